Background: an optimization exercise with open tools, aiming at small area. Do not read the settings as production practice. Where RTL was checked, it was by simulation tests only, not by an equivalence proof against the original. Runs are listed by start time; runs that overlapped did not see each other's results, and the first one shown may already differ from the original design. Not every run is shown, and edits may drop behaviour that the tests do not exercise. No functional check of the RTL was part of runs 2, 3 and 13. The flow treats the clock pin as an ideal source, which a real chip does not have. Power figures rest on the tool's default switching activity, not on a simulated workload.

[design.v]
`timescale 1ns / 1ps
module BCDToFND_Decoder(
    input [3:0] i_value,
    output [7:0] o_font
    );
    reg [7:0] r_font;
    assign o_font = r_font;
    always @(*) begin
        r_font = 8'hff;
        case (i_value)
            4'h0 : r_font = 8'hc0;
            4'h1 : r_font = 8'hf9;
            4'h2 : r_font = 8'ha4;
            4'h3 : r_font = 8'hb0;
            4'h4 : r_font = 8'h99;
            4'h5 : r_font = 8'h92;
            4'h6 : r_font = 8'h82;
            4'h7 : r_font = 8'hf8;
            4'h8 : r_font = 8'h80;
            4'h9 : r_font = 8'h98;
        endcase
    end
endmodule
`timescale 1ns / 1ps
module ButtonController(
    input i_clk,
    input i_reset,
    input i_button,
    output o_button
    );
    parameter   PUSHED = 1'b1,
                RELEASED = 1'b0,
                TRUE = 1'b1,
                FALSE = 1'b0;
    parameter   DEBOUNCE = 1_000_000;
    reg r_prevState;
    reg [31:0] r_counter;
    reg r_button;
    assign o_button = r_button;
    always @(posedge i_clk or posedge i_reset) begin
        if (i_reset) begin
            r_prevState <= RELEASED;
            r_counter <= 0;
            r_button <= FALSE;
        end
        else begin
            if (i_button == PUSHED && r_prevState == RELEASED && r_counter < DEBOUNCE) begin
                r_counter <= r_counter + 1;
                r_button <= FALSE;
            end
            else if (i_button == PUSHED && r_prevState == RELEASED && r_counter == DEBOUNCE) begin
                r_prevState <= PUSHED;
                r_counter <= 0;
                r_button <= FALSE;
            end
            else if (i_button == RELEASED && r_prevState == PUSHED && r_counter < DEBOUNCE) begin
                r_counter <= r_counter + 1;
                r_button <= FALSE;
            end
            else if (i_button == RELEASED && r_prevState == PUSHED && r_counter == DEBOUNCE) begin
                r_prevState <= RELEASED;
                r_counter <= 0;
                r_button <= TRUE;
            end
            else begin
                r_button <= FALSE;
            end
        end
    end
endmodule
`timescale 1ns / 1ps
module ClockDivider_1KHz(
    input i_clk,
    input i_reset,
    output o_clk,
    output o_tick
    );
    reg r_clk;
    reg [31:0] r_counter;
    assign o_clk = r_clk;
    assign o_tick = (r_counter == 50000 - 1) && !r_clk;
    always @(posedge i_clk or posedge i_reset) begin
        if (i_reset) begin
            r_clk <= 1'b0;
            r_counter <= 0;
        end
        else begin
            if (r_counter == 50000 - 1) begin
                r_clk <= ~r_clk;
                r_counter <= 0;
            end
            else begin
                r_counter <= r_counter + 1;
            end
        end
    end
endmodule
`timescale 1ns / 1ps
module ClockDivider_1MHz(
    input i_clk,
    input i_reset,
    output o_clk,
    output o_tick
    );
    reg r_clk;
    reg [5:0] r_counter;
    assign o_clk = r_clk;
    assign o_tick = (r_counter == 49) && !r_clk;
    always @(posedge i_clk or posedge i_reset) begin
        if(i_reset) begin
            r_clk <= 1'b0;
            r_counter <= 0;
        end
        else begin
            if(r_counter == 49) begin
                r_clk <= ~r_clk;
                r_counter <= 0;
            end
            else begin
                r_counter <= r_counter + 1;
            end
        end
    end
endmodule
`timescale 1ns / 1ps
module Comparator(
    input [9:0] i_counter,
    output o_fan_0, o_fan_1, o_fan_2, o_fan_3
    );
    assign o_fan_0 = (i_counter < 0)   ? 1'b1 : 1'b0;
    assign o_fan_1 = (i_counter < 333) ? 1'b1 : 1'b0;
    assign o_fan_2 = (i_counter < 666) ? 1'b1 : 1'b0;
    assign o_fan_3 = (i_counter < 999) ? 1'b1 : 1'b0;
endmodule
`timescale 1ns / 1ps
module Counter_FND(
    input i_clk,
    input i_reset,
    input i_en,
    output [1:0] o_counter
    );
    reg [1:0] r_counter;
    assign o_counter = r_counter;
    always @(posedge i_clk or posedge i_reset) begin
        if (i_reset) begin
            r_counter <= 0;
        end
        else if (i_en) begin
            r_counter <= r_counter + 1;
        end
    end
endmodule
`timescale 1ns / 1ps
module Counter_Fan(
    input i_clk,
    input i_reset,
    input i_en,
    output [9:0] o_counter
    );
    reg [9:0] r_counter;
    assign o_counter = r_counter;
    always @(posedge i_clk or posedge i_reset) begin
        if(i_reset) begin
            r_counter <= 0;
        end
        else if (i_en) begin
            if(r_counter == 999) begin
                r_counter <= 0;
            end
            else begin
                r_counter <= r_counter + 1;
            end
        end
    end
endmodule
`timescale 1ns / 1ps
module Decoder_2x4(
    input [1:0] i_digitPosition,
    output [3:0] o_Digit
    );
    reg [3:0] r_Digit;
    assign o_Digit = r_Digit;
    always @(*) begin
        case (i_digitPosition)
            2'b00 : r_Digit = 4'b1110;
            2'b01 : r_Digit = 4'b1101;
            2'b10 : r_Digit = 4'b1011;
            2'b11 : r_Digit = 4'b0111;
        endcase
    end
endmodule
`timescale 1ns / 1ps
module FNDValue(
    input [2:0] i_fanState,
    output [3:0] o_1000_value, o_100_value, o_10_value, o_1_value
    );
    reg [3:0] r_1000_value, r_100_value, r_10_value, r_1_value;
    assign o_1000_value = r_1000_value;
    assign o_100_value = r_100_value;
    assign o_10_value = r_10_value;
    assign o_1_value = r_1_value;
    always @(*) begin
        r_1000_value = 4'd0;
        r_100_value = 4'd0;
        r_10_value = 4'd0;
        r_1_value = 4'd0;
        case (i_fanState)
            3'd0 : r_1_value = 4'd0;
            3'd1 : r_1_value = 4'd1;
            3'd2 : r_1_value = 4'd2;
            3'd3 : r_1_value = 4'd3;
        endcase
    end
endmodule
`timescale 1ns / 1ps
module FSM_FanMode(
    input i_clk,
    input i_reset,
    input [3:0] i_button,
    output [2:0] o_fanState
    ); 
    parameter   S_FAN_0 = 3'd0,
                S_FAN_1 = 3'd1,
                S_FAN_2 = 3'd2,
                S_FAN_3 = 3'd3;
    reg [2:0] r_curState;
    reg [2:0] r_nextState;
    reg [2:0] r_fanState;
    assign o_fanState = r_fanState;
    always @(posedge i_clk or posedge i_reset) begin
        if (i_reset)    r_curState <= S_FAN_0;
        else            r_curState <= r_nextState;
    end
    always @(i_button or r_curState) begin
        r_nextState <= S_FAN_0;
        case (r_curState)
            S_FAN_0 : begin
                if     (i_button[1])      r_nextState <= S_FAN_1;
                else if(i_button[2])      r_nextState <= S_FAN_2;
                else if(i_button[3])      r_nextState <= S_FAN_3;
                else                      r_nextState <= S_FAN_0;
            end
            S_FAN_1 : begin
                if     (i_button[0])      r_nextState <= S_FAN_0;
                else if(i_button[2])      r_nextState <= S_FAN_2;
                else if(i_button[3])      r_nextState <= S_FAN_3;
                else                      r_nextState <= S_FAN_1;
            end
            S_FAN_2 : begin
                if     (i_button[0])      r_nextState <= S_FAN_0;
                else if(i_button[1])      r_nextState <= S_FAN_1;
                else if(i_button[3])      r_nextState <= S_FAN_3;
                else                      r_nextState <= S_FAN_2;
            end
            S_FAN_3 : begin
                if     (i_button[0])      r_nextState <= S_FAN_0;
                else if(i_button[1])      r_nextState <= S_FAN_1;
                else if(i_button[2])      r_nextState <= S_FAN_2;
                else                      r_nextState <= S_FAN_3;
            end
        endcase
    end
    always @(r_curState) begin
        case (r_curState)
            S_FAN_0 : r_fanState <= 3'd0;
            S_FAN_1 : r_fanState <= 3'd1;
            S_FAN_2 : r_fanState <= 3'd2;
            S_FAN_3 : r_fanState <= 3'd3;
            default : r_fanState <= 3'd0;
        endcase
    end
endmodule
`timescale 1ns / 1ps
module LightControl(
    input [2:0] i_fanState,
    output [3:0] o_light
    );
    reg [3:0] r_light;
    assign o_light = r_light;
    always @(*) begin
        case (i_fanState)
            3'd0 : r_light = 4'b0000;
            3'd1 : r_light = 4'b0001;
            3'd2 : r_light = 4'b0011;
            3'd3 : r_light = 4'b0111;
            default : r_light = 4'b0000;
        endcase
    end
endmodule
`timescale 1ns / 1ps
module MUX_4x1(
    input [3:0] i_x,
    input [2:0] sel,
    output o_y
    );
    reg r_y;
    assign o_y = r_y;
    always @(*) begin
        r_y = 1'b0;
        case (sel)
            3'b000 : r_y = i_x[0];
            3'b001 : r_y = i_x[1];
            3'b010 : r_y = i_x[2];
            3'b011 : r_y = i_x[3];
        endcase
    end
endmodule
`timescale 1ns / 1ps
module MUX_FNDValueSel(
    input [3:0] i_1000_value, i_100_value, i_10_value, i_1_value,
    input [1:0] i_digitPosition,
    output [3:0] o_value
    );
    reg [3:0] r_value;
    assign o_value = r_value;
    always @(*) begin
        case (i_digitPosition)
            2'b00 : r_value = i_1_value;
            2'b01 : r_value = i_10_value;
            2'b10 : r_value = i_100_value;
            2'b11 : r_value = i_1000_value;
        endcase
    end
endmodule
`timescale 1ns / 1ps
module FSM_Fan(
    input i_clk,
    input i_reset,
    input [3:0] i_button,
    output o_motor,
    output [3:0] o_light,
    output [3:0] o_FND_Digit,
    output [7:0] o_FND_Font
    );
    wire w_1M_clk, w_1M_tick;
    ClockDivider_1MHz clkdiv_1M(
        .i_clk(i_clk),
        .i_reset(i_reset),
        .o_clk(w_1M_clk),
        .o_tick(w_1M_tick)
    );
    wire [9:0] w_counter;
    Counter_Fan count_fan(
        .i_clk(i_clk),
        .i_reset(i_reset),
        .i_en(w_1M_tick),
        .o_counter(w_counter)
    );
    wire [3:0] w_fan;
    Comparator comp(
        .i_counter(w_counter),
        .o_fan_0(w_fan[0]), 
        .o_fan_1(w_fan[1]), 
        .o_fan_2(w_fan[2]), 
        .o_fan_3(w_fan[3])
    );
    wire [3:0] w_button;  
    ButtonController OffBTN(
        .i_clk(i_clk),
        .i_reset(i_reset),
        .i_button(i_button[0]),
        .o_button(w_button[0])
    );
    ButtonController Stage1_BTN(
        .i_clk(i_clk),
        .i_reset(i_reset),
        .i_button(i_button[1]),
        .o_button(w_button[1])
    );
    ButtonController Stage2_BTN(
        .i_clk(i_clk),
        .i_reset(i_reset),
        .i_button(i_button[2]),
        .o_button(w_button[2])
    );
    ButtonController Stage3_BTN(
        .i_clk(i_clk),
        .i_reset(i_reset),
        .i_button(i_button[3]),
        .o_button(w_button[3])
    );
    wire [2:0] w_fanState;
    FSM_FanMode modeSel(
        .i_clk(i_clk),
        .i_reset(i_reset),
        .i_button(w_button),
        .o_fanState(w_fanState)
    ); 
    MUX_4x1 MoterStageSel(
        .i_x(w_fan),
        .sel(w_fanState),
        .o_y(o_motor)
    );
    LightControl light(
        .i_fanState(w_fanState),
        .o_light(o_light)
    );
    wire w_1K_clk, w_1K_tick;
    ClockDivider_1KHz clkDiv_1K(
        .i_clk(i_clk),
        .i_reset(i_reset),
        .o_clk(w_1K_clk),
        .o_tick(w_1K_tick)
    );
    wire [1:0] w_digitPosition;
    Counter_FND count_FND(
        .i_clk(i_clk),
        .i_reset(i_reset),
        .i_en(w_1K_tick),
        .o_counter(w_digitPosition)
    );
    Decoder_2x4 SelDigit(
        .i_digitPosition(w_digitPosition),
        .o_Digit(o_FND_Digit)
    );
    wire [3:0] w_1000_value, w_100_value, w_10_value, w_1_value;
    FNDValue FNDVal(
        .i_fanState(w_fanState),
        .o_1000_value(w_1000_value), 
        .o_100_value(w_100_value), 
        .o_10_value(w_10_value), 
        .o_1_value(w_1_value)
    );
    wire [3:0] w_value;
    MUX_FNDValueSel FNDValSel(
        .i_1000_value(w_1000_value), 
        .i_100_value(w_100_value), 
        .i_10_value(w_10_value), 
        .i_1_value(w_1_value),
        .i_digitPosition(w_digitPosition),
        .o_value(w_value)
    );
    BCDToFND_Decoder Font(
        .i_value(w_value),
        .o_font(o_FND_Font)
    );
endmodule
[config.mk]
export PLATFORM = sky130hd
export DESIGN_NAME = FSM_Fan
export DESIGN_NICKNAME = FSM_Fan
export VERILOG_FILES = /design/flow/design.v
export SDC_FILE = /design/flow/constraint.sdc
export NUM_CORES = 4
export LEC_CHECK = 0
export CAP_MARGIN = 20
export CORE_MARGIN = 2
export CORE_UTILIZATION = 40
export SLEW_MARGIN = 20
[run.sh]
#!/bin/bash
# synth_recipe.tcl (not shown) runs the flow's synth.tcl, then flattens the netlist and writes it again
# the make line also repeats each setting of config.mk as NAME=value (left out here)
make -C /OpenROAD-flow-scripts/flow DESIGN_CONFIG=/design/flow/config.mk WORK_HOME=/design/flow/orfs CLKGATE_MAP_FILE= SYNTH_SCRIPT=/design/flow/synth_recipe.tcl finish
[constraint.sdc]
create_clock -name core_clock -period 10.0 [get_ports {i_clk}]
set_input_delay 2.0000 -clock core_clock [delete_from_list [all_inputs] [get_ports {i_clk}]]
set_output_delay 2.0000 -clock core_clock [all_outputs]
set_load 0.01 [all_outputs]
==> impl_metrics.tcl, run 1 <==
set metrics [dict create \
    synth_area_leader_cell "dfrtp_1" \
    setup-violations-final 0 \
    wl_met3_um 437 \
    synth_flop_cell "dfrtp_1" \
    drive_gt1_share_pct 6.58 \
    final_nets 861 \
    diodes 0 \
    vias 5779 \
    drt_pass1_iterations 5 \
    cts_tree "done" \
    clkSinkCount 190 \
    crit_type "reg2out" \
    yosysSeqAreaShare_pct 53.6 \
    clk_path_buf_depth 2 \
    worst_slew_pin_slew_ns 0.830 \
    die_x_um 153 \
    slew_headroom_pct 44.2 \
    grt_pass1_vias 5606 \
    synth_top_cell_area_share_pct 53.6 \
    p_per_area_mw_per_mm2 168 \
    numCtsBuffers 17 \
    period_needed_ns 4.43 \
    num_rows 54 \
    highest_layer "met4" \
    ant_nets 0 \
    seq_area_mm2 0.00475 \
    dieArea_mm2 0.0234 \
    grt_pass1_wl_um 26900 \
    fillCellCount 2037 \
    hold_start "Stage2_BTN.r_counter[24]" \
    tns_ns 0 \
    wl_per_cell_um 13.5 \
    synthArstFlopShare_pct 100 \
    postCtsSetupRepairBufs 0 \
    critPathRequiredTime_ns 8.00 \
    grt_max_degree 112 \
    cp-start-kind "flip-flop" \
    netlist_area_mm2 0.00887 \
    cts-root-buf "clkbuf_16" \
    hp-class "reg2reg" \
    critical_path_arrival_ns 2.43 \
    multiInputGateArea_mm2 0.00368 \
    netlist_instances 861 \
    rsz0062_at_grt "no" \
    power_leakage_nw 4.40 \
    wl_met2_um 6810 \
    yosysMostFrequentCell "dfrtp_1" \
    synth_edf_count 0 \
    ir_drop_mv 0.113 \
    r2r_start "Stage1_BTN.r_counter[26]" \
    max_freq_mhz 226 \
    drv_cap 0 \
    hold_ws_ns 0.366 \
    synth_warnings 12 \
    ys_ff_latch 190 \
    area_growth_pct 10.2 \
    status "timing/DRC/antenna clean" \
    core-area_mm2 0.0218 \
    yosys-top-cells-count "190 x dfrtp_1, 73 x nand2_1, 63 x nor2_1, 58 x clkbuf_1, 57 x nand3_1" \
    clock_latency_ns 0.43 \
    synth.area.top_cells "dfrtp_1 54%, xnor2_1 5.3%, xor2_1 3.8%" \
    ys_types 59 \
    first_iter_violations 235 \
    hold_viol 0 \
    wl_met1_um 7920 \
    grtUsageTotal_pct 13.8 \
    place_congestion 0.779 \
    finalMaxSlewViolations 0 \
    grt_overflow 0 \
    finClkSkew_ns 0.0120 \
    syn_avg_cell_area_um2 10.3 \
    clkTransAtPathRegs_ns 0.07 \
    drc 0 \
    hpwlAfterDp_um 10300 \
    pin_count 23 \
    end_kind "primary output" \
    wirelength_um 15300 \
    start_util_pct 40.6 \
    cts_hold_buf 0 \
    viasPerCell 5.11 \
    cts_resized 0 \
    port_buffers 19 \
    crit_start "count_fan.r_counter[0]" \
    critPathMaxFanout 4 \
    fp.dieH_um 153 \
    grt_antenna_before_repair 0 \
    finalCritPeriodShare_pct 44.3 \
    h-tree-depth 4 \
]
-- where the power goes --
part | internal (W) | total [W] | switching (W)
Sequential | 0.000811 | 0.000865 | 0.0000542
Clock | 0.000377 | 0.000669 | 0.000292
Combinational | 0.0000491 | 0.000109 | 0.0000596
Total | 0.00124 | 0.00164 | 0.000406
-- state kept, by name, indices dropped and copies added (netlist names) --
| register | flops |
|---|---|
| modeSel.r_curState | 2 |
| Stage2_BTN.r_prevState | 1 |
| OffBTN.r_counter | 32 |
| Stage1_BTN.r_counter | 32 |
| clkDiv_1K.r_counter | 32 |
| Stage1_BTN.r_prevState | 1 |
| OffBTN.r_prevState | 1 |
| count_FND.r_counter | 2 |
| Stage3_BTN.r_button | 1 |
| Stage2_BTN.r_button | 1 |
| OffBTN.r_button | 1 |
| clkdiv_1M.r_counter | 6 |
| Stage2_BTN.r_counter | 32 |
| Stage3_BTN.r_prevState | 1 |
| Stage1_BTN.r_button | 1 |
| Stage3_BTN.r_counter | 32 |
| clkdiv_1M.r_clk | 1 |
| count_fan.r_counter | 10 |
| clkDiv_1K.r_clk | 1 |
-- path summary, 6_finish.rpt --
| check | depth (start not counted) | endpoint | slack [ns] |
|---|---|---|---|
| setup / recovery | 6 | o_motor | 5.57 |
| hold / removal | 0 | Stage2_BTN.r_counter[24] | 0.37 |
| setup reg to reg | 5 | Stage1_BTN.r_counter[17] | 7.48 |
| hold reg to reg | 0 | Stage2_BTN.r_counter[24] | 0.37 |
| max in group asynchronous | 4 | Stage2_BTN.r_counter[30] | 6.79 |
| min in group asynchronous | 2 | OffBTN.r_counter[2] | 2.08 |
-- cells by family after synthesis --
| kind of cell | synth area share (%) |
|---|---|
| AO/OA/AOI/OAI | 4.99 |
| multiplexers | 2.12 |
| flip-flops | 53.6 |
| other | 0.0847 |
| adder cells (fa/ha/maj) | 2.40 |
| AND/OR/NAND/NOR | 22.8 |
| buffers and inverters | 4.88 |
| XOR/XNOR | 9.09 |
-- per-stage QoR --
step | worst slack [ns] | power, W | cell area (um2) | utilization, % | cells
after floorplan | 2.83 | 0.000955 | 8870 | - | 862
after global placement | 5.85 | 0.000986 | 9160 | 42.0 | 1098
after detailed placement | 5.84 | 0.000989 | 9160 | 42.0 | 1098
after CTS | 5.51 | 0.00166 | 9750 | 44.7 | 1130
after global routing | 5.38 | 0.00173 | 9780 | 44.8 | 1131
final | 5.57 | 0.00164 | 9780 | 44.8 | 1131
-- placed cells by master (no fill, tap or decap), types with 19 or more instances in the layout --
cell and count:
clkdlybuf4s50_1 19, dfrtp_1 190, inv_1 38, nand2_1 73, nand3_1 57, nand4_1 39, nor2_1 63, nor3_1 25
nor4_1 26, o21ai_0 21, xnor2_1 54, xor2_1 38
-- critical path, stage by stage, from the launching register on --
cell and delay, ns:
dfrtp_1 0.41, ha_1 0.23, and2_1 0.17, o311ai_0 0.33, o311ai_0 0.20, o31ai_1 0.10
clkdlybuf4s50_1 0.57
-- per-layer routing --
layer,vias to the layer above,GRT usage [%]
li1,2933,-
met1,2775,20.0
met2,61,21.0
met3,10,2.98
met4,0,4.19
met5,-,0
-- area by class of cell --
type,count,share of cell area (%)
flip-flops and latches,190,48.6
multi-input cells,566,37.7
inverters,39,1.57
clock buffers,20,4.57
repair buffers,24,2.53
clock inverters,12,1.41
well taps,280,3.58
==> run 2: changes to the inputs <==
==> design.v (replaced) <==
`timescale 1ns / 1ps
module FSM_Fan(
    input i_clk,
    input i_reset,
    input [3:0] i_button,
    output o_motor,
    output [3:0] o_light,
    output [3:0] o_FND_Digit,
    output [7:0] o_FND_Font
    );
    wire [3:0] w_event;
    genvar g;
    generate
        for (g = 0; g < 4; g = g + 1) begin : deb
            reg         r_state;
            reg  [19:0] r_cnt;
            wire        en = i_button[g] ^ r_state;
            wire [20:0] c;
            wire [19:0] sum = r_cnt ^ c[19:0];
            assign c[0] = en;
            assign c[20:1] = r_cnt & c[19:0];
            wire        full = &(r_cnt | ~20'hF4240);
            wire        flip = en & full;
            assign w_event[g] = flip & r_state;
            always @(posedge i_clk or posedge i_reset) begin
                if (i_reset) begin
                    r_state <= 1'b0;
                    r_cnt   <= 20'd0;
                end else begin
                    r_state <= r_state ^ flip;
                    r_cnt   <= sum & ~(20'hF4241 & {20{flip}});
                end
            end
        end
    endgenerate
    reg [1:0] r_stage, r_next;
    wire [3:0] w_own = 4'b0001 << r_next;
    wire [3:0] w_cand = w_event & ~w_own;
    wire [1:0] w_sel = w_cand[0] ? 2'd0 : w_cand[1] ? 2'd1 : w_cand[2] ? 2'd2 : 2'd3;
    always @(posedge i_clk or posedge i_reset) begin
        if (i_reset) begin
            r_stage <= 2'd0;
            r_next  <= 2'd0;
        end else begin
            r_stage <= r_next;
            if (|w_cand) r_next <= w_sel;
        end
    end
    reg [6:0] r_p;
    reg [9:0] r_f;
    reg [1:0] r_pos;
    wire w_tick = (r_p == 7'd99);
    always @(posedge i_clk or posedge i_reset) begin
        if (i_reset) begin
            r_p   <= 7'd50;
            r_f   <= 10'd0;
            r_pos <= 2'd0;
        end else begin
            r_p <= w_tick ? 7'd0 : r_p + 7'd1;
            if (w_tick) r_f <= (r_f == 10'd999) ? 10'd0 : r_f + 10'd1;
            if (r_p == 7'd49 && r_f == 10'd500) r_pos <= r_pos + 2'd1;
        end
    end
    assign o_motor = (r_stage == 2'd1) ? (r_f < 10'd333) :
                     (r_stage == 2'd2) ? (r_f < 10'd666) :
                     (r_stage == 2'd3) ? (r_f < 10'd999) : 1'b0;
    assign o_light = {1'b0, r_stage == 2'd3, r_stage[1], r_stage != 2'd0};
    assign o_FND_Digit = ~(4'b0001 << r_pos);
    reg [7:0] r_font;
    always @(*) begin
        case (r_pos == 2'd0 ? r_stage : 2'd0)
            2'd0: r_font = 8'hc0;
            2'd1: r_font = 8'hf9;
            2'd2: r_font = 8'ha4;
            default: r_font = 8'hb0;
        endcase
    end
    assign o_FND_Font = r_font;
endmodule
==> impl_metrics.tcl, run 2 <==
set metrics [dict create \
    status "timing/DRC/antenna clean" \
    ant_nets 0 \
    core-area_mm2 0.0119 \
    cts_resized 0 \
    h-tree-depth 3 \
    numCtsBuffers 9 \
    synth_top_cell_area_share_pct 53.7 \
    cp-start-kind "primary input" \
    vias 2707 \
    top_regs "deb.r_cnt: 80 flops, r_f: 10 flops, r_p: 7 flops" \
    rsz0062_at_grt "no" \
    grt_pass1_vias 2688 \
    end_kind "flip-flop" \
    timing.rr.end "deb[2].r_cnt[19]" \
    hp-class "reg2reg" \
    synth.area.top_cells "dfrtp_1 54%, ha_1 22%, nor2b_1 4.0%" \
    setup-violations-final 0 \
    hpwlAfterDp_um 4900 \
    fp.dieH_um 114 \
    area_growth_pct 12.9 \
    grtUsageTotal_pct 11.7 \
    diodes 0 \
    start_util_pct 40.7 \
    drt_pass1_iterations 4 \
    clkTransAtPathRegs_ns 0.07 \
    finClkSkew_ns 0.00444 \
    clk_path_buf_depth 2 \
    syn_avg_cell_area_um2 13.1 \
    critPathRequiredTime_ns 10.20 \
    synthArstFlopShare_pct 100 \
    cts_hold_buf 0 \
    port_buffers 19 \
    drv_cap 0 \
    viasPerCell 4.99 \
    tns_ns 0 \
    die_x_um 114 \
    power_w 0.000929 \
    grt_max_degree 59 \
    period_needed_ns 6.09 \
    fillCellCount 1103 \
    num_rows 40 \
    grt_antenna_before_repair 0 \
    timing.final.ws_setup_ns 3.91 \
    yosysMostFrequentCell "dfrtp_1" \
    max_freq_mhz 164 \
    slew_headroom_pct 53.5 \
    rrSetupSlack_ns 5.65 \
    netlist_instances 371 \
    yosysSeqAreaShare_pct 55.3 \
    stdcell_count 542 \
    final_cell_mix "104 x dfrtp_1, 85 x ha_1, 31 x nor2b_1" \
    largest_register "deb.r_cnt" \
    holdPathStages 0 \
    final_nets 482 \
    grt_pass1_wl_um 12100 \
    hold_end "r_stage[1]" \
    dieArea_mm2 0.0130 \
    critical_path_arrival_ns 6.29 \
    grt_overflow 0 \
    wl_per_cell_um 12.4 \
    layout_commonest_cell "dfrtp_1" \
    netlist_area_mm2 0.00485 \
    power_leakage_nw 2.90 \
    drc 0 \
    ys_types 44 \
    yosys-top-cells-count "104 x dfrtp_1, 85 x ha_1, 31 x nor2b_1, 20 x nor2_1" \
    hold_ws_ns 0.473 \
    synth_area_leader_cell "dfrtp_1" \
    postCtsSetupRepairBufs 0 \
    ys_ff_latch 107 \
    clkSinkCount 107 \
    largest_reg_flops 80 \
    cts-root-buf "clkbuf_16" \
    finalCritPeriodShare_pct 60.9 \
    dpl.cell_count 527 \
    first_iter_violations 53 \
    place_congestion 0.859 \
    wirelength_um 6750 \
    finalMaxSlewViolations 0 \
    synth_edf_count 0 \
    cts_tree "done" \
    clock_latency_ns 0.34 \
    pin_count 23 \
    hold_viol 0 \
    pre_cts_ws_ns 3.50 \
    worst_slew_pin_slew_ns 0.698 \
    hold_start "r_next[1]" \
    p_per_area_mw_per_mm2 170 \
    crit_type "in2reg" \
    r2r_cells 22 \
    drive_gt1_share_pct 6.84 \
    ir_drop_mv 0.115 \
    critPathMaxFanout 3 \
    synth_flop_cell "dfrtp_1" \
    synth_warnings 1 \
]
==> run 2: critical path, stage by stage <==
cell and delay (ns):
clkdlybuf4s50_1 0.45, xor2_1 0.18, ha_1 0.18, ha_1 0.18
ha_1 0.19, ha_1 0.18, ha_1 0.18, ha_1 0.18
ha_1 0.18, ha_1 0.18, ha_1 0.18, ha_1 0.17
ha_1 0.18, ha_1 0.18, ha_1 0.18, ha_1 0.18
ha_1 0.18, ha_1 0.19, ha_1 0.18, ha_1 0.18
ha_1 0.19, xnor2_1 0.17, nor2_1 0.06
==> run 2: metrics by stage <==
| step | utilization (%) | instance area, um2 |
|---|---|---|
| 6_report | 45.9 | 5470 |
| 3_3_place_gp | 43.4 | 5170 |
| 2_1_floorplan | - | 4850 |
| 5_1_grt | 45.9 | 5470 |
| 4_1_cts | 45.9 | 5470 |
| 3_5_place_dp | 43.4 | 5170 |
==> run 2: worst max-delay path by stage <==
stage	endpoint	start	slack, ns
finish	deb[2].r_cnt[19]	i_button[2]	3.91
global route	deb[2].r_cnt[19]	i_button[2]	3.60
CTS	deb[1].r_cnt[18]	i_button[1]	3.86
detailed placement	deb[1].r_cnt[18]	i_button[1]	3.50
global placement	deb[1].r_cnt[18]	i_button[1]	3.57
floorplan	deb[2].r_cnt[18]	i_button[2]	4.25
==> run 2: final cells by class <==
type	count	area, um2	share of cell area, %
multi-input cells	238	2050	37.4
repair buffers	20	198	3.61
clock buffers	12	256	4.69
flip-flops and latches	107	2680	49.0
well taps	147	184	3.36
inverters	15	58.8	1.07
clock inverters	3	46.3	0.846
==> run 2: kinds of logic (layout without fill, tap and decap cells) <==
logic type	after synthesis	count (layout)	synth area share, %
flops	107	107	55.3
xor+xnor	19	19	3.43
other cells	2	3	0.155
buf+inv	27	50	2.50
compound gates	21	21	2.87
mux	5	5	1.21
fa+ha+maj	85	85	21.9
simple gates	105	105	12.5
==> run 2: power by group <==
| group | internal, W | switching [W] | total (W) |
|---|---|---|---|
| Combinational | 0.0000339 | 0.0000347 | 0.0000686 |
| Clock | 0.000207 | 0.000148 | 0.000355 |
| Sequential | 0.000487 | 0.0000190 | 0.000506 |
| Total | 0.000728 | 0.000201 | 0.000929 |
==> run 2: per-layer routing <==
| metal | global-route usage, % | vias up | share of wire [%] |
|---|---|---|---|
| li1 | - | 1314 | - |
| met1 | 14.6 | 1334 | 47 |
| met2 | 19.1 | 42 | 47 |
| met3 | 3.18 | 17 | 3.4 |
| met4 | 5.61 | 0 | 2.8 |
| met5 | 0 | - | 0 |
==> run 3: changes to the inputs <==
--- a/design.v
+++ b/design.v
@@ -49,16 +49,17 @@
     reg [6:0] r_p;
     reg [9:0] r_f;
     reg [1:0] r_pos;
-    wire w_tick = (r_p == 7'd99);
+    wire w_tick = (r_p == 7'd38);
+    wire w_p49  = (r_p == 7'd68);
     always @(posedge i_clk or posedge i_reset) begin
         if (i_reset) begin
-            r_p   <= 7'd50;
+            r_p   <= 7'd9;
             r_f   <= 10'd0;
             r_pos <= 2'd0;
         end else begin
-            r_p <= w_tick ? 7'd0 : r_p + 7'd1;
+            r_p <= {r_p[5:0], ~(r_p[6] ^ r_p[2]) ^ w_tick};
             if (w_tick) r_f <= (r_f == 10'd999) ? 10'd0 : r_f + 10'd1;
-            if (r_p == 7'd49 && r_f == 10'd500) r_pos <= r_pos + 2'd1;
+            if (w_p49 && r_f == 10'd500) r_pos <= r_pos + 2'd1;
         end
     end
     assign o_motor = (r_stage == 2'd1) ? (r_f < 10'd333) :
==> flow/run.sh (new file) <==
#!/bin/bash
# The standard layout (standard.sh), with two changes made through ORFS's own
# variables: the port buffers are sky130_fd_sc_hd__buf_1, and clock tree
# synthesis inserts no dummy loads and builds the tree from clkbuf_4.
set -euo pipefail
export BUFFER_PORTS_ARGS="-buffer_cell sky130_fd_sc_hd__buf_1"
export CTS_ARGS="-sink_clustering_enable -repair_clock_nets -dont_use_dummy_load -buf_list sky130_fd_sc_hd__clkbuf_8"
bash standard.sh > standard.log 2>&1
==> standard.sh (new file) <==
#!/bin/bash
# synth_recipe.tcl (not shown) runs the flow's synth.tcl, then flattens the netlist and writes it again
# the make line also repeats each setting of config.mk as NAME=value (left out here)
make -C /OpenROAD-flow-scripts/flow DESIGN_CONFIG=/design/flow/config.mk WORK_HOME=/design/flow/orfs CLKGATE_MAP_FILE= SYNTH_SCRIPT=/design/flow/synth_recipe.tcl "${@:-finish}"
--- a/config.mk
+++ b/config.mk
@@ -7,5 +7,5 @@
 export LEC_CHECK = 0
 export CAP_MARGIN = 20
 export CORE_MARGIN = 2
-export CORE_UTILIZATION = 40
+export CORE_UTILIZATION = 80
 export SLEW_MARGIN = 20
removed: run.sh
==> impl_metrics.tcl, run 3 <==
set metrics [dict create \
    drt_pass1_iterations 4 \
    hpwlAfterDp_um 5320 \
    finClkSkew_ns 0.0326 \
    postCtsSetupRepairBufs 0 \
    status "timing/DRC/antenna clean" \
    synth_edf_count 0 \
    critPathMaxFanout 3 \
    cts-root-buf "clkbuf_8" \
    clkSinkCount 107 \
    grt_pass1_vias 2702 \
    cts_resized 0 \
    hold_ws_ns 0.385 \
    numCtsBuffers 9 \
    h-tree-depth 3 \
    cts_hold_buf 0 \
    largest_reg_flops 80 \
    hold_viol 0 \
    synthArstFlopShare_pct 100 \
    holdPathStages 0 \
    grt_max_degree 63 \
    ys_ff_latch 107 \
    rsz0062_at_grt "no" \
    hold_start "r_p[4]" \
    cts_tree "done" \
    final_nets 460 \
    worst_slew_pin_slew_ns 0.740 \
    tns_ns 0 \
    ys_types 42 \
    hp-class "reg2reg" \
    wl_per_cell_um 16.8 \
    dpl.cell_count 432 \
    synth_area_leader_cell "dfrtp_1" \
    top_regs "deb.r_cnt: 80 flops, r_f: 10 flops, r_p: 7 flops" \
    yosys-top-cells-count "105 x dfrtp_1, 83 x ha_1, 31 x nor2b_1, 18 x nor2_1, 11 x inv_1" \
    fp.dieH_um 80.8 \
    yosysMostFrequentCell "dfrtp_1" \
    setup-violations-final 0 \
    grtUsageTotal_pct 26.3 \
    final_cell_mix "105 x dfrtp_1, 83 x ha_1, 31 x nor2b_1" \
    clk_path_buf_depth 2 \
    vias 2583 \
    finalMaxSlewViolations 0 \
    grt_antenna_before_repair 0 \
    clock_latency_ns 0.36 \
    fillCellCount 250 \
    dieArea_mm2 0.00653 \
    clkTransAtPathRegs_ns 0.08 \
    grt_pass1_wl_um 12700 \
    crit_type "in2reg" \
    place_congestion 0.914 \
    drive_gt1_share_pct 5.96 \
    drv_cap 0 \
    power_leakage_nw 2.75 \
    synth_warnings 1 \
    syn_avg_cell_area_um2 13.5 \
    critical_path_arrival_ns 6.04 \
    r2r_cells 22 \
    finalCritPeriodShare_pct 58.2 \
    ir_drop_mv 0.158 \
    yosysSeqAreaShare_pct 56.8 \
    stdcell_count 441 \
    ant_nets 0 \
    end_kind "flip-flop" \
    port_buffers 19 \
    area_growth_pct 4.98 \
    num_rows 27 \
    layout_commonest_cell "dfrtp_1" \
    netlist_area_mm2 0.00472 \
    grt_overflow 0 \
    rrSetupSlack_ns 5.55 \
    synth_flop_cell "dfrtp_1" \
    first_iter_violations 154 \
    period_needed_ns 5.82 \
    cp-start-kind "primary input" \
    critPathRequiredTime_ns 10.22 \
    diodes 0 \
    max_freq_mhz 172 \
    p_per_area_mw_per_mm2 156 \
    netlist_instances 349 \
    viasPerCell 5.86 \
    wirelength_um 7410 \
    die_x_um 80.8 \
    slew_headroom_pct 50.7 \
    synth_top_cell_area_share_pct 55.7 \
    largest_register "deb.r_cnt" \
    hold_end "r_p[5]" \
    start_util_pct 84.2 \
    timing.rr.end "deb[0].r_cnt[19]" \
    core-area_mm2 0.00561 \
    synth.area.top_cells "dfrtp_1 56%, ha_1 22%, nor2b_1 4.1%" \
    drc 0 \
    pin_count 23 \
]
-- run 3: cell types whose count changed in the layout (fill, tap and decap cells not counted), sizes merged, moves of 3 or more --
cell and delta:
buf +19, xnor2 -5, clkdlybuf4s50 -19, inv -5, clkbuf -3
-- run 3: metal layers --
metal	global-route usage, %	wire length, um
met1	32.7	3100
met2	46.5	3900
met3	6.22	310
met4	6.95	111
met5	0	0
-- run 3: how the worst max path moves through the flow --
stage	start	to	slack, ns
CTS	i_button[0]	deb[0].r_cnt[19]	4.15
detailed placement	i_button[1]	deb[1].r_cnt[18]	3.82
global route	i_button[0]	deb[0].r_cnt[19]	3.96
global placement	i_button[0]	deb[0].r_cnt[18]	3.94
floorplan	i_button[2]	deb[2].r_cnt[18]	4.25
finish	i_button[0]	deb[0].r_cnt[19]	4.18
-- run 3: final cells by class --
type                       instances  area, um2  share of cell area, %
tap                               72       90.1                   1.82
sequential                       107       2680                   54.1
timing repair buffer              20       78.8                   1.59
multi-input combinational        222       1940                   39.1
inverter                          11       43.8                  0.884
clock buffer                       9        124                   2.50
-- run 3: per-stage QoR --
step	setup slack (ns)	power [W]	instance area, um2	utilization [%]
floorplan	4.25	0.000554	4720	-
global placement	3.94	0.000568	4830	86.1
detailed placement	3.82	0.000583	4830	86.1
CTS	4.15	0.000780	4950	88.4
global route	3.96	0.000816	4950	88.4
finish	4.18	0.000774	4950	88.4
-- run 3: power breakdown --
part | internal (W) | leakage (nW) | total (W) | switching, W
logic | 0.0000304 | 1.25 | 0.0000660 | 0.0000356
clock network | 0.0000812 | 0.0647 | 0.000203 | 0.000122
registers | 0.000485 | 1.43 | 0.000505 | 0.0000195
total | 0.000597 | 2.75 | 0.000774 | 0.000177
-- run 3: kinds of logic after synthesis --
logic type	share of synthesized area, %
XOR/XNOR	2.97
AO/OA/AOI/OAI	2.62
AND/OR/NAND/NOR	12.0
adder cells (fa/ha/maj)	22.0
flip-flops	56.8
buffers and inverters	2.23
multiplexers	1.19
other	0.159
-- run 3: critical path, cell delays in order --
cell and delay [ns]:
buf_1 0.12, xor2_1 0.19, ha_1 0.20, ha_1 0.18
ha_1 0.18, ha_1 0.18, ha_1 0.18, ha_1 0.18
ha_1 0.20, ha_1 0.19, ha_1 0.18, ha_1 0.18
ha_1 0.17, ha_1 0.17, ha_1 0.18, ha_1 0.18
ha_1 0.17, ha_1 0.18, ha_1 0.18, ha_1 0.19
ha_1 0.22, xnor2_1 0.18, nor2_1 0.06
==> run 4: changes to the inputs <==
--- a/design.v
+++ b/design.v
@@ -19,16 +19,16 @@
             wire [19:0] sum = r_cnt ^ c[19:0];
             assign c[0] = en;
             assign c[20:1] = r_cnt & c[19:0];
-            wire        full = &(r_cnt | ~20'hF4240);
+            wire        full = r_cnt[6] & r_cnt[9] & r_cnt[14] & ~|r_cnt[19:16];
             wire        flip = en & full;
             assign w_event[g] = flip & r_state;
             always @(posedge i_clk or posedge i_reset) begin
                 if (i_reset) begin
                     r_state <= 1'b0;
-                    r_cnt   <= 20'd0;
+                    r_cnt   <= 20'h10000;
                 end else begin
                     r_state <= r_state ^ flip;
-                    r_cnt   <= sum & ~(20'hF4241 & {20{flip}});
+                    r_cnt   <= (sum & ~(20'h04241 & {20{flip}})) | {3'd0, flip, 16'd0};
                 end
             end
         end
@@ -51,20 +51,24 @@
     reg [1:0] r_pos;
     wire w_tick = (r_p == 7'd38);
     wire w_p49  = (r_p == 7'd68);
+    wire [10:0] w_fc;
+    wire [9:0]  w_fsum = r_f ^ w_fc[9:0];
+    assign w_fc[0] = w_tick;
+    assign w_fc[10:1] = r_f & w_fc[9:0];
     always @(posedge i_clk or posedge i_reset) begin
         if (i_reset) begin
             r_p   <= 7'd9;
-            r_f   <= 10'd0;
+            r_f   <= 10'd24;
             r_pos <= 2'd0;
         end else begin
             r_p <= {r_p[5:0], ~(r_p[6] ^ r_p[2]) ^ w_tick};
-            if (w_tick) r_f <= (r_f == 10'd999) ? 10'd0 : r_f + 10'd1;
-            if (w_p49 && r_f == 10'd500) r_pos <= r_pos + 2'd1;
+            r_f <= w_fsum | (10'd24 & {10{w_fc[10]}});
+            if (w_p49 && r_f == 10'd524) r_pos <= r_pos + 2'd1;
         end
     end
-    assign o_motor = (r_stage == 2'd1) ? (r_f < 10'd333) :
-                     (r_stage == 2'd2) ? (r_f < 10'd666) :
-                     (r_stage == 2'd3) ? (r_f < 10'd999) : 1'b0;
+    assign o_motor = (r_stage == 2'd1) ? (r_f < 10'd357) :
+                     (r_stage == 2'd2) ? (r_f < 10'd690) :
+                     (r_stage == 2'd3) ? ~&r_f : 1'b0;
     assign o_light = {1'b0, r_stage == 2'd3, r_stage[1], r_stage != 2'd0};
     assign o_FND_Digit = ~(4'b0001 << r_pos);
     reg [7:0] r_font;
==> flow/run.sh (replaced) <==
#!/bin/bash
# The standard layout (standard.sh), with two changes made through ORFS's own
# variables: the port buffers are sky130_fd_sc_hd__buf_1, and clock tree
# synthesis inserts no dummy loads and builds the tree from clkbuf_8.
set -euo pipefail
export BUFFER_PORTS_ARGS="-buffer_cell sky130_fd_sc_hd__buf_1"
export CTS_ARGS="-sink_clustering_enable -repair_clock_nets -dont_use_dummy_load -buf_list sky130_fd_sc_hd__clkbuf_8"
bash standard.sh > standard.log 2>&1
==> impl_metrics.tcl, run 4 <==
set metrics [dict create \
    top_regs "deb.r_cnt: 80 flops, r_f: 10 flops, r_p: 7 flops" \
    cp-start-kind "primary input" \
    area_growth_pct 6.22 \
    end_kind "flip-flop" \
    r2r_cells 21 \
    yosysSeqAreaShare_pct 59.4 \
    diodes 0 \
    max_freq_mhz 172 \
    vias 2393 \
    switchingPower_w 0.000178 \
    critical_path_arrival_ns 6.06 \
    synth_warnings 1 \
    period_needed_ns 5.82 \
    rsz0062_at_grt "no" \
    critPathMaxFanout 3 \
    synth.area.top_cells "dfrtp_1 55%, ha_1 25%, dfstp_2 4.6%" \
    yosysMostFrequentCell "dfrtp_1" \
    critPathCapture "deb[2].r_cnt[19]" \
    h-tree-depth 3 \
    cts_hold_buf 0 \
    clk_path_buf_depth 2 \
    grtUsageTotal_pct 25.0 \
    crit_start "i_button[2]" \
    largest_register "deb.r_cnt" \
    cts-root-buf "clkbuf_8" \
    fillCellCount 246 \
    hold_viol 0 \
    dieArea_mm2 0.00627 \
    pwr-share-clk_pct 25.7 \
    highest_layer "met4" \
    place_congestion 0.810 \
    ys_ff_latch 107 \
    final_nets 429 \
    final_area_mm2 0.00481 \
    ant_nets 0 \
    power_leakage_nw 2.79 \
    cts_resized 0 \
    synth_edf_count 0 \
    wl_met3_um 267 \
    finalMaxSlewViolations 0 \
    timing.rr.end "deb[2].r_cnt[19]" \
    status "timing/DRC/antenna clean" \
    drv_cap 0 \
    grt_overflow 0 \
    ir_drop_mv 0.156 \
    first_iter_violations 90 \
    finalCritPeriodShare_pct 58.2 \
    combPwrFrac_pct 9.3 \
    pin_count 23 \
    drive_gt1_share_pct 10.6 \
    numCtsBuffers 9 \
    slew_headroom_pct 65.7 \
    grt_max_degree 82 \
    drc 0 \
    final_cell_mix "99 x dfrtp_1, 90 x ha_1, 19 x buf_1" \
    start_util_pct 82.7 \
    p_per_area_mw_per_mm2 162 \
    drt_pass1_iterations 4 \
    yosys-top-cells-count "99 x dfrtp_1, 90 x ha_1, 17 x nor2b_1" \
    dpl_cell_area_mm2 0.00466 \
    clkSinkCount 107 \
    worst_slew_pin_slew_ns 0.514 \
    wl_met1_um 2880 \
    ys_types 39 \
    wl_met2_um 3630 \
    seq_area_mm2 0.00269 \
    clkTransAtPathRegs_ns 0.08 \
    clock_latency_ns 0.36 \
    seq_power_share_pct 65.1 \
    die_x_um 79.2 \
    layout_commonest_cell "dfrtp_1" \
    postCtsSetupRepairBufs 0 \
    finClkSkew_ns 0.0304 \
    netlist_area_mm2 0.00452 \
    netlist_instances 305 \
    p_int_w 0.000601 \
    core-area_mm2 0.00547 \
    viasPerCell 5.94 \
    p_sw_share_pct 22.9 \
    largest_reg_flops 80 \
    grt_antenna_before_repair 0 \
    rrSetupSlack_ns 5.56 \
    grt_pass1_vias 2557 \
    synthArstFlopShare_pct 100 \
    cts_tree "done" \
    syn_avg_cell_area_um2 14.8 \
    setup-violations-final 0 \
    num_rows 27 \
    hp-class "reg2reg" \
    synth_area_leader_cell "dfrtp_1" \
    wl_per_cell_um 17.0 \
    synth_flop_cell "dfrtp_1" \
    port_buffers 19 \
    grt_pass1_wl_um 11600 \
    synth_top_cell_area_share_pct 54.8 \
    tns_ns 0 \
    crit_type "in2reg" \
    fp.dieH_um 79.2 \
    multiInputGateArea_mm2 0.00177 \
    critPathRequiredTime_ns 10.24 \
    wirelength_um 6860 \
    hpwlAfterDp_um 4690 \
]
run 4: cell types whose count changed in the layout (fill, tap and decap cells not counted), moves of 7 or more:
cell     previous run  this run
ha_1               83        90
nor2_1             18         7
xnor2_1            10         1
nor2b_1            31        17
run 4: worst min-delay path by stage:
stage / from / to / cells after the start
2_1_floorplan: r_p[4] / r_p[5] / 0
3_3_place_gp: r_p[4] / r_p[5] / 0
3_5_place_dp: r_p[2] / r_p[3] / 0
4_1_cts: r_p[2] / r_p[3] / 0
5_1_grt: r_p[0] / r_p[1] / 0
6_report: r_p[0] / r_p[1] / 0
run 4: area by class of cell:
class / instances / area share (%)
Timing Repair Buffer: 21 / 2.06
Sequential cell: 107 / 55.9
Multi-Input combinational cell: 186 / 36.9
Clock buffer: 9 / 2.58
Inverter: 8 / 0.677
Tap cell: 72 / 1.87
run 4: metal layers:
layer,global-route usage [%],vias to the layer above
met5,0,-
met3,6.25,9
met1,30.4,1226
met2,44.0,52
li1,-,1106
met4,8.28,0
run 4: stage by stage:
| stage | instances | hold WS (ns) | worst slack, ns | utilization, % | power, W |
|---|---|---|---|---|---|
| after floorplan | 306 | 0.373 | 4.33 | - | 0.000558 |
| after global placement | 393 | 0.389 | 4.02 | 85.2 | 0.000573 |
| after detailed placement | 393 | 0.400 | 3.87 | 85.2 | 0.000589 |
| after CTS | 402 | 0.414 | 4.17 | 87.4 | 0.000787 |
| after global routing | 403 | 0.416 | 4.04 | 87.8 | 0.000819 |
| final | 403 | 0.415 | 4.18 | 87.8 | 0.000780 |
run 4: power groups by stage:
stage               sequential, W  clock (W)  combinational, W
finish                   0.000507   0.000200         0.0000721
global route             0.000512   0.000219         0.0000878
CTS                      0.000507   0.000205         0.0000740
detailed placement       0.000516          0         0.0000734
global placement         0.000512          0         0.0000604
floorplan                0.000509          0         0.0000486
run 4: cell families (layout without fill, tap and decap cells):
kind of cell	count (synthesis)	count (layout)	synth area share [%]
DFF	107	107	59.4
xor gates and xnor gates	9	9	1.74
other	2	3	0.166
buffers and inverters	13	38	1.49
muxes	6	6	1.47
AOI/OAI and AO/OA	12	12	1.85
adders and majority gates	90	90	24.9
and+or+nand+nor	66	66	8.99
run 4: critical path, stage by stage:
cell    delay, ns
buf_1        0.14
xor2_1       0.20
ha_1         0.19
ha_1         0.18
ha_1         0.19
ha_1         0.20
ha_1         0.18
ha_1         0.18
ha_1         0.20
ha_1         0.18
ha_1         0.18
ha_1         0.18
ha_1         0.18
ha_1         0.18
ha_1         0.18
ha_1         0.18
ha_1         0.19
ha_1         0.20
ha_1         0.20
ha_1         0.18
ha_1         0.19
xor2_1       0.15
==> run 5: changes to the inputs <==
--- a/config.mk
+++ b/config.mk
@@ -5,7 +5,7 @@
 export SDC_FILE = /design/flow/constraint.sdc
 export NUM_CORES = 4
 export LEC_CHECK = 0
-export CAP_MARGIN = 20
+export CAP_MARGIN = 0
 export CORE_MARGIN = 2
 export CORE_UTILIZATION = 80
-export SLEW_MARGIN = 20
+export SLEW_MARGIN = 0
==> impl_metrics.tcl, run 5 <==
set metrics [dict create \
    grtUsageTotal_pct 25.0 \
    drc 0 \
    power_w 0.000776 \
    grt_pass1_vias 2557 \
    max_freq_mhz 173 \
    wirelength_um 6640 \
    postCtsSetupRepairBufs 0 \
    port_buffers 19 \
    synthXorXnorAreaFrac_pct 1.74 \
    p_int_w 0.000600 \
    numCtsBuffers 9 \
    met1_usage_pct 30.4 \
    ys_types 39 \
    hold_ws_ns 0.413 \
    synth_compound_area_share_pct 1.85 \
    grtUsageMet3_pct 6.25 \
    synth.area.top_cells "dfrtp_1 55%, ha_1 25%, dfstp_2 4.6%" \
    cp-start-kind "primary input" \
    critPathBufInv 1 \
    drt_pass1_iterations 4 \
    synth_area_leader_cell "dfrtp_1" \
    yosysSeqAreaShare_pct 59.4 \
    final_cell_mix "99 x dfrtp_1, 90 x ha_1, 19 x buf_1" \
    critPathMaxFanout 3 \
    critical_path_arrival_ns 6.03 \
    wl_per_cell_um 16.5 \
    power_leakage_nw 2.78 \
    core-area_mm2 0.00547 \
    top_usage_layer "met2" \
    slew_headroom_pct 34.7 \
    netlist_instances 305 \
    start_util_pct 82.7 \
    muxShareOfSynthArea_pct 1.47 \
    first_iter_violations 115 \
    clock_latency_ns 0.36 \
    h-tree-depth 3 \
    status "timing/DRC/antenna clean" \
    dieArea_mm2 0.00627 \
    cts_resized 0 \
    area_growth_pct 5.78 \
    fin_util_pct 87.4 \
    critPathMostFrequentCell "ha_1" \
    grt_max_degree 82 \
    synth_edf_count 0 \
    layout_commonest_cell "dfrtp_1" \
    vias 2351 \
    grt_overflow 0 \
    cpMaxStageDelayCell "ha_1" \
    end_kind "flip-flop" \
    grt_pass1_wl_um 11600 \
    finalCritPeriodShare_pct 57.9 \
    dpl.cell_count 393 \
    synth_flop_cell "dfrtp_1" \
    hpwlAfterDp_um 4690 \
    final_nets 428 \
    hp-class "reg2reg" \
    cp_cell_sequence "buf_1 > xor2_1 > ha_1 > ha_1 > ha_1 > ha_1 > ha_1 > ha_1 > ha_1 > ha_1 > ha_1 > ha_1 > ha_1 > ha_1 > ha_1 > ha_1 > ha_1 > ha_1 > ha_1 > ha_1 > ha_1 > xor2_1" \
    yosys-top-cells-count "99 x dfrtp_1, 90 x ha_1, 17 x nor2b_1" \
    combPwrFrac_pct 9.1 \
    ys_ff_latch 107 \
    yosysMostFrequentCell "dfrtp_1" \
    ant_nets 0 \
    diodes 0 \
    finClkSkew_ns 0.0302 \
    stdcell_count 402 \
    synth_warnings 1 \
    place_congestion 0.810 \
    worst_slew_pin_slew_ns 0.980 \
    pin_count 23 \
    p_per_area_mw_per_mm2 162 \
    viasPerCell 5.85 \
    clk_path_buf_depth 2 \
    drive_gt1_share_pct 10.3 \
    cts_tree "done" \
    switchingPower_w 0.000176 \
    clkSinkCount 107 \
    tns_ns 0 \
    max_stage_delay_ns 0.21 \
    setup-violations-final 0 \
    grt_antenna_before_repair 0 \
    crit_type "in2reg" \
    seq_power_share_pct 65.3 \
    synth_top_family_by_area "adder cells" \
    clkTransAtPathRegs_ns 0.08 \
    synthArstFlopShare_pct 100 \
    largest_register "deb.r_cnt" \
    cts-root-buf "clkbuf_8" \
    pwr-share-clk_pct 25.6 \
    synth_top_cell_area_share_pct 54.8 \
    fp.dieH_um 79.2 \
    die_x_um 79.2 \
    critPathRequiredTime_ns 10.24 \
    finalMaxSlewViolations 0 \
    ir_drop_mv 0.155 \
    syn_avg_cell_area_um2 14.8 \
    hold_viol 0 \
    synth-simple-area-share_pct 8.99 \
    largest_reg_flops 80 \
    num_rows 27 \
    p_sw_share_pct 22.7 \
    cts_hold_buf 0 \
    top_regs "deb.r_cnt: 80 flops, r_f: 10 flops, r_p: 7 flops" \
    drv_cap 0 \
    period_needed_ns 5.79 \
    rsz0062_at_grt "no" \
    grt.met2_usage_pct 44.0 \
    worst_path_dominant_cell_family "adder cells" \
    yosys.area_share.adder_pct 24.9 \
    netlist_area_mm2 0.00452 \
]
[run 5: layer usage]
metal | up-vias | wire (um)
met1 | 1200 | 2870
met3 | 10 | 217
met4 | 0 | 78
li1 | 1104 | -
met2 | 37 | 3480
met5 | - | 0
[run 5: worst paths after layout]
path	startpoint	slack (ns)	end	cells past startpoint
worst max-delay path	i_button[2]	4.21	deb[2].r_cnt[19]	22
worst min-delay path	r_p[2]	0.41	r_p[3]	0
worst max register to register	flip-flop	5.58	deb[3].r_cnt[19]	21
worst min register to register	r_p[2]	0.41	r_p[3]	0
max in group asynchronous	i_reset	7.10	deb[1].r_cnt[17]	3
min in group asynchronous	i_reset	1.59	deb[0].r_cnt[11]	2
[run 5: worst reg2reg max path: stages, from the launching register on]
cell,delay [ns]
dfrtp_1,0.41
xor2_1,0.18
ha_1,0.20
ha_1,0.20
ha_1,0.20
ha_1,0.19
ha_1,0.18
ha_1,0.18
ha_1,0.18
ha_1,0.18
ha_1,0.18
ha_1,0.18
ha_1,0.18
ha_1,0.18
ha_1,0.18
ha_1,0.19
ha_1,0.19
ha_1,0.18
ha_1,0.18
ha_1,0.18
ha_1,0.19
xor2_1,0.14
[run 5: cell families (layout without fill, tap and decap cells)]
logic type | count (synthesis) | after routing
DFF | 107 | 107
muxes | 6 | 6
buffers and inverters | 13 | 37
other | 2 | 3
and+or+nand+nor | 66 | 66
xor gates and xnor gates | 9 | 9
AOI/OAI and AO/OA | 12 | 12
adders and majority gates | 90 | 90
[run 5: through the flow]
stage / area, um2 / worst slack (ns)
after global placement: 4660 / 4.02
after detailed placement: 4660 / 3.87
after CTS: 4790 / 4.17
final: 4790 / 4.21
after global routing: 4790 / 4.03
after floorplan: 4530 / 4.33
[run 5: power by group through the flow]
stage / Sequential, W / Combinational [W] / Clock (W)
2_1_floorplan: 0.000509 / 0.0000486 / 0
3_3_place_gp: 0.000512 / 0.0000604 / 0
3_5_place_dp: 0.000516 / 0.0000734 / 0
4_1_cts: 0.000507 / 0.0000740 / 0.000205
5_1_grt: 0.000512 / 0.0000863 / 0.000220
6_report: 0.000507 / 0.0000707 / 0.000199
[run 5: area by class of cell]
type | count | area [um2]
clock buffer | 9 | 124
inverter | 8 | 32.5
fill | 253 | 687
multi-input combinational | 186 | 1770
tap | 72 | 90.1
sequential | 107 | 2690
timing repair buffer | 20 | 78.8
==> run 6: changes to the inputs <==
==> flow/run.sh (replaced) <==
#!/bin/bash
# The standard layout (standard.sh), with changes made through ORFS's own
# variables and hooks: the port buffers are sky130_fd_sc_hd__buf_1; clock
# tree synthesis inserts no dummy loads and builds the tree from clkbuf_4;
# after it, post_cts.tcl upsizes to clkbuf_8 the clock buffers whose
# estimated clock-pin slew is over LEAF_SLEW_PS.
set -euo pipefail
export BUFFER_PORTS_ARGS="-buffer_cell sky130_fd_sc_hd__buf_1"
export CTS_ARGS="-sink_clustering_enable -repair_clock_nets -dont_use_dummy_load -buf_list sky130_fd_sc_hd__clkbuf_4"
export POST_CTS_TCL="$(pwd)/flow/post_cts.tcl"
export LEAF_SLEW_PS=78
bash standard.sh > standard.log 2>&1
==> flow/post_cts.tcl (new file) <==
# Upsize clock leaf buffers whose estimated clock-pin slew is high, then
# legalize the placement again.
estimate_parasitics -placement
set big [get_lib_cells sky130_fd_sc_hd__clkbuf_8]
foreach net [get_nets clknet_*] {
  set worst 0
  foreach pin [get_pins -of_objects $net -filter "direction == input"] {
    foreach edge {rise fall} {
      foreach a {min max} {
        set s [sta::time_ui_sta [get_property $pin slew_${a}_$edge]]
        set worst [expr {max($worst, $s * 1e12)}]
      }
    }
  }
  set drv [get_cells -of_objects [get_pins -of_objects $net -filter "direction == output"]]
  if {$worst > $::env(LEAF_SLEW_PS)} {
    puts "upsizing [get_full_name $drv] (estimated slew [format %.1f $worst] ps)"
    replace_cell $drv $big
  }
}
detailed_placement
check_placement -verbose
==> impl_metrics.tcl, run 6 <==
set metrics [dict create \
    ys_ff_latch 107 \
    synthXorXnorAreaFrac_pct 1.74 \
    finalMaxSlewViolations 0 \
    pin_count 23 \
    vias 2392 \
    crit_type "in2reg" \
    drive_gt1_share_pct 10.3 \
    ir_drop_mv 0.178 \
    netlist_instances 305 \
    wirelength_um 6550 \
    grtUsageTotal_pct 24.8 \
    syn_avg_cell_area_um2 14.8 \
    yosysMostFrequentCell "dfrtp_1" \
    core-area_mm2 0.00547 \
    top_regs "deb.r_cnt: 80 flops, r_f: 10 flops, r_p: 7 flops" \
    rrSetupSlack_ns 5.58 \
    place_congestion 0.810 \
    largest_register "deb.r_cnt" \
    diodes 0 \
    synth-simple-area-share_pct 8.99 \
    netlist_area_mm2 0.00452 \
    muxShareOfSynthArea_pct 1.47 \
    hp-class "reg2reg" \
    period_needed_ns 5.80 \
    synth_warnings 1 \
    clkTransAtPathRegs_ns 0.08 \
    first_iter_violations 117 \
    largest_reg_flops 80 \
    port_buffers 19 \
    layout_commonest_cell "dfrtp_1" \
    start_util_pct 82.7 \
    max_freq_mhz 172 \
    yosysSeqAreaShare_pct 59.4 \
    drt_pass1_iterations 4 \
    rsz0062_at_grt "no" \
    status "timing/DRC/antenna clean" \
    r2r_cells 21 \
    fillCellCount 255 \
    wl_per_cell_um 16.3 \
    finalCritPeriodShare_pct 58.0 \
    clock_latency_ns 0.35 \
    setup-violations-final 0 \
    grt_antenna_before_repair 0 \
    synth_area_leader_cell "dfrtp_1" \
    drv_cap 0 \
    worst_slew_pin_slew_ns 0.980 \
    grt_pass1_wl_um 11500 \
    critPathRequiredTime_ns 10.23 \
    cp-start-kind "primary input" \
    final_cell_mix "99 x dfrtp_1, 90 x ha_1, 19 x buf_1" \
    clkSinkCount 107 \
    synth_edf_count 0 \
    synthArstFlopShare_pct 100 \
    yosys.area_share.adder_pct 24.9 \
    hold_ws_ns 0.413 \
    grt_overflow 0 \
    hpwlAfterDp_um 4690 \
    final_nets 428 \
    power_leakage_nw 2.78 \
    viasPerCell 5.95 \
    fp.dieH_um 79.2 \
    die_x_um 79.2 \
    grt_max_degree 82 \
    hold_end "r_p[1]" \
    area_growth_pct 5.78 \
    dieArea_mm2 0.00627 \
    end_kind "flip-flop" \
    yosys-top-cells-count "99 x dfrtp_1, 90 x ha_1, 17 x nor2b_1" \
    synth.area.top_cells "dfrtp_1 55%, ha_1 25%, dfstp_2 4.6%" \
    num_rows 27 \
    hold_start "r_p[0]" \
    timing.rr.end "deb[2].r_cnt[19]" \
    synth_top_cell_area_share_pct 54.8 \
    hold_viol 0 \
    slew_headroom_pct 34.6 \
    ant_nets 0 \
    synth_compound_area_share_pct 1.85 \
    critical_path_arrival_ns 6.04 \
    drc 0 \
    critPathMaxFanout 3 \
    synth_flop_cell "dfrtp_1" \
    cts_tree "done" \
    p_per_area_mw_per_mm2 162 \
    grt_pass1_vias 2586 \
    ys_types 39 \
    synth_top_family_by_area "adder cells" \
    holdPathStages 0 \
    finClkSkew_ns 0.0328 \
    tns_ns 0 \
]
==> run 6: report_power, final <==
part / switching (W) / internal (W)
clock network: 0.000117 / 0.0000810
registers: 0.0000203 / 0.000487
logic: 0.0000383 / 0.0000325
total: 0.000175 / 0.000600
==> run 6: how the worst max path moves through the flow <==
stage,start,endpoint,depth (start not counted)
2_1_floorplan,i_button[0],deb[0].r_cnt[19],21
3_3_place_gp,i_button[2],deb[2].r_cnt[19],22
3_5_place_dp,i_button[2],deb[2].r_cnt[19],22
5_1_grt,i_button[2],deb[2].r_cnt[19],22
6_report,i_button[2],deb[2].r_cnt[19],22
==> run 6: area by class of cell <==
class,count,area (um2),share of cell area [%]
Clock buffer,9,124,2.59
Inverter,8,32.5,0.680
Multi-Input combinational cell,186,1770,37.0
Sequential cell,107,2690,56.2
Tap cell,72,90.1,1.88
Timing Repair Buffer,20,78.8,1.65
==> run 6: worst max-delay path: stages <==
cell,delay (ns)
buf_1,0.14
xor2_1,0.20
ha_1,0.20
ha_1,0.18
ha_1,0.18
ha_1,0.21
ha_1,0.19
ha_1,0.18
ha_1,0.20
ha_1,0.18
ha_1,0.18
ha_1,0.18
ha_1,0.19
ha_1,0.18
ha_1,0.18
ha_1,0.18
ha_1,0.18
ha_1,0.19
ha_1,0.19
ha_1,0.18
ha_1,0.19
xor2_1,0.14
==> run 6: layer usage <==
| metal | vias up | routed length [um] | track usage (%) | share of wire [%] |
|---|---|---|---|---|
| li1 | 1107 | - | - | - |
| met1 | 1214 | 2730 | 30.0 | 42 |
| met2 | 51 | 3420 | 43.5 | 52 |
| met3 | 20 | 230 | 5.45 | 3.5 |
| met4 | 0 | 174 | 10.2 | 2.7 |
| met5 | - | 0 | 0 | 0 |
==> run 6: logic make-up after synthesis <==
group | after synthesis
DFF | 107
adders and majority gates | 90
and+or+nand+nor | 66
buffers and inverters | 13
AOI/OAI and AO/OA | 12
xor gates and xnor gates | 9
muxes | 6
other | 2
==> run 6: metrics by stage <==
step / setup slack, ns / power, W / cell area [um2] / util (%) / std cells
after detailed placement: 3.87 / 0.000589 / 4660 / 85.2 / 393
after floorplan: 4.33 / 0.000558 / 4530 / - / 306
after global placement: 4.02 / 0.000573 / 4660 / 85.2 / 393
final: 4.20 / 0.000776 / 4790 / 87.4 / 402
after global routing: 4.05 / 0.000817 / 4790 / 87.4 / 402
==> run 7: changes to the inputs <==
--- a/flow/run.sh
+++ b/flow/run.sh
@@ -8,5 +8,5 @@
 export BUFFER_PORTS_ARGS="-buffer_cell sky130_fd_sc_hd__buf_1"
 export CTS_ARGS="-sink_clustering_enable -repair_clock_nets -dont_use_dummy_load -buf_list sky130_fd_sc_hd__clkbuf_4"
 export POST_CTS_TCL="$(pwd)/flow/post_cts.tcl"
-export LEAF_SLEW_PS=78
+export LEAF_SLEW_PS=115
 bash standard.sh > standard.log 2>&1
==> flow/post_cts.tcl (replaced) <==
# Upsize to clkbuf_8 each clock buffer that drives flip-flops and whose
# estimated clock-pin slew is over LEAF_SLEW_PS, repeating until none is, then
# legalize the placement again.
set big [get_lib_cells sky130_fd_sc_hd__clkbuf_8]
set changed 1
while {$changed} {
  set changed 0
  estimate_parasitics -placement
  foreach net [get_nets clknet_*] {
    set worst 0
    set flops 0
    foreach pin [get_pins -of_objects $net -filter "direction == input"] {
      if {[get_property $pin name] eq "CLK"} { incr flops }
      foreach edge {rise fall} {
        foreach a {min max} {
          set s [sta::time_ui_sta [get_property $pin slew_${a}_$edge]]
          set worst [expr {max($worst, $s * 1e12)}]
        }
      }
    }
    set drv [get_cells -of_objects [get_pins -of_objects $net -filter "direction == output"]]
    puts "clock net [get_full_name $net]: [get_property $drv ref_name], $flops flip-flops, estimated slew [format %.1f $worst] ps"
    if {$flops > 0 && $worst > $::env(LEAF_SLEW_PS) && [get_property $drv ref_name] ne "sky130_fd_sc_hd__clkbuf_8"} {
      puts "upsizing [get_full_name $drv]"
      replace_cell $drv $big
      set changed 1
    }
  }
}
detailed_placement
check_placement -verbose
==> impl_metrics.tcl, run 7 <==
set metrics [dict create \
    yosysSeqAreaShare_pct 59.4 \
    p_per_area_mw_per_mm2 159 \
    rsz0062_at_grt "no" \
    area_growth_pct 5.23 \
    core-area_mm2 0.00547 \
    grtUsageTotal_pct 24.4 \
    grt_pass1_vias 2548 \
    clock_latency_ns 0.43 \
    grt_antenna_before_repair 0 \
    largest_reg_flops 80 \
    critPathRequiredTime_ns 10.30 \
    num_rows 27 \
    fp.dieH_um 79.2 \
    final_area_mm2 0.00476 \
    crit_type "in2reg" \
    grt_overflow 0 \
    dpl.cell_count 393 \
    layout_commonest_cell "dfrtp_1" \
    end_kind "flip-flop" \
    grt_max_degree 82 \
    final_cell_mix "99 x dfrtp_1, 90 x ha_1, 19 x buf_1" \
    yosys-top-cells-count "99 x dfrtp_1, 90 x ha_1, 17 x nor2b_1" \
    clkTransAtPathRegs_ns 0.08 \
    cpMaxStageDelayCell "ha_1" \
    drv_cap 0 \
    netlist_instances 305 \
    netlist_area_mm2 0.00452 \
    vias 2336 \
    worst_path_dominant_cell_family "adder cells" \
    synth_top_cell_area_share_pct 54.8 \
    cp_cell_sequence "buf_1 > xor2_1 > ha_1 > ha_1 > ha_1 > ha_1 > ha_1 > ha_1 > ha_1 > ha_1 > ha_1 > ha_1 > ha_1 > ha_1 > ha_1 > ha_1 > ha_1 > ha_1 > ha_1 > ha_1 > ha_1 > xor2_1" \
    finClkSkew_ns 0.0294 \
    pin_count 23 \
    tns_ns 0 \
    cp-start-kind "primary input" \
    port_buffers 19 \
    yosysMostFrequentCell "dfrtp_1" \
    synth.area.top_cells "dfrtp_1 55%, ha_1 25%, dfstp_2 4.6%" \
    power_leakage_nw 2.77 \
    place_congestion 0.810 \
    critPathBufInv 1 \
    max_stage_delay_ns 0.20 \
    max_freq_mhz 175 \
    largest_register "deb.r_cnt" \
    final_nets 428 \
    critical_path_arrival_ns 6.01 \
    wl_met2_um 3440 \
    wirelength_um 6470 \
    status "timing/DRC/antenna clean" \
    critPathMostFrequentCell "ha_1" \
    diodes 0 \
    stdcell_count 402 \
    setup-violations-final 0 \
    synth_warnings 1 \
    start_util_pct 82.7 \
    viasPerCell 5.81 \
    synth_edf_count 0 \
    die_x_um 79.2 \
    synth_area_leader_cell "dfrtp_1" \
    dpl_cell_area_mm2 0.00466 \
    wl_per_cell_um 16.1 \
    ys_ff_latch 107 \
    finalCritPeriodShare_pct 57.1 \
    drc 0 \
    clkSinkCount 107 \
    first_iter_violations 102 \
    syn_avg_cell_area_um2 14.8 \
    cts_tree "done" \
    worst_slew_pin_slew_ns 0.980 \
    grt_pass1_wl_um 11400 \
    hold_viol 0 \
    ant_nets 0 \
    hp-class "reg2reg" \
    top_regs "deb.r_cnt: 80 flops, r_f: 10 flops, r_p: 7 flops" \
    hpwlAfterDp_um 4690 \
    highest_layer "met4" \
    drt_pass1_iterations 4 \
    period_needed_ns 5.71 \
    drive_gt1_share_pct 10.3 \
    ys_types 39 \
    synth_flop_cell "dfrtp_1" \
    critPathMaxFanout 3 \
    ir_drop_mv 0.176 \
    fillCellCount 261 \
    slew_headroom_pct 34.7 \
    wl_met1_um 2750 \
    wl_met3_um 205 \
    dieArea_mm2 0.00627 \
    finalMaxSlewViolations 0 \
    synthArstFlopShare_pct 100 \
]
## run 7: layout make-up
cell class | count | area (um2) | area share (%)
sequential | 107 | 2690 | 56.5
timing repair buffer | 20 | 78.8 | 1.66
clock buffer | 9 | 98.8 | 2.08
multi-input combinational | 186 | 1770 | 37.2
tap | 72 | 90.1 | 1.89
inverter | 8 | 32.5 | 0.683
## run 7: metrics by stage
step | util (%) | total power (W) | hold slack (ns) | worst slack [ns]
after floorplan | - | 0.000558 | 0.373 | 4.33
after global placement | 85.2 | 0.000573 | 0.389 | 4.02
after detailed placement | 85.2 | 0.000589 | 0.400 | 3.87
after global routing | 87.0 | 0.000798 | 0.416 | 4.16
final | 87.0 | 0.000756 | 0.413 | 4.29
## run 7: path summary, 6_finish.rpt
kind | end | from | cells after the start | slack, ns
max | deb[2].r_cnt[19] | i_button[2] | 22 | 4.29
min | r_p[1] | r_p[0] | 0 | 0.41
max reg2reg | deb[2].r_cnt[19] | flip-flop | 21 | 5.61
min reg2reg | r_p[1] | r_p[0] | 0 | 0.41
max in group asynchronous | r_p[5] | i_reset | 3 | 7.18
min in group asynchronous | deb[0].r_cnt[13] | i_reset | 2 | 1.52
## run 7: metal layers
metal / up-vias / global-route usage [%]
li1: 1107 / -
met4: 0 / 7.07
met5: - / 0
met1: 1187 / 29.3
met3: 6 / 7.16
met2: 36 / 43.1
## run 7: report_power, final
part	total [W]	switching, W	internal (W)
Combinational	0.0000707	0.0000382	0.0000324
Sequential	0.000507	0.0000201	0.000487
Clock	0.000179	0.000116	0.0000633
Total	0.000756	0.000174	0.000582
## run 7: kinds of logic (layout without fill, tap and decap cells)
kind of cell | Yosys count | after routing | synth area share, %
flops | 107 | 107 | 59.4
fa+ha+maj | 90 | 90 | 24.9
simple gates | 66 | 66 | 8.99
buf+inv | 13 | 37 | 1.49
compound gates | 12 | 12 | 1.85
xor+xnor | 9 | 9 | 1.74
mux | 6 | 6 | 1.47
other cells | 2 | 3 | 0.166
==> run 8: changes to the inputs <==
--- a/flow/run.sh
+++ b/flow/run.sh
@@ -3,7 +3,8 @@
 # variables and hooks: the port buffers are sky130_fd_sc_hd__buf_1; clock
 # tree synthesis inserts no dummy loads and builds the tree from clkbuf_4;
 # after it, post_cts.tcl upsizes to clkbuf_8 the clock buffers whose
-# estimated clock-pin slew is over LEAF_SLEW_PS.
+# estimated clock-pin slew is over LEAF_SLEW_PS, and swaps lightly loaded
+# logic cells to their drive-strength-1 variants when those are smaller.
 set -euo pipefail
 export BUFFER_PORTS_ARGS="-buffer_cell sky130_fd_sc_hd__buf_1"
 export CTS_ARGS="-sink_clustering_enable -repair_clock_nets -dont_use_dummy_load -buf_list sky130_fd_sc_hd__clkbuf_4"
--- a/flow/post_cts.tcl
+++ b/flow/post_cts.tcl
@@ -1,6 +1,6 @@
 # Upsize to clkbuf_8 each clock buffer that drives flip-flops and whose
 # estimated clock-pin slew is over LEAF_SLEW_PS, repeating until none is, then
-# legalize the placement again.
+# legalize the placement again. Before that, downsize lightly loaded logic.
 set big [get_lib_cells sky130_fd_sc_hd__clkbuf_8]
 set changed 1
 while {$changed} {
@@ -27,5 +27,24 @@
     }
   }
 }
+# Swap each logic cell that has a smaller variant of the same function
+# (drive strength 1) and drives fewer than 8 pins to that variant.
+foreach inst [get_cells *] {
+  set ref [get_property $inst ref_name]
+  if {![regexp {^(sky130_fd_sc_hd__[a-z0-9]+)_([0-9]+)$} $ref -> base drive]} { continue }
+  if {$drive == 1 || [string match *clkbuf* $base] || [string match *df* $base]} { continue }
+  set small [get_lib_cells -quiet ${base}_1]
+  if {$small eq ""} { continue }
+  if {[get_property $small area] >= [get_property [get_lib_cells $ref] area]} { continue }
+  set loads 0
+  foreach pin [get_pins -of_objects $inst -filter "direction == output"] {
+    set net [get_nets -of_objects $pin]
+    if {$net ne ""} { incr loads [llength [get_pins -of_objects $net -filter "direction == input"]] }
+  }
+  if {$loads >= 8} { continue }
+  puts "downsizing [get_full_name $inst] from $ref to ${base}_1"
+  replace_cell $inst $small
+}
+
 detailed_placement
 check_placement -verbose
==> impl_metrics.tcl, run 8 <==
set metrics [dict create \
    status "timing/DRC/antenna clean" \
    muxShareOfSynthArea_pct 1.47 \
    critPathBufInv 1 \
    port_buffers 19 \
    cts_tree "done" \
    hpwlAfterDp_um 4690 \
    cp-start-kind "primary input" \
    pre_cts_ws_ns 3.87 \
    synth-simple-area-share_pct 8.99 \
    pin_count 23 \
    start_util_pct 82.7 \
    cp_cell_sequence "buf_1 > xor2_1 > ha_1 > ha_1 > ha_1 > ha_1 > ha_1 > ha_1 > ha_1 > ha_1 > ha_1 > ha_1 > ha_1 > ha_1 > ha_1 > ha_1 > ha_1 > ha_1 > ha_1 > ha_1 > ha_1 > xor2_1" \
    ys_ff_latch 107 \
    synth_top_family_by_area "adder cells" \
    worst_slew_pin_slew_ns 0.980 \
    dieArea_mm2 0.00627 \
    ys_types 39 \
    area_growth_pct 5.06 \
    critPathMostFrequentCell "ha_1" \
    num_rows 27 \
    final_nets 428 \
    slew_headroom_pct 34.7 \
    synth_compound_area_share_pct 1.85 \
    core-area_mm2 0.00547 \
    yosysSeqAreaShare_pct 59.4 \
    ant_nets 0 \
    largest_register "deb.r_cnt" \
    stdcell_count 402 \
    tns_ns 0 \
    r2r_cells 21 \
    crit_start "i_button[2]" \
    synthArstFlopShare_pct 100 \
    synth_edf_count 0 \
    synthXorXnorAreaFrac_pct 1.74 \
    finClkSkew_ns 0.0295 \
    grt_pass1_wl_um 11400 \
    max_freq_mhz 175 \
    layout_commonest_cell "dfrtp_1" \
    yosys.area_share.adder_pct 24.9 \
    syn_avg_cell_area_um2 14.8 \
    critPathCapture "deb[2].r_cnt[19]" \
    clkSinkCount 107 \
    final_cell_mix "99 x dfrtp_1, 90 x ha_1, 19 x buf_1" \
    setup-violations-final 0 \
    finalMaxSlewViolations 0 \
    ir_drop_mv 0.176 \
    vias 2334 \
    drv_cap 0 \
    hp-class "reg2reg" \
    diodes 0 \
    top_regs "deb.r_cnt: 80 flops, r_f: 10 flops, r_p: 7 flops" \
    finalCritPeriodShare_pct 57.1 \
    clkTransAtPathRegs_ns 0.08 \
    drc 0 \
    timing.final.ws_setup_ns 4.29 \
    period_needed_ns 5.71 \
    synth_flop_cell "dfrtp_1" \
    synth_area_leader_cell "dfrtp_1" \
    viasPerCell 5.81 \
    largest_reg_flops 80 \
    grt_max_degree 82 \
    max_stage_delay_ns 0.20 \
    grtUsageTotal_pct 24.4 \
    fp.dieH_um 79.2 \
    wirelength_um 6470 \
    grt_antenna_before_repair 0 \
    place_congestion 0.810 \
    synth_warnings 1 \
    rsz0062_at_grt "no" \
    cpMaxStageDelayCell "ha_1" \
    yosysMostFrequentCell "dfrtp_1" \
    yosys-top-cells-count "99 x dfrtp_1, 90 x ha_1, 17 x nor2b_1" \
    clock_latency_ns 0.43 \
    drt_pass1_iterations 4 \
    synth_top_cell_area_share_pct 54.8 \
    end_kind "flip-flop" \
    netlist_area_mm2 0.00452 \
    netlist_instances 305 \
    power_leakage_nw 2.77 \
    rrSetupSlack_ns 5.60 \
    crit_type "in2reg" \
    critPathMaxFanout 3 \
    drive_gt1_share_pct 9.70 \
    crit_cells 22 \
    wl_per_cell_um 16.1 \
    synth.area.top_cells "dfrtp_1 55%, ha_1 25%, dfstp_2 4.6%" \
    p_per_area_mw_per_mm2 159 \
    critPathRequiredTime_ns 10.30 \
    grt_overflow 0 \
    dpl.cell_count 393 \
    hold_viol 0 \
    critical_path_arrival_ns 6.01 \
    grt_pass1_vias 2551 \
    first_iter_violations 92 \
    worst_path_dominant_cell_family "adder cells" \
    timing.rr.end "deb[2].r_cnt[19]" \
    die_x_um 79.2 \
]
## run 8: cell counts after synthesis
Identical to the previous run, type by type.
## run 8: worst min path at each step
stage,slack (ns),endpoint,startpoint,cells after the start
2_1_floorplan,0.37,r_p[5],r_p[4],0
3_3_place_gp,0.39,r_p[5],r_p[4],0
3_5_place_dp,0.40,r_p[3],r_p[2],0
5_1_grt,0.41,r_p[1],r_p[0],0
6_report,0.41,r_p[1],r_p[0],0
## run 8: per-stage QoR
step           area, um2  total power (W)  hold WS (ns)  utilization [%]
2_1_floorplan       4530         0.000558         0.373                -
3_3_place_gp        4660         0.000573         0.389             85.2
3_5_place_dp        4660         0.000589         0.400             85.2
5_1_grt             4750         0.000798         0.411             86.9
6_report            4750         0.000756         0.406             86.9
## run 8: cell families after synthesis
logic type,count (synthesis)
compound gates,12
fa+ha+maj,90
xor+xnor,9
simple gates,66
other cells,2
buf+inv,13
flops,107
mux,6
## run 8: where the power goes
part           switching [W]  leakage (nW)  total (W)  internal (W)
sequential         0.0000201          1.40   0.000507      0.000487
combinational      0.0000382          1.31  0.0000707     0.0000325
clock               0.000116        0.0544   0.000179     0.0000633
total               0.000174          2.77   0.000756      0.000582
## run 8: routing by layer
metal,up-vias,global-route usage (%),part of all wire (%),wire length (um)
li1,1107,-,-,-
met1,1185,29.3,42,2740
met2,36,43.1,53,3450
met3,6,7.16,3.2,205
met4,0,7.07,1.2,76
met5,-,0,0,0
## run 8: final cells by class
type	count	area, um2
inverters	8	32.5
multi-input cells	186	1770
well taps	72	90.1
clock buffers	9	98.8
repair buffers	20	78.8
fillers	264	719
flip-flops and latches	107	2690
==> run 9: changes to the inputs <==
--- a/config.mk
+++ b/config.mk
@@ -7,5 +7,5 @@
 export LEC_CHECK = 0
 export CAP_MARGIN = 0
 export CORE_MARGIN = 2
-export CORE_UTILIZATION = 80
+export CORE_UTILIZATION = 60
 export SLEW_MARGIN = 0
==> impl_metrics.tcl, run 9 <==
set metrics [dict create \
    status "timing/DRC/antenna clean" \
    stdcell_count 429 \
    power_leakage_nw 2.77 \
    top_regs "deb.r_cnt: 80 flops, r_f: 10 flops, r_p: 7 flops" \
    die_x_um 90.8 \
    first_iter_violations 59 \
    wl_per_cell_um 12.8 \
    max_stage_delay_ns 0.19 \
    wirelength_um 5470 \
    fp.dieH_um 90.8 \
    hp-class "reg2reg" \
    ant_nets 0 \
    yosys-top-cells-count "99 x dfrtp_1, 90 x ha_1, 17 x nor2b_1" \
    synth_edf_count 0 \
    critical_path_arrival_ns 5.85 \
    period_needed_ns 5.54 \
    syn_avg_cell_area_um2 14.8 \
    final_nets 428 \
    critPathBufInv 1 \
    finalCritPeriodShare_pct 55.4 \
    viasPerCell 5.23 \
    max_freq_mhz 181 \
    yosysSeqAreaShare_pct 59.4 \
    drive_gt1_share_pct 9.70 \
    pre_cts_ws_ns 3.97 \
    cp_cell_sequence "buf_1 > xor2_1 > ha_1 > ha_1 > ha_1 > ha_1 > ha_1 > ha_1 > ha_1 > ha_1 > ha_1 > ha_1 > ha_1 > ha_1 > ha_1 > ha_1 > ha_1 > ha_1 > ha_1 > ha_1 > ha_1 > xor2_1" \
    rrSetupSlack_ns 5.77 \
    diodes 0 \
    dieArea_mm2 0.00825 \
    pin_count 23 \
    grt_max_degree 80 \
    hold_start "r_p[4]" \
    r2r_cells 21 \
    core-area_mm2 0.00729 \
    timing.rr.end "deb[2].r_cnt[19]" \
    p_per_area_mw_per_mm2 159 \
    port_buffers 19 \
    grt_antenna_before_repair 0 \
    clkTransAtPathRegs_ns 0.08 \
    hold_ws_ns 0.400 \
    synth_warnings 1 \
    fillCellCount 552 \
    slew_headroom_pct 36.4 \
    dpl.cell_count 420 \
    timing.final.ws_setup_ns 4.46 \
    grt_pass1_vias 2313 \
    largest_register "deb.r_cnt" \
    multiInputGateArea_mm2 0.00177 \
    area_growth_pct 6.08 \
    critPathRequiredTime_ns 10.31 \
    clkSinkCount 107 \
    drt_pass1_iterations 4 \
    netlist_area_mm2 0.00452 \
    grt_overflow 0 \
    largest_reg_flops 80 \
    rsz0062_at_grt "no" \
    finClkSkew_ns 0.0249 \
    hold_end "r_p[5]" \
    clock_latency_ns 0.44 \
    holdPathStages 0 \
    vias 2243 \
    cts_tree "done" \
    hold_viol 0 \
    synth.area.top_cells "dfrtp_1 55%, ha_1 25%, dfstp_2 4.6%" \
    grtUsageTotal_pct 15.6 \
    layout_commonest_cell "dfrtp_1" \
    yosysMostFrequentCell "dfrtp_1" \
    ir_drop_mv 0.136 \
    start_util_pct 62.0 \
    worst_slew_pin_slew_ns 0.953 \
    synthArstFlopShare_pct 100 \
    drc 0 \
    drv_cap 0 \
    ys_types 39 \
    hpwlAfterDp_um 3980 \
    critPathMostFrequentCell "ha_1" \
    final_cell_mix "99 x dfrtp_1, 90 x ha_1, 19 x buf_1" \
    synth_area_leader_cell "dfrtp_1" \
    critPathMaxFanout 3 \
    grt_pass1_wl_um 10000 \
    tns_ns 0 \
    finalMaxSlewViolations 0 \
    crit_type "in2reg" \
    ys_ff_latch 107 \
    place_congestion 0.713 \
    netlist_instances 305 \
    synth_top_cell_area_share_pct 54.8 \
    cp-start-kind "primary input" \
    setup-violations-final 0 \
    end_kind "flip-flop" \
    seq_area_mm2 0.00269 \
    power_w 0.000762 \
    synth_flop_cell "dfrtp_1" \
    worst_path_dominant_cell_family "adder cells" \
    num_rows 31 \
    cpMaxStageDelayCell "ha_1" \
]
## run 9: cell types whose count changed in the layout (fill, tap and decap cells not counted)
cell	change
clkbuf_4	-2
clkbuf_8	+2
## run 9: through the flow
step	instance area, um2	util [%]
final	4800	65.8
after global routing	4800	65.8
after detailed placement	4700	64.4
after global placement	4700	64.4
after floorplan	4530	-
## run 9: metal layers
layer / track usage (%) / share of wire, %
met1: 19.1 / 49
met2: 25.8 / 46
met3: 5.01 / 3.7
met5: 0 / 0
met4: 6.06 / 1.6
## run 9: area by class of cell
cell class,count,area share [%]
Clock buffer,9,2.32
Tap cell,99,2.58
Timing Repair Buffer,20,1.64
Sequential cell,107,56.0
Inverter,8,0.678
Multi-Input combinational cell,186,36.8
## run 9: cell families (layout without fill, tap and decap cells)
kind of cell | Yosys count | count (layout) | synth area share (%)
buffers and inverters | 13 | 37 | 1.49
other | 2 | 3 | 0.166
AND/OR/NAND/NOR | 66 | 66 | 8.99
flip-flops | 107 | 107 | 59.4
multiplexers | 6 | 6 | 1.47
XOR/XNOR | 9 | 9 | 1.74
AO/OA/AOI/OAI | 12 | 12 | 1.85
adder cells (fa/ha/maj) | 90 | 90 | 24.9
## run 9: worst max-delay path by stage
stage                 from                to  slack (ns)  depth (start not counted)
3_3_place_gp   i_button[2]  deb[2].r_cnt[19]        4.02                         22
6_report       i_button[2]  deb[2].r_cnt[19]        4.46                         22
2_1_floorplan  i_button[0]  deb[0].r_cnt[19]        4.33                         21
5_1_grt        i_button[2]  deb[2].r_cnt[19]        4.29                         22
3_5_place_dp   i_button[2]  deb[2].r_cnt[19]        3.97                         22
## run 9: report_power, final
part	total [W]	switching (W)	internal (W)	leakage (nW)
Combinational	0.0000640	0.0000337	0.0000303	1.31
Clock	0.000193	0.000121	0.0000717	0.0595
Sequential	0.000504	0.0000180	0.000486	1.40
==> run 10: changes to the inputs <==
--- a/config.mk
+++ b/config.mk
@@ -7,5 +7,6 @@
 export LEC_CHECK = 0
 export CAP_MARGIN = 0
 export CORE_MARGIN = 2
-export CORE_UTILIZATION = 60
+export CORE_UTILIZATION = 90
+export PLACE_DENSITY = 0.9
 export SLEW_MARGIN = 0
==> impl_metrics.tcl, run 10 <==
set metrics [dict create \
    status "did not finish" \
    lastStage "global placement without I/O (3_1_place_gp_skip_io)" \
    error_line "[ERROR GPL-0301] Utilization 102.216 % exceeds 100%." \
    yosysMostFrequentCell "dfrtp_1" \
    die_x_um 74.9 \
    fp.dieH_um 74.9 \
    synthArstFlopShare_pct 100 \
    num_rows 25 \
    ys_ff_latch 107 \
    synth_area_leader_cell "dfrtp_1" \
    syn_avg_cell_area_um2 14.8 \
    synth_edf_count 0 \
    netlist_instances 305 \
    synth_top_cell_area_share_pct 54.8 \
    synth.area.top_cells "dfrtp_1 55%, ha_1 25%, dfstp_2 4.6%" \
    ys_types 39 \
    start_util_pct 94.5 \
    yosysSeqAreaShare_pct 59.4 \
    netlist_area_mm2 0.00452 \
    synth_warnings 1 \
    synth_flop_cell "dfrtp_1" \
    yosys-top-cells-count "99 x dfrtp_1, 90 x ha_1, 17 x nor2b_1" \
]
## run 10: cell counts after synthesis
No cell type changed its count.
## run 10: cells by family after synthesis
family | count (synthesis) | synth area share, %
AND/OR/NAND/NOR | 66 | 8.99
buffers and inverters | 13 | 1.49
multiplexers | 6 | 1.47
flip-flops | 107 | 59.4
adder cells (fa/ha/maj) | 90 | 24.9
AO/OA/AOI/OAI | 12 | 1.85
other | 2 | 0.166
XOR/XNOR | 9 | 1.74
==> run 11: changes to the inputs <==
--- a/flow/run.sh
+++ b/flow/run.sh
@@ -7,7 +7,7 @@
 # logic cells to their drive-strength-1 variants when those are smaller.
 set -euo pipefail
 export BUFFER_PORTS_ARGS="-buffer_cell sky130_fd_sc_hd__buf_1"
-export CTS_ARGS="-sink_clustering_enable -repair_clock_nets -dont_use_dummy_load -buf_list sky130_fd_sc_hd__clkbuf_4"
+export CTS_ARGS="-sink_clustering_enable -repair_clock_nets -dont_use_dummy_load -buf_list sky130_fd_sc_hd__clkbuf_4 -sink_clustering_size 10 -sink_clustering_max_diameter 30"
 export POST_CTS_TCL="$(pwd)/flow/post_cts.tcl"
 export LEAF_SLEW_PS=115
 bash standard.sh > standard.log 2>&1
--- a/config.mk
+++ b/config.mk
@@ -7,6 +7,5 @@
 export LEC_CHECK = 0
 export CAP_MARGIN = 0
 export CORE_MARGIN = 2
-export CORE_UTILIZATION = 90
-export PLACE_DENSITY = 0.9
+export CORE_UTILIZATION = 80
 export SLEW_MARGIN = 0
==> impl_metrics.tcl, run 11 <==
set metrics [dict create \
    area_growth_pct 5.06 \
    critPathMostFrequentCell "ha_1" \
    grt_pass1_wl_um 11400 \
    wirelength_um 6470 \
    num_rows 27 \
    grt_antenna_before_repair 0 \
    clkSinkCount 107 \
    worst_slew_pin_slew_ns 0.980 \
    clkTransAtPathRegs_ns 0.08 \
    pin_count 23 \
    hold_ws_ns 0.406 \
    diodes 0 \
    status "timing/DRC/antenna clean" \
    grt_pass1_vias 2551 \
    cts_tree "done" \
    ys_types 39 \
    power_leakage_nw 2.77 \
    slew_headroom_pct 34.7 \
    seq_area_mm2 0.00269 \
    period_needed_ns 5.71 \
    vias 2334 \
    grt_overflow 0 \
    critical_path_arrival_ns 6.01 \
    worst_path_dominant_cell_family "adder cells" \
    crit_type "in2reg" \
    synth.area.top_cells "dfrtp_1 55%, ha_1 25%, dfstp_2 4.6%" \
    netlist_instances 305 \
    rrSetupSlack_ns 5.60 \
    tns_ns 0 \
    core-area_mm2 0.00547 \
    hold_end "r_p[1]" \
    finalMaxSlewViolations 0 \
    finalCritPeriodShare_pct 57.1 \
    r2r_cells 21 \
    die_x_um 79.2 \
    syn_avg_cell_area_um2 14.8 \
    hpwlAfterDp_um 4690 \
    hold_start "r_p[0]" \
    critPathRequiredTime_ns 10.30 \
    ir_drop_mv 0.176 \
    timing.rr.end "deb[2].r_cnt[19]" \
    synth_edf_count 0 \
    yosysSeqAreaShare_pct 59.4 \
    drc 0 \
    finClkSkew_ns 0.0295 \
    largest_register "deb.r_cnt" \
    largest_reg_flops 80 \
    drt_pass1_iterations 4 \
    ys_ff_latch 107 \
    fillCellCount 264 \
    top_regs "deb.r_cnt: 80 flops, r_f: 10 flops, r_p: 7 flops" \
    synth_warnings 1 \
    timing.final.ws_setup_ns 4.29 \
    port_buffers 19 \
    final_cell_mix "99 x dfrtp_1, 90 x ha_1, 19 x buf_1" \
    ant_nets 0 \
    synthArstFlopShare_pct 100 \
    hold_viol 0 \
    yosys-top-cells-count "99 x dfrtp_1, 90 x ha_1, 17 x nor2b_1" \
    hp-class "reg2reg" \
    final_nets 428 \
    max_freq_mhz 175 \
    first_iter_violations 92 \
    critPathMaxFanout 3 \
    fin_util_pct 86.9 \
    setup-violations-final 0 \
    cp-start-kind "primary input" \
    drive_gt1_share_pct 9.70 \
    fp.dieH_um 79.2 \
    synth_flop_cell "dfrtp_1" \
    cp_cell_sequence "buf_1 > xor2_1 > ha_1 > ha_1 > ha_1 > ha_1 > ha_1 > ha_1 > ha_1 > ha_1 > ha_1 > ha_1 > ha_1 > ha_1 > ha_1 > ha_1 > ha_1 > ha_1 > ha_1 > ha_1 > ha_1 > xor2_1" \
    end_kind "flip-flop" \
    netlist_area_mm2 0.00452 \
    clock_latency_ns 0.43 \
    max_stage_delay_ns 0.20 \
    cpMaxStageDelayCell "ha_1" \
    pre_cts_ws_ns 3.87 \
    wl_per_cell_um 16.1 \
    p_per_area_mw_per_mm2 159 \
    multiInputGateArea_mm2 0.00177 \
    place_congestion 0.810 \
    yosysMostFrequentCell "dfrtp_1" \
    drv_cap 0 \
    holdPathStages 0 \
    start_util_pct 82.7 \
    layout_commonest_cell "dfrtp_1" \
    critPathBufInv 1 \
    grtUsageTotal_pct 24.4 \
    rsz0062_at_grt "no" \
    dieArea_mm2 0.00627 \
    grt_max_degree 82 \
    synth_area_leader_cell "dfrtp_1" \
    viasPerCell 5.81 \
    synth_top_cell_area_share_pct 54.8 \
]
-- run 11: cell families (layout without fill, tap and decap cells) --
logic type      Yosys count  count (layout)  share of synthesized area (%)
fa+ha+maj                90              90                           24.9
xor+xnor                  9               9                           1.74
mux                       6               6                           1.47
buf+inv                  13              37                           1.49
other cells               2               3                          0.166
compound gates           12              12                           1.85
flops                   107             107                           59.4
simple gates             66              66                           8.99
-- run 11: stage by stage --
stage / instances / total power, W / cell area (um2)
finish: 402 / 0.000756 / 4750
global route: 402 / 0.000798 / 4750
detailed placement: 393 / 0.000589 / 4660
global placement: 393 / 0.000573 / 4660
floorplan: 306 / 0.000558 / 4530
-- run 11: layout make-up --
| type | count | share of cell area [%] |
|---|---|---|
| inverter | 8 | 0.684 |
| multi-input combinational | 186 | 37.1 |
| timing repair buffer | 20 | 1.66 |
| clock buffer | 9 | 2.08 |
| tap | 72 | 1.90 |
| sequential | 107 | 56.5 |
-- run 11: how the worst max path moves through the flow --
stage | depth (start not counted) | startpoint | end
floorplan | 21 | i_button[0] | deb[0].r_cnt[19]
global placement | 22 | i_button[2] | deb[2].r_cnt[19]
detailed placement | 22 | i_button[2] | deb[2].r_cnt[19]
global route | 22 | i_button[2] | deb[2].r_cnt[19]
finish | 22 | i_button[2] | deb[2].r_cnt[19]
-- run 11: power by group --
group / total (W) / leakage [nW] / internal [W] / switching (W)
combinational: 0.0000707 / 1.31 / 0.0000325 / 0.0000382
clock: 0.000179 / 0.0544 / 0.0000633 / 0.000116
sequential: 0.000507 / 1.40 / 0.000487 / 0.0000201
total: 0.000756 / 2.77 / 0.000582 / 0.000174
-- run 11: layer usage --
layer,wire length (um),global-route usage (%)
met1,2740,29.3
met2,3450,43.1
met3,205,7.16
met4,76,7.07
met5,0,0
==> run 12: changes to the inputs <==
--- a/flow/run.sh
+++ b/flow/run.sh
@@ -7,7 +7,7 @@
 # logic cells to their drive-strength-1 variants when those are smaller.
 set -euo pipefail
 export BUFFER_PORTS_ARGS="-buffer_cell sky130_fd_sc_hd__buf_1"
-export CTS_ARGS="-sink_clustering_enable -repair_clock_nets -dont_use_dummy_load -buf_list sky130_fd_sc_hd__clkbuf_4 -sink_clustering_size 10 -sink_clustering_max_diameter 30"
+export CTS_ARGS="-sink_clustering_enable -repair_clock_nets -dont_use_dummy_load -buf_list sky130_fd_sc_hd__clkbuf_4 -sink_clustering_size 12 -sink_clustering_max_diameter 40 -sink_clustering_buffer sky130_fd_sc_hd__clkbuf_4"
 export POST_CTS_TCL="$(pwd)/flow/post_cts.tcl"
 export LEAF_SLEW_PS=115
 bash standard.sh > standard.log 2>&1
==> impl_metrics.tcl, run 12 <==
set metrics [dict create \
    synth_edf_count 0 \
    synth_top_cell_area_share_pct 54.8 \
    combPwrFrac_pct 9.3 \
    ir_drop_mv 0.176 \
    num_rows 27 \
    ant_nets 0 \
    grt_pass1_vias 2551 \
    fp.dieH_um 79.2 \
    grt_max_degree 82 \
    first_iter_violations 92 \
    highest_layer "met4" \
    hold_viol 0 \
    synth.area.top_cells "dfrtp_1 55%, ha_1 25%, dfstp_2 4.6%" \
    largest_reg_flops 80 \
    p_int_w 0.000582 \
    cp-start-kind "primary input" \
    dieArea_mm2 0.00627 \
    area_growth_pct 5.06 \
    rrSetupSlack_ns 5.60 \
    slew_headroom_pct 34.7 \
    clock_latency_ns 0.43 \
    cts_tree "done" \
    ys_types 39 \
    grtUsageTotal_pct 24.4 \
    finClkSkew_ns 0.0295 \
    start_util_pct 82.7 \
    p_sw_share_pct 23.0 \
    netlist_area_mm2 0.00452 \
    finalCritPeriodShare_pct 57.1 \
    crit_type "in2reg" \
    grt_antenna_before_repair 0 \
    vias 2334 \
    diodes 0 \
    status "timing/DRC/antenna clean" \
    largest_register "deb.r_cnt" \
    max_freq_mhz 175 \
    worst_slew_pin_slew_ns 0.980 \
    port_buffers 19 \
    top_regs "deb.r_cnt: 80 flops, r_f: 10 flops, r_p: 7 flops" \
    hp-class "reg2reg" \
    drt_pass1_iterations 4 \
    hold_ws_ns 0.406 \
    place_congestion 0.810 \
    die_x_um 79.2 \
    clkSinkCount 107 \
    rsz0062_at_grt "no" \
    setup-violations-final 0 \
    grt_overflow 0 \
    grt_pass1_wl_um 11400 \
    netlist_instances 305 \
    yosysMostFrequentCell "dfrtp_1" \
    drive_gt1_share_pct 9.70 \
    pin_count 23 \
    wl_met3_um 205 \
    final_nets 428 \
    wl_per_cell_um 16.1 \
    synth_warnings 1 \
    tns_ns 0 \
    p_per_area_mw_per_mm2 159 \
    ys_ff_latch 107 \
    critPathRequiredTime_ns 10.30 \
    synthArstFlopShare_pct 100 \
    critical_path_arrival_ns 6.01 \
    final_cell_mix "99 x dfrtp_1, 90 x ha_1, 19 x buf_1" \
    layout_commonest_cell "dfrtp_1" \
    clkTransAtPathRegs_ns 0.08 \
    wl_met2_um 3450 \
    syn_avg_cell_area_um2 14.8 \
    drc 0 \
    finalMaxSlewViolations 0 \
    drv_cap 0 \
    wl_met1_um 2740 \
    period_needed_ns 5.71 \
    switchingPower_w 0.000174 \
    power_leakage_nw 2.77 \
    pwr-share-clk_pct 23.7 \
    yosys-top-cells-count "99 x dfrtp_1, 90 x ha_1, 17 x nor2b_1" \
    core-area_mm2 0.00547 \
    end_kind "flip-flop" \
    wirelength_um 6470 \
    yosysSeqAreaShare_pct 59.4 \
    synth_area_leader_cell "dfrtp_1" \
    viasPerCell 5.81 \
    critPathMaxFanout 3 \
    seq_power_share_pct 67.0 \
    synth_flop_cell "dfrtp_1" \
    hpwlAfterDp_um 4690 \
]
run 12: final cells by class:
cell class	count	area, um2
Sequential cell	107	2690
Multi-Input combinational cell	186	1770
Fill cell	264	719
Clock buffer	9	98.8
Tap cell	72	90.1
Timing Repair Buffer	20	78.8
Inverter	8	32.5
run 12: logic make-up after synthesis:
kind of cell / share of synthesized area (%)
AO/OA/AOI/OAI: 1.85
adder cells (fa/ha/maj): 24.9
other: 0.166
AND/OR/NAND/NOR: 8.99
XOR/XNOR: 1.74
multiplexers: 1.47
flip-flops: 59.4
buffers and inverters: 1.49
run 12: power by group through the flow:
stage | logic, W | clock network [W] | registers, W
3_3_place_gp | 0.0000604 | 0 | 0.000512
3_5_place_dp | 0.0000734 | 0 | 0.000516
5_1_grt | 0.0000858 | 0.000201 | 0.000512
6_report | 0.0000707 | 0.000179 | 0.000507
2_1_floorplan | 0.0000486 | 0 | 0.000509
run 12: worst paths after layout:
check,startpoint,end,cells after the start
hold / removal,r_p[0],r_p[1],0
hold reg to reg,r_p[0],r_p[1],0
setup reg to reg,flip-flop,deb[2].r_cnt[19],21
setup / recovery,i_button[2],deb[2].r_cnt[19],22
max in group asynchronous,i_reset,r_p[5],3
min in group asynchronous,i_reset,deb[0].r_cnt[13],2
run 12: metrics by stage:
step                      total power (W)  setup slack, ns  cell area, um2  util [%]  instances
final                            0.000756             4.29            4750      86.9        402
after global routing             0.000798             4.16            4750      86.9        402
after detailed placement         0.000589             3.87            4660      85.2        393
after global placement           0.000573             4.02            4660      85.2        393
after floorplan                  0.000558             4.33            4530         -        306
run 12: metal layers:
metal | up-vias | track usage (%)
li1 | 1107 | -
met1 | 1185 | 29.3
met2 | 36 | 43.1
met3 | 6 | 7.16
met4 | 0 | 7.07
met5 | - | 0
run 12: worst max-delay path: stages:
cell	delay [ns]
buf_1	0.12
xor2_1	0.19
ha_1	0.19
ha_1	0.18
ha_1	0.18
ha_1	0.20
ha_1	0.19
ha_1	0.18
ha_1	0.20
ha_1	0.18
ha_1	0.18
ha_1	0.18
ha_1	0.18
ha_1	0.19
ha_1	0.18
ha_1	0.18
ha_1	0.18
ha_1	0.19
ha_1	0.20
ha_1	0.18
ha_1	0.19
xor2_1	0.15
==> run 13: changes to the inputs <==
--- a/design.v
+++ b/design.v
@@ -49,19 +49,19 @@
     reg [6:0] r_p;
     reg [9:0] r_f;
     reg [1:0] r_pos;
-    wire w_tick = (r_p == 7'd38);
-    wire w_p49  = (r_p == 7'd68);
+    wire w_tick = (r_p == 7'd89);
+    wire w_p49  = (r_p == 7'd72);
     wire [10:0] w_fc;
     wire [9:0]  w_fsum = r_f ^ w_fc[9:0];
     assign w_fc[0] = w_tick;
     assign w_fc[10:1] = r_f & w_fc[9:0];
     always @(posedge i_clk or posedge i_reset) begin
         if (i_reset) begin
-            r_p   <= 7'd9;
+            r_p   <= 7'd17;
             r_f   <= 10'd24;
             r_pos <= 2'd0;
         end else begin
-            r_p <= {r_p[5:0], ~(r_p[6] ^ r_p[2]) ^ w_tick};
+            r_p <= {r_p[5:0], ~(r_p[6] ^ r_p[3]) ^ w_tick};
             r_f <= w_fsum | (10'd24 & {10{w_fc[10]}});
             if (w_p49 && r_f == 10'd524) r_pos <= r_pos + 2'd1;
         end
--- a/flow/run.sh
+++ b/flow/run.sh
@@ -7,7 +7,7 @@
 # logic cells to their drive-strength-1 variants when those are smaller.
 set -euo pipefail
 export BUFFER_PORTS_ARGS="-buffer_cell sky130_fd_sc_hd__buf_1"
-export CTS_ARGS="-sink_clustering_enable -repair_clock_nets -dont_use_dummy_load -buf_list sky130_fd_sc_hd__clkbuf_4 -sink_clustering_size 12 -sink_clustering_max_diameter 40 -sink_clustering_buffer sky130_fd_sc_hd__clkbuf_4"
+export CTS_ARGS="-sink_clustering_enable -repair_clock_nets -dont_use_dummy_load -buf_list sky130_fd_sc_hd__clkbuf_4"
 export POST_CTS_TCL="$(pwd)/flow/post_cts.tcl"
 export LEAF_SLEW_PS=115
 bash standard.sh > standard.log 2>&1
==> impl_metrics.tcl, run 13 <==
set metrics [dict create \
    status "timing/DRC/antenna clean" \
    fin_util_pct 86.9 \
    period_needed_ns 5.63 \
    die_x_um 79.1 \
    grt_pass1_wl_um 11300 \
    critPathRequiredTime_ns 10.30 \
    cts_tree "done" \
    final_cell_mix "99 x dfrtp_1, 90 x ha_1, 19 x buf_1" \
    clkTransAtPathRegs_ns 0.08 \
    vias 2319 \
    yosysSeqAreaShare_pct 59.5 \
    rsz0062_at_grt "no" \
    finClkSkew_ns 0.0208 \
    largest_register "deb.r_cnt" \
    layout_commonest_cell "dfrtp_1" \
    top_regs "deb.r_cnt: 80 flops, r_f: 10 flops, r_p: 7 flops" \
    ys_ff_latch 107 \
    drive_gt1_share_pct 9.09 \
    port_buffers 19 \
    pre_cts_ws_ns 3.93 \
    setup-violations-final 0 \
    hold_viol 0 \
    yosysMostFrequentCell "dfrtp_1" \
    clkSinkCount 107 \
    synth_warnings 1 \
    finalCritPeriodShare_pct 56.3 \
    diodes 0 \
    yosys-top-cells-count "99 x dfrtp_1, 90 x ha_1, 18 x nor2b_1, 9 x inv_1" \
    fp.dieH_um 79.1 \
    start_util_pct 82.5 \
    syn_avg_cell_area_um2 14.8 \
    grt_max_degree 95 \
    netlist_area_mm2 0.00452 \
    critical_path_arrival_ns 5.94 \
    hpwlAfterDp_um 4590 \
    clock_latency_ns 0.43 \
    area_growth_pct 5.26 \
    num_rows 27 \
    synth_area_leader_cell "dfrtp_1" \
    synth_edf_count 0 \
    ys_types 38 \
    cpMaxStageDelayCell "ha_1" \
    synthArstFlopShare_pct 100 \
    hp-class "reg2reg" \
    max_freq_mhz 177 \
    ant_nets 0 \
    synth_flop_cell "dfrtp_1" \
    largest_reg_flops 80 \
    drc 0 \
    synth.area.top_cells "dfrtp_1 55%, ha_1 25%, dfstp_2 4.7%" \
    finalMaxSlewViolations 0 \
    pin_count 23 \
    cp-start-kind "primary input" \
    wl_per_cell_um 16.0 \
    dieArea_mm2 0.00626 \
    critPathMostFrequentCell "ha_1" \
    place_congestion 0.780 \
    synth_top_cell_area_share_pct 54.9 \
    ir_drop_mv 0.159 \
    cp_cell_sequence "buf_1 > xor2_1 > ha_1 > ha_1 > ha_1 > ha_1 > ha_1 > ha_1 > ha_1 > ha_1 > ha_1 > ha_1 > ha_1 > ha_1 > ha_1 > ha_1 > ha_1 > ha_1 > ha_1 > ha_1 > ha_1 > xor2_1" \
    power_leakage_nw 2.76 \
    crit_type "in2reg" \
    grt_antenna_before_repair 0 \
    timing.final.ws_setup_ns 4.37 \
    worst_path_dominant_cell_family "adder cells" \
    grtUsageTotal_pct 24.3 \
    critPathBufInv 1 \
    viasPerCell 5.77 \
    critPathMaxFanout 3 \
    drv_cap 0 \
    p_per_area_mw_per_mm2 161 \
    core-area_mm2 0.00547 \
    tns_ns 0 \
    grt_pass1_vias 2564 \
    worst_slew_pin_slew_ns 1.12 \
    first_iter_violations 80 \
    max_stage_delay_ns 0.20 \
    grt_overflow 0 \
    end_kind "flip-flop" \
    netlist_instances 305 \
    slew_headroom_pct 25.1 \
    final_nets 428 \
    drt_pass1_iterations 6 \
    wirelength_um 6440 \
]
run 13: path summary, 6_finish.rpt:
path	from	end	slack, ns	cells past startpoint
max	i_button[1]	deb[1].r_cnt[19]	4.37	22
min	r_p[5]	r_p[6]	0.39	0
max reg2reg	flip-flop	deb[3].r_cnt[19]	5.66	21
min reg2reg	r_p[5]	r_p[6]	0.39	0
max in group asynchronous	i_reset	r_f[0]	7.17	3
min in group asynchronous	i_reset	deb[0].r_cnt[19]	1.46	2
run 13: cells by family (layout without fill, tap and decap cells):
| kind of cell | after synthesis | count (layout) | share of synthesized area [%] |
|---|---|---|---|
| flops | 107 | 107 | 59.5 |
| fa+ha+maj | 90 | 90 | 24.9 |
| simple gates | 66 | 66 | 8.98 |
| buf+inv | 14 | 38 | 1.58 |
| compound gates | 12 | 12 | 1.83 |
| xor+xnor | 9 | 9 | 1.75 |
| mux | 5 | 5 | 1.25 |
| other cells | 2 | 3 | 0.166 |
run 13: power by group:
| group | internal, W | switching, W | leakage (nW) |
|---|---|---|---|
| logic | 0.0000325 | 0.0000377 | 1.30 |
| registers | 0.000487 | 0.0000203 | 1.40 |
| clock network | 0.0000676 | 0.000119 | 0.0569 |
| total | 0.000587 | 0.000177 | 2.76 |
run 13: layer usage:
layer  track usage [%]  share of wire [%]
met2              41.6                 51
met5                 0                  0
met1              29.2                 43
met4              9.31                1.7
met3              7.39                3.9
run 13: area by class of cell:
cell class	instances	area, um2
multi-input cells	185	1760
repair buffers	20	78.8
fillers	264	719
well taps	72	90.1
inverters	9	36.3
flip-flops and latches	107	2690
clock buffers	9	105
run 13: through the flow:
step | instance area [um2] | hold WS (ns) | std cells | total power [W]
3_3_place_gp | 4650 | 0.359 | 393 | 0.000573
2_1_floorplan | 4520 | 0.355 | 306 | 0.000558
3_5_place_dp | 4650 | 0.369 | 393 | 0.000589
6_report | 4750 | 0.386 | 402 | 0.000764
5_1_grt | 4750 | 0.397 | 402 | 0.000806
run 13: worst reg2reg max path: cells and delay by family (launching register included):
kind | cells | cell delay [ns]
adders and majority gates | 19 | 3.49
xor gates and xnor gates | 2 | 0.33
DFF | 1 | 0.41

==> afterwards: timing with drivers on the ports <==
The results above use ideal ports. As a check the final layouts listed here were re-extracted and re-timed, cells and wires unchanged. Step 1, drivers: a clkbuf_16 drives i_clk and a buf_2 each remaining input, both assumed. Step 2 times the ports against the registers' clock, not the clock port: input delays grow and output delays shrink by t, the midpoint of the rising clock arrivals with the driver on. a / b / c = ideal / step 1 / step 2; a / b = the first two.
run | t (ns) | setup WS [ns] | latest minus earliest clock arrival (ns)
run 1 | 0.465 | 5.567 / 5.522 / 5.916 | 0.013 / 0.012
run 2 | 0.370 | 3.912 / 3.923 / 3.553 | 0.008 / 0.007
run 3 | 0.367 | 4.178 / 4.175 / 3.808 | 0.033 / 0.033
run 4 | 0.378 | 4.185 / 4.190 / 3.812 | 0.032 / 0.033
run 5 | 0.376 | 4.208 / 4.213 / 3.837 | 0.033 / 0.032
run 6 | 0.367 | 4.196 / 4.202 / 3.834 | 0.033 / 0.033
run 7 | 0.447 | 4.291 / 4.296 / 3.850 | 0.029 / 0.029
run 8 | 0.447 | 4.285 / 4.291 / 3.844 | 0.029 / 0.030
run 9 | 0.453 | 4.465 / 4.460 / 4.007 | 0.025 / 0.026
run 11 | 0.447 | 4.285 / 4.291 / 3.844 | 0.029 / 0.030
run 12 | 0.447 | 4.285 / 4.291 / 3.844 | 0.029 / 0.030
run 13 | 0.450 | 4.366 / 4.376 / 3.927 | 0.022 / 0.021
After both steps setup and hold are still met in every run listed. For run 9, which loses most, drivers alone change the setup slack by -0.005 ns; drivers and shift together by -0.458 ns.
